Context: an optimization exercise on an open-source flow, tuned for small area. The choices shown serve that exercise and are no tape-out recipe.
RTL that was checked went through simulation tests only; none was proved equivalent to the original.
Runs are listed by start time; runs that overlapped did not see each other's results, and the first one shown may already differ from the original design.
Some runs may be left out. An edit can pass the tests and still lose a function that they never use.
Function not checked in runs 2 to 7: the RTL went through the layout flow alone.
No activity file was given, so power comes from the tool's default toggle rates.

==> flow/design.v <==
module my_fifo #(
                   parameter DATA_W           = 128      ,         
                   parameter DEPTH            = 16     ,         
                   parameter UPP_TH           = 4      ,         
                   parameter LOW_TH           = 2                
                )
                (
                   input                   clk         ,         
                   input                   rstn        ,         
                   input                   i_wren      ,         
                   input  [DATA_W - 1 : 0] i_wrdata    ,         
                   output                  o_alm_full  ,         
                   output                  o_full      ,         
                   input                   i_rden      ,         
                   output [DATA_W - 1 : 0] o_rddata    ,         
                   output                  o_alm_empty ,         
                   output                  o_empty               
                );
logic [DATA_W - 1        : 0] data_rg [DEPTH] ;         
logic [$clog2(DEPTH) - 1 : 0] wrptr_rg        ;         
logic [$clog2(DEPTH) - 1 : 0] rdptr_rg        ;         
logic [$clog2(DEPTH)     : 0] dcount_rg       ;         
logic                         wren_s          ;         
logic                         rden_s          ;         
logic                         full_s          ;         
logic                         empty_s         ;         
always @ (posedge clk) begin
   if (!rstn) begin      
      for (int i = 0; i < DEPTH; i++) begin
         data_rg[i] <= '0 ;
      end
      wrptr_rg  <= 0              ;
      rdptr_rg  <= 0              ;      
      dcount_rg <= 0              ;
   end
   else begin   
      if (wren_s) begin                          
         data_rg [wrptr_rg] <= i_wrdata ;         
         if (wrptr_rg == DEPTH - 1) begin
            wrptr_rg <= 0               ;         
         end
         else begin
            wrptr_rg <= wrptr_rg + 1    ;         
         end
      end
      if (rden_s) begin         
         if (rdptr_rg == DEPTH - 1) begin
            rdptr_rg <= 0               ;         
         end
         else begin
            rdptr_rg <= rdptr_rg + 1    ;         
         end
      end
      if (wren_s && !rden_s) begin                
         dcount_rg <= dcount_rg + 1 ;
      end                    
      else if (!wren_s && rden_s) begin           
         dcount_rg <= dcount_rg - 1 ;         
      end
   end
end
assign full_s      = (dcount_rg == DEPTH) ? 1'b1 : 0                ; 
assign empty_s     = (dcount_rg == 0    ) ? 1'b1 : 0                ;
assign wren_s      = i_wren & !full_s                               ;  
assign rden_s      = i_rden & !empty_s                              ;
assign o_full      = full_s                          ;
assign o_empty     = empty_s                                        ;
assign o_alm_full  = ((dcount_rg > UPP_TH) ? 1'b1 : 0)              ;
assign o_alm_empty = (dcount_rg < LOW_TH) ? 1'b1 : 0                ;  
assign o_rddata    = data_rg [rdptr_rg]                             ;   
endmodule
==> flow/run.sh <==
#!/bin/bash
# synth_recipe.tcl (not shown) runs the flow's synth.tcl, then flattens the netlist and writes it again
# the make line also repeats each setting of config.mk as NAME=value (left out here)
make -C /OpenROAD-flow-scripts/flow DESIGN_CONFIG=/design/flow/config.mk WORK_HOME=/design/flow/orfs CLKGATE_MAP_FILE= SYNTH_SCRIPT=/design/flow/synth_recipe.tcl finish
==> flow/config.mk <==
export PLATFORM = sky130hd
export DESIGN_NAME = my_fifo
export DESIGN_NICKNAME = my_fifo
export VERILOG_FILES = /design/flow/design.v
export SDC_FILE = /design/flow/constraint.sdc
export NUM_CORES = 4
export LEC_CHECK = 0
export CAP_MARGIN = 20
export CORE_MARGIN = 2
export CORE_UTILIZATION = 45
export PLACE_DENSITY = 0.6
export SLEW_MARGIN = 20
==> flow/constraint.sdc <==
create_clock -name core_clock -period 4.5 [get_ports {clk}]
set_input_delay 0.9000 -clock core_clock [delete_from_list [all_inputs] [get_ports {clk}]]
set_output_delay 0.9000 -clock core_clock [all_outputs]
set_load 0.01 [all_outputs]
==> impl_metrics.ini, run 1 <==
[drt]
drt-pass1-iter-count = 6
met2WireLength_um = 133000
drt-total-wl_um = 266000
drtIter0Drc = 5955
drt-vias-per-instance = 5.84
vias = 50460
drc_errors = 0
top_layer = met5
routedWlPerCell_um = 30.8
met3_length_um = 20300
wl_met1_um = 106000
ant_nets = 0

[critical_path]
slowest_delay_ps = 690
cp-end-kind = primary output
critPathRequiredTime_ps = 3600
path_cells = buf_12 -> mux4_2 -> o22ai_1 -> nor2_1 -> clkdlybuf4s50_1
reg2reg_from = dcount_rg[0]
crit_slowest_cell = dfxtp_4
reg2regPathDepth = 9
start_kind = flip-flop
r2r_setup_slack_ps = 810
cp_max_fo = 43
arrival_ps = 3540
r2r_end = dcount_rg[4]
path_class = flip-flop to primary output

[clocking]
cts_root_buf = clkbuf_16
clk_latency_ps = 880
cts_buffer_depth = 3
hold_buffers = 0
clk_pin_slew_worst_paths_ps = 60
cts_tree = yes
cts_num_sinks = 2065
htreeDepth = 4
numCtsBuffers = 213

[logic_synthesis]
yosys_warnings = 1
yosysSeqAreaShare_pct = 67.2
synth_nets = 5819
ys_ff_latch = 2065
syn_area_mm2 = 0.0920
synth_cells = 5677
synth_area_per_cell_um2 = 16.2
synth.top_cell.area_share_pct = 66.9
async_flop_share_pct = 0
synthFlopType = edfxtp_1
synth.distinct_cells = 40
yosysMostFrequentCell = and2_1
synth_common_cells = and2_1 (2051), edfxtp_1 (2048), mux4_2 (512), clkbuf_1 (323), a22oi_1 (216)
synth.largest_area_cell = edfxtp_1
synth.top_cells.by_area = edfxtp_1 (67%), and2_1 (14%), mux4_2 (13%)
synth-edff-count = 2048

[die]
boundaryPins = 264
initial_core_util_pct = 45.4
rows = 165
dieWidth_um = 456
die_y_um = 456
core-area_mm2 = 0.203
dieArea_mm2 = 0.208

[timing]
setup_viol_count_final = 0
fmax_mhz = 225
timing.clock.skew_ps = 48.0
drv_slew = 0
timing.hold.ws_ps = 488
rsz0062_at_grt = no
period_needed_ps = 4440
worst_pin_slew_ps = 1060
fin_setup_tns_ps = 0
fin_crit_sh_pct = 98.7
maxSlewHeadroom_pct = 29.4
hold_viol = 0

[layout]
drive_gt1_share_pct = 16.7
fin_nets = 5925
final_cells = 8647
fillers = 16352
area_growth_pct = 14.0
final_area_mm2 = 0.105

[power]
max-vdd-ir-drop_v = 0.000365
p_leak_nw = 37.2
power.total_mw = 47.9
power_density_mw_per_mm2 = 457

[hold_path]
holdPathEnd = wrptr_rg[3]
hp-class = input port to flip-flop
hold_path_depth = 3
hold_path_startpoint = rstn

[placement]
gp_congestion = 0.742
place_area_mm2 = 0.0980
dp.cells = 8232
io_buffers = 263
place_hpwl_um = 129000

[run]
cap_violations = 0

[global_routing]
overflow = 0
grt_pass1_vias = 52400
grt_use_total_pct = 25.7
grt_max_degree = 129
antenna_found_initial = 38
grt_pass1_wl_um = 385000

[run_status]
status = timing/DRC/antenna clean
-- cells by family (layout without fill, tap and decap cells) --
kind of cell / after synthesis / count (layout) / synth area share [%]
AO/OA/AOI/OAI: 278 / 278 / 2.18
XOR/XNOR: 4 / 4 / 0.0381
adder cells (fa/ha/maj): 10 / 10 / 0.144
buffers and inverters: 541 / 828 / 2.80
flip-flops: 2065 / 2065 / 67.2
multiplexers: 515 / 515 / 12.6
other: 0 / 10 / 0
AND/OR/NAND/NOR: 2264 / 2265 / 15.0
-- worst max-delay path by stage --
stage            startpoint  cells after the start            end  slack [ps]
2_1_floorplan          rstn                      5  data_rg[5][0]        -910
3_3_place_gp   dcount_rg[0]                      9   dcount_rg[4]         740
3_5_place_dp      flip-flop                      4   o_rddata[96]         770
4_1_cts           flip-flop                      5   o_rddata[25]         0.1
5_1_grt           flip-flop                      6   o_rddata[13]           3
6_report          flip-flop                      5   o_rddata[69]          60
-- what timing repair did --
action	in CTS	in global routing
endpoints found under the hold margin	0	0
pin swaps	1	0
buffers inserted	5	2
setup endpoints to repair	47	4
gates cloned	1	0
resized for setup	3	3
-- where the power goes --
group | switching [mW] | internal [mW]
Clock | 7.64 | 9.48
Sequential | 0.293 | 22.1
Combinational | 4.44 | 3.99
Total | 12.4 | 35.5
-- per-stage QoR --
stage / util (%) / worst slack (ps)
after floorplan: - / -906
after global placement: 48.3 / 738
after detailed placement: 48.3 / 773
after CTS: 51.7 / 0.101
after global routing: 51.7 / 3.03
final: 51.7 / 59.4
-- sequential cells by signal (all words and copies together), names as in the netlist, named ones only --
signal     cells
wrptr_rg       4
dcount_rg      5
rdptr_rg       4
data_rg     2048
-- cell usage in the layout, fill, tap and decap left out, types with 3 or more instances in the layout --
master           netlist  final
clkbuf_16              0    214
nor2b_4                0      4
o21ai_0                4      4
a21oi_1                8      8
o22ai_1               40     40
dfxtp_1               17     13
nand2_1              125    125
mux4_2               512    512
inv_16                 0      3
diode_2                0     10
nand2b_4               0     16
mux2i_1                3      3
buf_4                100     60
nor3_4                 0      8
a22oi_1              216    216
clkdlybuf4s50_1        0    262
clkinv_1               0     60
nor4_4                 0      4
nand2b_1              22      6
nor3_2                 8      4
inv_1                  9      9
ha_1                   9      9
xor2_1                 3      3
buf_12                 0     96
edfxtp_1            2048   2048
nor2_1                37     34
dfxtp_4                0      3
and2_1              2051   2049
clkinv_16              0      7
clkbuf_1             323     64
o211ai_1               3      3
bufinv_16              0     12
clkinv_2               0     29
-- final cells by class --
cell class              count  area (um^2)  share of cell area (%)
repair buffers            422         5050                    4.82
diodes                     10         25.0                  0.0239
flip-flops and latches   2065        61900                    59.0
multi-input cells        3072        27800                    26.6
well taps                2672         3340                    3.19
clock inverters           119         1080                    1.03
clock buffers             278         5600                    5.34
inverters                   9         33.8                  0.0322
-- per-layer routing --
metal  GRT usage (%)  vias to the layer above
met5               0                        -
met4            6.84                       20
met3            3.59                      380
met2            43.2                     2172
met1            35.1                    26638
li1                -                    21250
-- worst max-delay path, delay by kind of cell (launching register included) --
kind	cells	cell delay, ps
buffers and inverters	2	1040
flip-flops	1	690
AND/OR/NAND/NOR	1	500
multiplexers	1	260
AO/OA/AOI/OAI	1	80
==> run 2, diff against run 1 <==
==> flow/design.v (replaced) <==
module my_fifo #(
                   parameter DATA_W           = 128      ,
                   parameter DEPTH            = 16     ,
                   parameter UPP_TH           = 4      ,
                   parameter LOW_TH           = 2
                )
                (
                   input                   clk         ,
                   input                   rstn        ,
                   input                   i_wren      ,
                   input  [DATA_W - 1 : 0] i_wrdata    ,
                   output                  o_alm_full  ,
                   output                  o_full      ,
                   input                   i_rden      ,
                   output [DATA_W - 1 : 0] o_rddata    ,
                   output                  o_alm_empty ,
                   output                  o_empty
                );
logic [DATA_W - 1        : 0] data_rg [DEPTH] ;
logic [DEPTH - 1         : 0] wrsel_rg        ;         
logic [DEPTH - 1         : 0] wrseln_rg       ;         
logic [DEPTH - 1         : 0] rdsel_rg        ;         
logic [$clog2(DEPTH)     : 0] dcount_rg       ;
logic [DATA_W - 1        : 0] rd_s            ;
logic [DEPTH - 1         : 0] we_s, hold_s    ;
logic wren_s, rden_s, full_s, empty_s;
assign we_s   = wrsel_rg & {DEPTH{wren_s}};
assign hold_s = wrseln_rg | {DEPTH{!wren_s}};
always @ (posedge clk) begin
   for (int i = 0; i < DEPTH; i++)
      data_rg[i] <= ({DATA_W{we_s[i]}} & i_wrdata) | ({DATA_W{hold_s[i]}} & data_rg[i]);
end
always @ (posedge clk) begin
   if (!rstn) begin
      wrsel_rg  <= 1;
      wrseln_rg <= ~1;
      rdsel_rg  <= 1;
      dcount_rg <= 0;
   end
   else begin
      if (wren_s) begin
         wrsel_rg  <= {wrsel_rg[DEPTH-2:0], wrsel_rg[DEPTH-1]};
         wrseln_rg <= {wrseln_rg[DEPTH-2:0], wrseln_rg[DEPTH-1]};
      end
      if (rden_s) rdsel_rg <= {rdsel_rg[DEPTH-2:0], rdsel_rg[DEPTH-1]};
      if (wren_s && !rden_s)      dcount_rg <= dcount_rg + 1'b1;
      else if (!wren_s && rden_s) dcount_rg <= dcount_rg - 1'b1;
   end
end
assign full_s      = (dcount_rg == DEPTH);
assign empty_s     = (dcount_rg == 0);
assign wren_s      = i_wren & !full_s & rstn;
assign rden_s      = i_rden & !empty_s;
assign o_full      = full_s;
assign o_empty     = empty_s;
assign o_alm_full  = (dcount_rg > UPP_TH);
assign o_alm_empty = (dcount_rg < LOW_TH);
always_comb begin
   rd_s = '0;
   for (int i = 0; i < DEPTH; i++) rd_s = rd_s | ({DATA_W{rdsel_rg[i]}} & data_rg[i]);
end
assign o_rddata    = rd_s;
endmodule
--- a/flow/config.mk
+++ b/flow/config.mk
@@ -7,6 +7,6 @@
 export LEC_CHECK = 0
 export CAP_MARGIN = 20
 export CORE_MARGIN = 2
-export CORE_UTILIZATION = 45
-export PLACE_DENSITY = 0.6
+export CORE_UTILIZATION = 65
+export PLACE_DENSITY = 0.75
 export SLEW_MARGIN = 20
==> run 2 against run 1 <==
Effect of this change: fmax is 0.39% higher; die area is 43% lower; power is 1.8% lower; clock skew is 25 ps lower; worst hold slack worse by 38 ps; sequential power hardly changed; largest cell class unchanged.
==> impl_metrics.ini, run 2 <==
[critical_path]
reg2regPathDepth = 6
cp_max_fo = 46
arrival_ps = 3520
r2r_setup_slack_ps = 1360
r2r_end = data_rg[13][112]
reg2reg_from = dcount_rg[0]
path_class = flip-flop to primary output
start_kind = flip-flop
critPathRequiredTime_ps = 3600
cp-end-kind = primary output

[layout]
fillers = 7955
largest_reg_flops = 2048
fin_nets = 6218
largest_register = data_rg
final_cells = 7771
final_cell_mix = a22o_1 (2560), dfxtp_1 (2085), a221oi_1 (512)
drive_gt1_share_pct = 8.64
area_growth_pct = 12.3
final_util_pct = 73.2
layout_commonest_cell = a22o_1

[clocking]
ctsResizeCount = 0
clk_latency_ps = 830
htreeDepth = 4
cts_buffer_depth = 3
cts_root_buf = clkbuf_16
cts_num_sinks = 2101
clk_pin_slew_worst_paths_ps = 60
post-cts-setup-buffers = 0
numCtsBuffers = 199
hold_buffers = 0
cts_tree = yes

[hold_path]
holdPathEnd = wrsel_rg[2]
hp-class = flip-flop to flip-flop
hold_path_depth = 1
hold_path_startpoint = wrsel_rg[2]

[placement]
post-place-ws_ps = 893
io_buffers = 263
gp_congestion = 0.831
dp.cells = 7404
place_hpwl_um = 134000

[logic_synthesis]
synth_nets = 6522
yosys_warnings = 2
syn_area_mm2 = 0.0755
async_flop_share_pct = 0
synth_common_cells = a22o_1 (2560), dfxtp_1 (2101), a221oi_1 (512), clkbuf_1 (348), buf_2 (250)
yosysSeqAreaShare_pct = 55.7
synth.distinct_cells = 32
ys_ff_latch = 2101
synth.largest_area_cell = dfxtp_1
synth_cells = 6385
synth.top_cell.area_share_pct = 55.7
synthFlopType = dfxtp_1
synth-edff-count = 0
synth.top_cells.by_area = dfxtp_1 (56%), a22o_1 (30%), a221oi_1 (5.9%)
yosysMostFrequentCell = a22o_1
synth_area_per_cell_um2 = 11.8

[timing]
drv_slew = 0
period_needed_ps = 4420
hold_viol = 0
worst_pin_slew_ps = 1240
setup_viol_count_final = 0
finalWorstSetupSlack_ps = 76.7
fin_setup_tns_ps = 0
fmax_mhz = 226
timing.clock.skew_ps = 23.1
rsz0062_at_grt = no
maxSlewHeadroom_pct = 17.1
fin_crit_sh_pct = 98.3

[drt]
drtIter0Drc = 8908
vias = 62047
ant_nets = 0
drt-pass1-iter-count = 8
drt-total-wl_um = 275000
drt-vias-per-instance = 7.98
drc_errors = 0
routedWlPerCell_um = 35.3

[die]
core-area_mm2 = 0.116
dieArea_mm2 = 0.119
initial_core_util_pct = 65.2
rows = 125
dieWidth_um = 345
die_y_um = 345
boundaryPins = 264

[global_routing]
antenna_found_initial = 26
grt_pass1_wl_um = 399000
overflow = 0
grt_pass1_vias = 59921
grt_use_total_pct = 44.5
grt_max_degree = 98

[power]
p_leak_nw = 32.7
power_density_mw_per_mm2 = 555
max-vdd-ir-drop_v = 0.000445

[run_status]
status = timing/DRC/antenna clean

[run]
cap_violations = 0
==> run 2: cell count changes in the layout (fill, tap and decap cells not counted), moves of 512 or more <==
cell      change
a221oi_1    +512
and2_1     -2045
mux4_2      -512
a22o_1     +2560
dfxtp_1    +2072
edfxtp_1   -2048
==> run 2: critical path, stage by stage, from the launching register on <==
cell and delay, ps:
dfxtp_4 1080, buf_4 430, a221oi_1 170, nand4_1 360, clkdlybuf4s50_1 620
==> run 2: area by class of cell <==
| type | instances | area (um^2) | area share, % |
|---|---|---|---|
| clock buffer | 291 | 5970 | 7.05 |
| multi-input combinational | 3340 | 28900 | 34.1 |
| sequential | 2101 | 42100 | 49.7 |
| inverter | 4 | 15.0 | 0.0177 |
| timing repair buffer | 435 | 4960 | 5.86 |
| clock inverter | 58 | 811 | 0.957 |
| tap | 1524 | 1910 | 2.25 |
| antenna | 18 | 45.0 | 0.0532 |
==> run 2: logic make-up (layout without fill, tap and decap cells) <==
| family | after synthesis | count (layout) | synth area share (%) |
|---|---|---|---|
| flip-flops | 2101 | 2101 | 55.7 |
| AND/OR/NAND/NOR | 202 | 202 | 1.69 |
| XOR/XNOR | 2 | 2 | 0.0232 |
| AO/OA/AOI/OAI | 3111 | 3111 | 36.0 |
| multiplexers | 20 | 20 | 0.265 |
| buffers and inverters | 944 | 788 | 6.16 |
| adder cells (fa/ha/maj) | 5 | 5 | 0.0929 |
| other | 0 | 18 | 0 |
==> run 2: worst max-delay path by stage <==
stage	start	to	slack, ps	cells after the start
after detailed placement	rstn	dcount_rg[3]	890	9
final	rdsel_rg[6]	o_rddata[1]	80	4
after global routing	rdsel_rg[6]	o_rddata[125]	110	5
after floorplan	dcount_rg[0]	dcount_rg[3]	1570	11
after global placement	rstn	dcount_rg[3]	880	9
after CTS	rdsel_rg[2]	o_rddata[98]	220	5
==> run 2: metrics by stage <==
stage          power [mW]  hold slack, ps  cell area, um^2
2_1_floorplan        26.5             427            75500
3_3_place_gp         29.4             433            77900
3_5_place_dp         29.6             439            77900
4_1_cts              46.8             453            84700
5_1_grt              48.3             471            84700
6_report             47.0             450            84700
==> run 2: per-layer routing <==
metal	vias up	GRT usage, %	routed length (um)
met5	-	0	133
met4	22	22.3	14800
met3	1160	11.5	39200
met2	5099	66.4	118000
met1	30833	60.1	103000
li1	24933	-	-
==> run 2: where the power goes <==
group	leakage (nW)	internal, mW	switching [mW]
Sequential	17.1	20.8	1.40
Combinational	12.3	3.98	3.34
Clock	3.36	10.3	7.22
==> run 3, diff against run 2 <==
--- a/flow/config.mk
+++ b/flow/config.mk
@@ -8,5 +8,7 @@
 export CAP_MARGIN = 20
 export CORE_MARGIN = 2
 export CORE_UTILIZATION = 65
+export CTS_BUF_LIST = sky130_fd_sc_hd__clkbuf_2 sky130_fd_sc_hd__clkbuf_4
+export CTS_CLUSTER_SIZE = 20
 export PLACE_DENSITY = 0.75
 export SLEW_MARGIN = 20
==> run 3 against run 2 <==
Effect of this change: via count increased by 3.8%; cell count rose by 7.2%; utilization decreased by 0.066 points; power is 3.7% lower; fmax down 1.1%; cell area is essentially flat; synthesized cell count unchanged; sequential power barely moved; setup slack lost 49 ps; non-clock buffer count up 15; critical path type unchanged.
==> impl_metrics.ini, run 3 <==
[hold_path]
hp-class = input port to flip-flop

[power]
p_leak_nw = 33.3
power_density_mw_per_mm2 = 535
power.total_mw = 45.3
max-vdd-ir-drop_v = 0.000494

[clocking]
clk_pin_slew_worst_paths_ps = 70
cts_buffer_depth = 4
cts_tree = yes
clk_latency_ps = 1300
numCtsBuffers = 543
hold_buffers = 0
cts_root_buf = clkbuf_4
cts_num_sinks = 2101
htreeDepth = 6

[timing]
maxSlewHeadroom_pct = 16.7
period_needed_ps = 4470
drv_slew = 0
worst_pin_slew_ps = 1250
fin_crit_sh_pct = 99.4
fmax_mhz = 224
timing.clock.skew_ps = 86.0
setup_viol_count_final = 0
finalWorstSetupSlack_ps = 27.5
hold_viol = 0

[placement]
post-place-ws_ps = 893
place_area_mm2 = 0.0779
dp.cells = 7404
gp_congestion = 0.831
io_buffers = 263
place_hpwl_um = 134000

[layout]
largest_register = data_rg
area_growth_pct = 12.2
fillers = 8225
final_cells = 8327
fin_nets = 6577
drive_gt1_share_pct = 15.2
final_area_mm2 = 0.0846
largest_reg_flops = 2048
final_cell_mix = a22o_1 (2560), dfxtp_1 (2085), clkbuf_4 (754)
layout_commonest_cell = a22o_1

[logic_synthesis]
synth_common_cells = a22o_1 (2560), dfxtp_1 (2101), a221oi_1 (512), clkbuf_1 (348), buf_2 (250)
synth_nets = 6522
async_flop_share_pct = 0
synth.top_cells.by_area = dfxtp_1 (56%), a22o_1 (30%), a221oi_1 (5.9%)
synth.distinct_cells = 32
synth_cells = 6385
synthFlopType = dfxtp_1
yosysSeqAreaShare_pct = 55.7
yosys_warnings = 2
syn_area_mm2 = 0.0755
ys_ff_latch = 2101
synth.top_cell.area_share_pct = 55.7
synth-edff-count = 0
yosysMostFrequentCell = a22o_1
synth.largest_area_cell = dfxtp_1
synth_area_per_cell_um2 = 11.8

[critical_path]
cp_max_fo = 25
path_class = flip-flop to primary output
critPathRequiredTime_ps = 3600
slowest_delay_ps = 800
cp-end-kind = primary output
start_kind = flip-flop
path_cells = buf_6 -> a22o_1 -> a221oi_1 -> nand4_1 -> clkdlybuf4s50_1
crit_slowest_cell = dfxtp_4
arrival_ps = 3570

[die]
rows = 125
initial_core_util_pct = 65.2
dieWidth_um = 345
die_y_um = 345
boundaryPins = 264
dieArea_mm2 = 0.119
core-area_mm2 = 0.116

[drt]
ant_nets = 0
routedWlPerCell_um = 33.7
drt-total-wl_um = 281000
vias = 64412
drt-pass1-iter-count = 6
drc_errors = 0
drt-vias-per-instance = 7.74
drtIter0Drc = 9296

[global_routing]
grt_pass1_vias = 62937
grt_max_degree = 98
overflow = 0
antenna_found_initial = 30
grt_pass1_wl_um = 408000
grt_use_total_pct = 45.5

[run_status]
status = timing/DRC/antenna clean

[run]
cap_violations = 0
## run 3: cell types whose count changed in the layout (fill, tap and decap cells not counted), moves of 13 or more
cell       change
clkbuf_16    -206
inv_2         +15
clkinv_1      +90
clkinv_2      -18
clkbuf_4     +754
clkbuf_8      -50
bufinv_16     -13
clkbuf_1      -35
## run 3: cell type report
type | instances | area, um^2 | area share (%)
Antenna cell | 28 | 70.1 | 0.0828
Clock buffer | 754 | 5660 | 6.69
Clock inverter | 126 | 674 | 0.797
Inverter | 4 | 15.0 | 0.0177
Multi-Input combinational cell | 3340 | 28900 | 34.1
Sequential cell | 2101 | 42100 | 49.8
Tap cell | 1524 | 1910 | 2.25
Timing Repair Buffer | 450 | 5310 | 6.28
## run 3: cells by family after synthesis
logic type | share of synthesized area (%)
buffers and inverters | 6.16
AOI/OAI and AO/OA | 36.0
DFF | 55.7
adders and majority gates | 0.0929
and+or+nand+nor | 1.69
muxes | 0.265
xor gates and xnor gates | 0.0232
## run 3: report_power, final
group	total, mW	switching [mW]	internal (mW)
combinational	7.42	3.41	4.01
sequential	22.1	1.33	20.8
clock	15.7	7.65	8.09
## run 3: layer usage
layer / up-vias / track usage (%) / wire length, um
met4: 16 / 23.8 / 15100
met2: 5646 / 67.5 / 120000
li1: 25974 / - / -
met5: - / 0 / 106
met1: 31577 / 60.3 / 103000
met3: 1199 / 13.4 / 43200
## run 3: critical path: cells and delay by family (launching register included)
kind            cells  cell delay [ps]
compound gates      2              250
simple gates        1              260
buf+inv             2             1000
flops               1              800
## run 3: stage by stage
step                util, %  setup TNS [ps]  hold WS (ps)
floorplan                 -               0           427
global placement       67.3               0           433
detailed placement     67.3               0           439
CTS                    73.0               0           354
global route           73.1           -10.8           410
finish                 73.1               0           449
## run 3: final timing paths
kind,slack [ps],to,from,depth (start not counted)
max,30,o_rddata[14],rdsel_rg[15],5
min,450,rdsel_rg[0],rstn,3
max reg2reg,1330,data_rg[13][110],dcount_rg[0],6
min reg2reg,450,wrsel_rg[9],wrsel_rg[9],1
## run 3: timing repair
item,in CTS,in global routing
endpoints found under the setup margin,121,10
buffers inserted,12,2
gates cloned,0,0
resized for setup,4,7
pin swaps,3,6
==> run 4, diff against run 3 <==
==> flow/design.v (replaced) <==
module my_fifo #(
                   parameter DATA_W           = 128      ,         
                   parameter DEPTH            = 16     ,         
                   parameter UPP_TH           = 4      ,         
                   parameter LOW_TH           = 2                
                )
                (
                   input                   clk         ,
                   input                   rstn        ,
                   input                   i_wren      ,
                   input  [DATA_W - 1 : 0] i_wrdata    ,
                   output                  o_alm_full  ,
                   output                  o_full      ,
                   input                   i_rden      ,
                   output [DATA_W - 1 : 0] o_rddata    ,
                   output                  o_alm_empty ,
                   output                  o_empty
                );
localparam NS = DEPTH - 1;
logic [DATA_W - 1        : 0] head_rg         ;         
logic [DATA_W - 1        : 0] mem_rg [NS]     ;         
logic [NS - 1            : 0] wrsel_rg        ;         
logic [NS - 1            : 0] wrseln_rg       ;         
logic [NS - 1            : 0] rdsel_rg        ;         
logic [$clog2(DEPTH)     : 0] dcount_rg       ;         
logic wren_s, rden_s, full_s, empty_s, one_s;
logic ld_wr_s, ld_mem_s, hold_head_s, wr_mem_s;
logic [NS - 1 : 0] we_s, hold_s, rs_s;
logic [DATA_W - 1 : 0] head_nx_s;
assign full_s   = (dcount_rg == DEPTH);
assign empty_s  = (dcount_rg == 0);
assign one_s    = (dcount_rg == 1);
assign wren_s   = i_wren & !full_s & rstn;
assign rden_s   = i_rden & !empty_s;
assign ld_wr_s     = wren_s & (empty_s | (one_s & i_rden));
assign ld_mem_s    = rden_s & !one_s;
assign hold_head_s = !(ld_wr_s | ld_mem_s);
assign wr_mem_s    = wren_s & !ld_wr_s;
assign we_s   = wrsel_rg & {NS{wr_mem_s}};
assign hold_s = wrseln_rg | {NS{!wr_mem_s}};
assign rs_s   = rdsel_rg & {NS{ld_mem_s}};
always @ (posedge clk) begin
   for (int i = 0; i < NS; i++)
      mem_rg[i] <= ({DATA_W{we_s[i]}} & i_wrdata) | ({DATA_W{hold_s[i]}} & mem_rg[i]);
end
always_comb begin
   head_nx_s = ({DATA_W{ld_wr_s}} & i_wrdata) | ({DATA_W{hold_head_s}} & head_rg);
   for (int i = 0; i < NS; i++) head_nx_s = head_nx_s | ({DATA_W{rs_s[i]}} & mem_rg[i]);
end
always @ (posedge clk) head_rg <= head_nx_s;
always @ (posedge clk) begin
   if (!rstn) begin
      wrsel_rg  <= 1;
      wrseln_rg <= ~1;
      rdsel_rg  <= 1;
      dcount_rg <= 0;
   end
   else begin
      if (wr_mem_s) begin
         wrsel_rg  <= {wrsel_rg[NS-2:0], wrsel_rg[NS-1]};
         wrseln_rg <= {wrseln_rg[NS-2:0], wrseln_rg[NS-1]};
      end
      if (ld_mem_s) rdsel_rg <= {rdsel_rg[NS-2:0], rdsel_rg[NS-1]};
      if (wren_s && !rden_s)      dcount_rg <= dcount_rg + 1'b1;
      else if (!wren_s && rden_s) dcount_rg <= dcount_rg - 1'b1;
   end
end
assign o_full      = full_s;
assign o_empty     = empty_s;
assign o_alm_full  = (dcount_rg > UPP_TH);
assign o_alm_empty = (dcount_rg < LOW_TH);
assign o_rddata    = head_rg;
endmodule
==> flow/flow/run.sh (new file) <==
#!/bin/bash
# Standard ORFS layout, with smaller port buffers and a clock tree without dummy loads.
set -euo pipefail
cat >> config.mk <<'EOF'
export BUFFER_PORTS_ARGS = -buffer_cell sky130_fd_sc_hd__buf_1
export CTS_ARGS = -sink_clustering_enable -repair_clock_nets -dont_use_dummy_load -buf_list {sky130_fd_sc_hd__clkbuf_2 sky130_fd_sc_hd__clkbuf_4 sky130_fd_sc_hd__clkbuf_8} -root_buf sky130_fd_sc_hd__clkbuf_8
EOF
bash standard.sh > standard.log 2>&1
==> flow/standard.sh (new file) <==
#!/bin/bash
# synth_recipe.tcl (not shown) runs the flow's synth.tcl, then flattens the netlist and writes it again
# the make line also repeats each setting of config.mk as NAME=value (left out here)
make -C /OpenROAD-flow-scripts/flow DESIGN_CONFIG=/design/flow/config.mk WORK_HOME=/design/flow/orfs CLKGATE_MAP_FILE= SYNTH_SCRIPT=/design/flow/synth_recipe.tcl "${@:-finish}"
--- a/flow/config.mk
+++ b/flow/config.mk
@@ -8,7 +8,7 @@
 export CAP_MARGIN = 20
 export CORE_MARGIN = 2
 export CORE_UTILIZATION = 65
-export CTS_BUF_LIST = sky130_fd_sc_hd__clkbuf_2 sky130_fd_sc_hd__clkbuf_4
-export CTS_CLUSTER_SIZE = 20
 export PLACE_DENSITY = 0.75
 export SLEW_MARGIN = 20
+export BUFFER_PORTS_ARGS = -buffer_cell sky130_fd_sc_hd__buf_1
+export CTS_ARGS = -sink_clustering_enable -repair_clock_nets -dont_use_dummy_load -buf_list {sky130_fd_sc_hd__clkbuf_2 sky130_fd_sc_hd__clkbuf_4 sky130_fd_sc_hd__clkbuf_8} -root_buf sky130_fd_sc_hd__clkbuf_8
removed: flow/run.sh
==> run 4 against run 3 <==
Effect of this change: still clean on timing, DRC and antenna; clock skew down 10 ps; first-iteration DRC count fell by 1.4%; die area is 1.1% lower; synthesized cell count increased by 0.83%; highest routed layer unchanged.
==> impl_metrics.ini, run 4 <==
[drt]
top_layer = met5
vias = 61792
ant_nets = 0
drc_errors = 0
wl_met1_um = 97800
drt-vias-per-instance = 7.96
met3_length_um = 35200
drt-pass1-iter-count = 8
drtIter0Drc = 9166
met2WireLength_um = 115000
routedWlPerCell_um = 33.8
drt-total-wl_um = 263000

[critical_path]
cp-startpoint = dcount_rg[2]
reg2regPathDepth = 9
reg2reg_from = dcount_rg[0]
cp_max_fo = 20
path_class = flip-flop to primary output
critPathRequiredTime_ps = 3600
arrival_ps = 2630
start_kind = flip-flop
cp-end-kind = primary output

[die]
dieArea_mm2 = 0.118
rows = 124
initial_core_util_pct = 65.4
boundaryPins = 264
core-area_mm2 = 0.114
die_y_um = 343
dieWidth_um = 343

[placement]
io_buffers = 263
post-place-ws_ps = 1060
gp_congestion = 0.800
place_area_mm2 = 0.0759
place_hpwl_um = 128000

[layout]
final_cell_mix = a22o_1 (2136), dfxtp_1 (2083), a22oi_1 (336)
reg_top3 = mem_rg: 1920 flops, head_rg: 128 flops
area_growth_pct = 7.89
fin_nets = 6380
largest_reg_flops = 1920
largest_register = mem_rg
final_util_pct = 70.6
drive_gt1_share_pct = 8.78
final_area_mm2 = 0.0805
layout_commonest_cell = a22o_1

[logic_synthesis]
synth_common_cells = a22o_1 (2136), dfxtp_1 (2098), clkbuf_1 (512), a22oi_1 (336), buf_2 (270)
syn_area_mm2 = 0.0746
synth.largest_area_cell = dfxtp_1
synth_cells = 6438
ys_ff_latch = 2098
synth_nets = 6575
synthFlopType = dfxtp_1
async_flop_share_pct = 0
synth.top_cell.area_share_pct = 56.3
synth.top_cells.by_area = dfxtp_1 (56%), a22o_1 (25%), a22oi_1 (3.4%)
yosysSeqAreaShare_pct = 56.3
synth-edff-count = 0
synth_area_per_cell_um2 = 11.6
synth.distinct_cells = 45
yosysMostFrequentCell = a22o_1
yosys_warnings = 2

[clocking]
clk_latency_ps = 1000
cts_num_sinks = 2098
htreeDepth = 5
ctsResizeCount = 0
numCtsBuffers = 333
cts_tree = yes
post-cts-setup-buffers = 0
cts_root_buf = clkbuf_8
clk_pin_slew_worst_paths_ps = 60
hold_buffers = 0
cts_buffer_depth = 4

[global_routing]
grt_pass1_wl_um = 388000
grt_max_degree = 130
overflow = 0
grt_pass1_vias = 59979
antenna_found_initial = 27
grt_use_total_pct = 43.2

[timing]
worst_pin_slew_ps = 1230
setup_viol_count_final = 0
maxSlewHeadroom_pct = 17.7
drv_slew = 0
fin_setup_tns_ps = 0
finalWorstSetupSlack_ps = 971
fmax_mhz = 283
period_needed_ps = 3530
timing.clock.skew_ps = 75.5
fin_crit_sh_pct = 78.4
rsz0062_at_grt = no
hold_viol = 0

[power]
power_density_mw_per_mm2 = 534
p_leak_nw = 29.8
max-vdd-ir-drop_v = 0.000673
p_sw_share_pct = 29.1
p_comb_share_pct = 18.1
internal_power_mw = 30.5
clkPwrFrac_pct = 30.7
p_switching_mw = 12.5
sequentialPowerShare_pct = 51.2

[run]
cap_violations = 0

[hold_path]
hold_path_depth = 2
hp-class = input port to flip-flop
hold_path_startpoint = rstn

[run_status]
status = timing/DRC/antenna clean
## run 4: cell count changes after synthesis, moves of 19 or more
cell      previous run  this run
nand2_1              8        49
a22oi_1              0       336
a222oi_1             0       128
and3_1               0        88
a221o_1              0       128
clkbuf_1           348       512
mux2i_1             20         1
a221oi_1           512       216
nand4_1            128         2
a22o_1            2560      2136
a31oi_1              0       128
buf_2              250       270
and4_1               0        40
buf_4              161         2
## run 4: cell families (layout without fill, tap and decap cells)
logic type / Yosys count / count (layout) / share of synthesized area [%]
buffers and inverters: 957 / 760 / 5.38
AO/OA/AOI/OAI: 3157 / 3157 / 36.4
other: 0 / 10 / 0
AND/OR/NAND/NOR: 216 / 216 / 1.79
adder cells (fa/ha/maj): 5 / 5 / 0.0838
XOR/XNOR: 4 / 4 / 0.0470
flip-flops: 2098 / 2098 / 56.3
multiplexers: 1 / 1 / 0.0134
## run 4: final timing paths
check | endpoint | slack [ps]
max | o_alm_empty | 970
min reg2reg | mem_rg[13][123] | 480
max reg2reg | mem_rg[14][96] | 1070
min | dcount_rg[2] | 270
## run 4: power by group through the flow
| stage | Sequential (mW) | Clock [mW] | Combinational, mW |
|---|---|---|---|
| 2_1_floorplan | 22.0 | 0 | 5.03 |
| 3_3_place_gp | 22.2 | 0 | 7.42 |
| 3_5_place_dp | 22.3 | 0 | 7.58 |
| 4_1_cts | 22.0 | 13.2 | 7.61 |
| 5_1_grt | 22.2 | 13.9 | 8.19 |
| 6_report | 22.0 | 13.2 | 7.77 |
## run 4: stage by stage
step / std cells / power (mW) / hold WS (ps)
6_report: 7763 / 43.0 / 273
5_1_grt: 7761 / 44.3 / 264
4_1_cts: 7752 / 42.8 / 200
3_5_place_dp: 7419 / 29.9 / 463
3_3_place_gp: 7419 / 29.7 / 460
2_1_floorplan: 6438 / 27.0 / 438
## run 4: per-layer routing
layer	GRT usage (%)	up-vias
met3	10.9	1067
met1	56.6	30600
met2	65.6	4879
met4	23.1	36
met5	0	-
li1	-	25210
## run 4: critical path, cell delays in order (launching register included)
cell and delay [ps]:
dfxtp_1 490, or3_1 880, nor2_1 120, buf_1 170
## run 4: layout make-up
cell class                      count  area (um^2)
Timing Repair Buffer              423         3150
Sequential cell                  2098        42100
Inverter                            4         15.0
Antenna cell                       10         25.0
Tap cell                         1512         1890
Clock buffer                      333         4580
Fill cell                        8255        33500
Multi-Input combinational cell   3383        28800
==> run 5, diff against run 4 <==
==> flow/design.v (replaced) <==
module fifo_ao22 (input a1, input a2, input b1, input b2, output x);
   assign x = (a1 & a2) | (b1 & b2);
endmodule
module fifo_aoi222 (input a1, input a2, input b1, input b2, input c1, input c2, output y);
   assign y = ~((a1 & a2) | (b1 & b2) | (c1 & c2));
endmodule
module fifo_nand2 (input a, input b, output y);
   assign y = ~(a & b);
endmodule
module my_fifo #(
                   parameter DATA_W           = 128      ,         
                   parameter DEPTH            = 16     ,         
                   parameter UPP_TH           = 4      ,         
                   parameter LOW_TH           = 2                
                )
                (
                   input                   clk         ,
                   input                   rstn        ,
                   input                   i_wren      ,
                   input  [DATA_W - 1 : 0] i_wrdata    ,
                   output                  o_alm_full  ,
                   output                  o_full      ,
                   input                   i_rden      ,
                   output [DATA_W - 1 : 0] o_rddata    ,
                   output                  o_alm_empty ,
                   output                  o_empty
                );
localparam NS = DEPTH - 1;           
localparam NP = NS + 2;              
localparam NG = (NP + 2) / 3;        
logic [DATA_W - 1        : 0] head_rg         ;         
logic [DATA_W - 1        : 0] mem_rg [NS]     ;         
logic [NS - 1            : 0] wrsel_rg        ;         
logic [NS - 1            : 0] rdsel_rg        ;         
logic [$clog2(DEPTH)     : 0] dcount_rg       ;         
logic wren_s, rden_s, full_s, empty_s, one_s;
logic ld_wr_s, ld_mem_s, hold_head_s, wr_mem_s;
logic [NS - 1 : 0] we_s, hold_s;
logic [NP - 1 : 0] hsel_s;                               
assign full_s   = (dcount_rg == DEPTH);
assign empty_s  = (dcount_rg == 0);
assign one_s    = (dcount_rg == 1);
assign wren_s   = i_wren & !full_s & rstn;
assign rden_s   = i_rden & !empty_s;
assign ld_wr_s     = wren_s & (empty_s | (one_s & i_rden));
assign ld_mem_s    = rden_s & !one_s;
assign hold_head_s = !(ld_wr_s | ld_mem_s);
assign wr_mem_s    = wren_s & !ld_wr_s;
assign we_s   = wrsel_rg & {NS{wr_mem_s}};
assign hold_s = ~we_s;
assign hsel_s = {hold_head_s, ld_wr_s, rdsel_rg & {NS{ld_mem_s}}};
genvar i, b, g;
generate
   for (i = 0; i < NS; i++) begin : g_ent
      logic [DATA_W - 1 : 0] nx;
      for (b = 0; b < DATA_W; b++) begin : g_bit
         fifo_ao22 u_mx (.a1(i_wrdata[b]), .a2(we_s[i]), .b1(mem_rg[i][b]), .b2(hold_s[i]), .x(nx[b]));
      end
      always @ (posedge clk) mem_rg[i] <= nx;
   end
   for (b = 0; b < DATA_W; b++) begin : g_rd
      logic [NP - 1 : 0]     src;
      logic [3 * NG - 1 : 0] sel_p, src_p;
      logic [NG - 1 : 0]     z;
      logic                  z2;
      for (i = 0; i < NS; i++) begin : g_src
         assign src[i] = mem_rg[i][b];
      end
      assign src[NS]     = i_wrdata[b];
      assign src[NS + 1] = head_rg[b];
      assign sel_p = {{(3 * NG - NP){1'b0}}, hsel_s};
      assign src_p = {{(3 * NG - NP){1'b0}}, src};
      for (g = 0; g < NG; g++) begin : g_grp
         if (3 * g + 2 < NP) begin : g3
            fifo_aoi222 u_ao (.a1(sel_p[3*g]), .a2(src_p[3*g]), .b1(sel_p[3*g+1]), .b2(src_p[3*g+1]),
                              .c1(sel_p[3*g+2]), .c2(src_p[3*g+2]), .y(z[g]));
         end else begin : g2
            fifo_nand2 u_n0 (.a(sel_p[3*g]), .b(src_p[3*g]), .y(z[g]));
            fifo_nand2 u_n1 (.a(sel_p[3*g+1]), .b(src_p[3*g+1]), .y(z2));
         end
      end
      always @ (posedge clk) head_rg[b] <= ~(&z & z2);
   end
endgenerate
always @ (posedge clk) begin
   if (!rstn) begin
      wrsel_rg  <= 1;
      rdsel_rg  <= 1;
      dcount_rg <= 0;
   end
   else begin
      if (wr_mem_s) wrsel_rg <= {wrsel_rg[NS-2:0], wrsel_rg[NS-1]};
      if (ld_mem_s) rdsel_rg <= {rdsel_rg[NS-2:0], rdsel_rg[NS-1]};
      if (wren_s && !rden_s)      dcount_rg <= dcount_rg + 1'b1;
      else if (!wren_s && rden_s) dcount_rg <= dcount_rg - 1'b1;
   end
end
assign o_full      = full_s;
assign o_empty     = empty_s;
assign o_alm_full  = (dcount_rg > UPP_TH);
assign o_alm_empty = (dcount_rg < LOW_TH);
assign o_rddata    = head_rg;
endmodule
==> flow/flow/run.sh (replaced) <==
#!/bin/bash
# Standard ORFS layout, with small port buffers, a clock tree of small buffers without
# dummy loads, and power recovery (downsizing) after global routing.
set -euo pipefail
cat >> config.mk <<'EOF'
export BUFFER_PORTS_ARGS = -buffer_cell sky130_fd_sc_hd__buf_1
export CTS_ARGS = -sink_clustering_enable -repair_clock_nets -dont_use_dummy_load -buf_list {sky130_fd_sc_hd__clkbuf_4 sky130_fd_sc_hd__clkbuf_8} -root_buf sky130_fd_sc_hd__clkbuf_8 -sink_clustering_buffer sky130_fd_sc_hd__clkbuf_4 -sink_clustering_size 10 -sink_clustering_max_diameter 35
export RECOVER_POWER = 100
EOF
bash standard.sh > standard.log 2>&1
==> flow/config.mk (replaced) <==
export PLATFORM = sky130hd
export DESIGN_NAME = my_fifo
export DESIGN_NICKNAME = my_fifo
export VERILOG_FILES = /design/flow/design.v
export SDC_FILE = /design/flow/constraint.sdc
export NUM_CORES = 4
export LEC_CHECK = 0
export CAP_MARGIN = 0
export CORE_MARGIN = 2
export CORE_UTILIZATION = 65
export PLACE_DENSITY = 0.8
export SLEW_MARGIN = 0
export SYNTH_HIERARCHICAL = 1
export SYNTH_MINIMUM_KEEP_SIZE = 0
export BUFFER_PORTS_ARGS = -buffer_cell sky130_fd_sc_hd__buf_1
export CTS_ARGS = -sink_clustering_enable -repair_clock_nets -dont_use_dummy_load -buf_list {sky130_fd_sc_hd__clkbuf_4 sky130_fd_sc_hd__clkbuf_8} -root_buf sky130_fd_sc_hd__clkbuf_8 -sink_clustering_buffer sky130_fd_sc_hd__clkbuf_4 -sink_clustering_size 10 -sink_clustering_max_diameter 35
export RECOVER_POWER = 100
==> run 5 against run 4 <==
Effect of this change: non-clock buffer count up 6; cell count down 4.0%; now fails the layout checks on max-capacitance violations, max-slew violations; cell area down 5.5%; clock power down 28%; highest routed layer unchanged; synthesized cell count down 15%.
==> impl_metrics.ini, run 5 <==
[run_status]
status = complete, but fails checks
violatedChecks = max-capacitance violations, max-slew violations

[clocking]
htreeDepth = 5
post-cts-setup-buffers = 0
cts_root_buf = clkbuf_8
clk_pin_slew_worst_paths_ps = 110
cts_buffer_depth = 4
cts_num_sinks = 2083
ctsResizeCount = 0
clk_latency_ps = 990
cts_tree = yes
numCtsBuffers = 293
hold_buffers = 0

[drt]
drc_errors = 0
drt-total-wl_um = 251000
drt-vias-per-instance = 8.14
routedWlPerCell_um = 33.7
drt-pass1-iter-count = 10
vias = 60678
ant_nets = 0
drtIter0Drc = 11768

[power]
max-vdd-ir-drop_v = 0.000524
power_density_mw_per_mm2 = 528
p_leak_nw = 28.3

[timing]
setup_viol_count_final = 0
timing.hold.ws_ps = 446
period_needed_ps = 4080
fin_crit_sh_pct = 90.8
timing.clock.skew_ps = 85.6
rsz0062_at_grt = no
drv_slew = 1316
hold_viol = 0
maxSlewHeadroom_pct = -67.5
fmax_mhz = 245
worst_pin_slew_ps = 2510

[placement]
place_area_mm2 = 0.0740
gp_congestion = 0.816
io_buffers = 263
dp.cells = 7141
place_hpwl_um = 129000

[layout]
reg_top3 = mem_rg: 1920 flops, head_rg: 128 flops
final_cells = 7452
regArea_mm2 = 0.0417
largest_reg_flops = 1920
final_cell_mix = dfxtp_1 (2083), a22o_1 (1920), a222oi_1 (640)
final_area_mm2 = 0.0761
drive_gt1_share_pct = 8.01
fillers = 7565
largest_register = mem_rg
multiInputGateArea_mm2 = 0.0271
area_growth_pct = 9.01
fin_nets = 6170
layout_commonest_cell = dfxtp_1

[logic_synthesis]
synth-edff-count = 0
synth_area_per_cell_um2 = 12.8
synth.top_cell.area_share_pct = 59.7
synth_nets = 5590
syn_area_mm2 = 0.0698
ys_ff_latch = 2083
synth.top_cells.by_area = dfxtp_1 (60%), a22o_1 (24%), a222oi_1 (9.2%)
synth.largest_area_cell = dfxtp_1
yosys_warnings = 9
yosysSeqAreaShare_pct = 59.7
synth_common_cells = dfxtp_1 (2083), a22o_1 (1920), a222oi_1 (640), nand2_1 (288), nand4_1 (130)
async_flop_share_pct = 0
yosysMostFrequentCell = dfxtp_1
synthFlopType = dfxtp_1
synth_cells = 5453
synth.distinct_cells = 31

[global_routing]
grt_pass1_vias = 58823
grt_max_degree = 129
grt_use_total_pct = 43.6
overflow = 0
antenna_found_initial = 29
grt_pass1_wl_um = 373000

[hold_path]
hp-class = flip-flop to flip-flop

[critical_path]
crit_slowest_cell = clkbuf_2
arrival_ps = 4950
cp_max_fo = 36
path_class = flip-flop to flip-flop
cp-end-kind = flip-flop
path_cells = inv_1 -> ha_1 -> or4bb_1 -> buf_4 -> o2111ai_1 -> clkbuf_2 -> clkbuf_2 -> a22o_1
critPathRequiredTime_ps = 5360
start_kind = flip-flop
slowest_delay_ps = 1090
critical_path.most_common_cell = clkbuf_2

[run]
cap_violations = 19

[die]
dieArea_mm2 = 0.110
rows = 120
core-area_mm2 = 0.107
initial_core_util_pct = 65.4
die_y_um = 332
dieWidth_um = 332
boundaryPins = 264
[run 5: cell types whose count changed in the layout (fill, tap and decap cells not counted), moves of 216 or more]
cell      delta
clkbuf_4   +253
a221oi_1   -216
nand2_1    +238
a222oi_1   +512
a22o_1     -216
a22oi_1    -336
clkbuf_8   -284
[run 5: area by class of cell]
| cell class | instances | area share, % |
|---|---|---|
| flip-flops and latches | 2083 | 54.8 |
| diodes | 18 | 0.0592 |
| well taps | 1403 | 2.31 |
| inverters | 23 | 0.252 |
| multi-input cells | 3203 | 35.6 |
| clock buffers | 293 | 3.29 |
| repair buffers | 429 | 3.66 |
[run 5: where the power goes]
part	internal (mW)	switching [mW]	leakage, nW
sequential	21.2	1.87	16.9
clock	3.50	5.97	1.48
combinational	3.38	4.28	9.92
[run 5: path summary, 6_finish.rpt]
kind / from / end / slack (ps) / cells past startpoint
worst max register to register: dcount_rg[1] / mem_rg[6][89] / 420 / 8
worst min register to register: mem_rg[1][80] / head_rg[80] / 450 / 2
worst max-delay path: dcount_rg[1] / mem_rg[6][89] / 420 / 8
worst min-delay path: mem_rg[1][80] / head_rg[80] / 450 / 2
[run 5: kinds of logic after synthesis]
family	share of synthesized area, %
AND/OR/NAND/NOR	4.59
adder cells (fa/ha/maj)	0.0896
multiplexers	0.258
buffers and inverters	1.63
AO/OA/AOI/OAI	33.7
XOR/XNOR	0.0251
flip-flops	59.7
[run 5: per-stage QoR]
| stage | utilization (%) | setup slack, ps | setup TNS, ps | total power [mW] |
|---|---|---|---|---|
| floorplan | - | -4270 | -5539710 | 28.3 |
| global placement | 69.3 | 920 | 0 | 30.6 |
| detailed placement | 69.3 | 871 | 0 | 30.9 |
| CTS | 71.7 | 822 | 0 | 40.0 |
| global route | 71.3 | 375 | 0 | 41.5 |
| finish | 71.3 | 415 | 0 | 40.2 |
[run 5: per-layer routing]
layer / global-route usage, % / wire (um) / vias to the layer above
li1: - / - / 24648
met1: 58.0 / 90700 / 29271
met2: 64.2 / 106000 / 5612
met3: 12.6 / 39900 / 1117
met4: 23.4 / 14200 / 30
met5: 0 / 180 / -
[run 5: critical path, delay by kind of cell (launching register included)]
kind                       cells  cell delay (ps)
and+or+nand+nor                1              490
AOI/OAI and AO/OA              2              580
DFF                            1              360
adders and majority gates      1              260
buffers and inverters          4             2280
[run 5: per-module statistics from Yosys, one instance, submodules excluded]
| module | flops+latches | times used | cells inside |
|---|---|---|---|
| fifo_aoi222 | 0 | 640 | 1 |
| fifo_ao22 | 0 | 1920 | 1 |
| my_fifo | 2083 | 1 | 2637 |
| fifo_nand2 | 0 | 256 | 1 |
==> run 6, diff against run 5 <==
==> flow/flow/run.sh (replaced) <==
#!/bin/bash
# Standard ORFS layout, with small port buffers, a clock tree of small buffers without
# dummy loads, and power recovery (downsizing) after global routing.
set -euo pipefail
cat >> config.mk <<'EOF'
export BUFFER_PORTS_ARGS = -buffer_cell sky130_fd_sc_hd__buf_1
export CTS_ARGS = -sink_clustering_enable -repair_clock_nets -dont_use_dummy_load -buf_list {sky130_fd_sc_hd__clkbuf_4 sky130_fd_sc_hd__clkbuf_8} -root_buf sky130_fd_sc_hd__clkbuf_8 -sink_clustering_buffer sky130_fd_sc_hd__clkbuf_8 -sink_clustering_size 16 -sink_clustering_max_diameter 40
export RECOVER_POWER = 100
EOF
bash standard.sh > standard.log 2>&1
==> flow/config.mk (replaced) <==
export PLATFORM = sky130hd
export DESIGN_NAME = my_fifo
export DESIGN_NICKNAME = my_fifo
export VERILOG_FILES = /design/flow/design.v
export SDC_FILE = /design/flow/constraint.sdc
export NUM_CORES = 4
export LEC_CHECK = 0
export CAP_MARGIN = 0
export CORE_MARGIN = 2
export CORE_UTILIZATION = 65
export PLACE_DENSITY = 0.8
export SLEW_MARGIN = 0
export SYNTH_HIERARCHICAL = 1
export SYNTH_MINIMUM_KEEP_SIZE = 0
export BUFFER_PORTS_ARGS = -buffer_cell sky130_fd_sc_hd__buf_1
export CTS_ARGS = -sink_clustering_enable -repair_clock_nets -dont_use_dummy_load -buf_list {sky130_fd_sc_hd__clkbuf_4 sky130_fd_sc_hd__clkbuf_8} -root_buf sky130_fd_sc_hd__clkbuf_8 -sink_clustering_buffer sky130_fd_sc_hd__clkbuf_8 -sink_clustering_size 16 -sink_clustering_max_diameter 40
export RECOVER_POWER = 100
==> run 6 against run 5 <==
Effect of this change: the layout still fails its checks (max-capacitance violations, max-slew violations); count of clock-buffer cells in the layout fell by 107; cell count down 1.4%; cell area about the same; combinational power barely moved; register-to-register slack better by 20 ps; sequential cell count did not move; synthesized area unchanged; first-iteration DRC count fell by 0.12%; power increased by 0.13%; fmax grew 0.38%; critical path depth unchanged; wire length fell by 0.16%; critical path type unchanged; highest routed layer unchanged.
==> impl_metrics.ini, run 6 <==
[timing]
period_needed_ps = 4070
hold_viol = 0
fmax_mhz = 246
setup_viol_count_final = 0
fin_crit_sh_pct = 90.4
fin_setup_tns_ps = 0
maxSlewHeadroom_pct = -69.1
rsz0062_at_grt = no
worst_pin_slew_ps = 2540
finalWorstSetupSlack_ps = 431
drv_slew = 1288
timing.clock.skew_ps = 93.6

[die]
dieWidth_um = 332
core-area_mm2 = 0.107
initial_core_util_pct = 65.4
boundaryPins = 264
rows = 120
die_y_um = 332
dieArea_mm2 = 0.110

[global_routing]
grt_max_degree = 129
grt_pass1_vias = 58103
overflow = 0
grt_pass1_wl_um = 372000
grt_use_total_pct = 43.5
antenna_found_initial = 32

[clocking]
htreeDepth = 4
cts_tree = yes
post-cts-setup-buffers = 0
hold_buffers = 0
cts_root_buf = clkbuf_8
clk_pin_slew_worst_paths_ps = 80
ctsResizeCount = 0
clk_latency_ps = 940
cts_num_sinks = 2083
cts_buffer_depth = 3
numCtsBuffers = 186

[critical_path]
critical_path.most_common_cell = clkbuf_2
cp-end-kind = flip-flop
critPathRequiredTime_ps = 5320
path_cells = inv_1 -> ha_1 -> or4bb_1 -> buf_4 -> o2111ai_1 -> clkbuf_2 -> clkbuf_2 -> a22o_1
crit_slowest_cell = clkbuf_2
cp_max_fo = 36
r2r_setup_slack_ps = 430
start_kind = flip-flop
r2r_end = mem_rg[6][97]
critical_path_buf_inv_count = 4
path_class = flip-flop to flip-flop
crit_family = buffers and inverters
slowest_delay_ps = 1130
arrival_ps = 4890
reg2regPathDepth = 8
reg2reg_from = dcount_rg[1]

[logic_synthesis]
synth.distinct_cells = 31
yosys_warnings = 9
ys_ff_latch = 2083
async_flop_share_pct = 0
synth_common_cells = dfxtp_1 (2083), a22o_1 (1920), a222oi_1 (640), nand2_1 (288), nand4_1 (130)
synth.top_cells.by_area = dfxtp_1 (60%), a22o_1 (24%), a222oi_1 (9.2%)
synth.largest_area_cell = dfxtp_1
synth_nets = 5590
syn_area_mm2 = 0.0698
synth_cells = 5453
synth-edff-count = 0
yosysMostFrequentCell = dfxtp_1
yosysSeqAreaShare_pct = 59.7
synthFlopType = dfxtp_1
synth.top_cell.area_share_pct = 59.7
synth_area_per_cell_um2 = 12.8

[drt]
drt-pass1-iter-count = 10
drtIter0Drc = 11754
ant_nets = 0
routedWlPerCell_um = 34.1
vias = 59856
drt-total-wl_um = 251000
drc_errors = 0
drt-vias-per-instance = 8.15

[hold_path]
holdPathEnd = head_rg[91]
hold_path_depth = 2
hp-class = flip-flop to flip-flop
hold_path_startpoint = mem_rg[4][91]

[power]
power_density_mw_per_mm2 = 529
p_leak_nw = 28.2
max-vdd-ir-drop_v = 0.000525
power.total_mw = 40.3

[layout]
area_growth_pct = 9.06
reg_top3 = mem_rg: 1920 flops, head_rg: 128 flops
final_cell_mix = dfxtp_1 (2083), a22o_1 (1920), a222oi_1 (640)
layout_commonest_cell = dfxtp_1
largest_reg_flops = 1920
fin_nets = 6063
drive_gt1_share_pct = 6.36
largest_register = mem_rg

[placement]
gp_congestion = 0.816
post-place-ws_ps = 871
place_hpwl_um = 129000
io_buffers = 263

[run_status]
status = complete, but fails checks
violatedChecks = max-capacitance violations, max-slew violations

[run]
cap_violations = 18
run 6: worst max path at each step:
stage | start | to | depth (start not counted) | slack (ps)
4_1_cts | dcount_rg[1] | o_full | 6 | 880
6_report | dcount_rg[1] | mem_rg[6][97] | 8 | 430
2_1_floorplan | i_rden | head_rg[100] | 7 | -4270
3_5_place_dp | i_rden | head_rg[87] | 7 | 870
5_1_grt | dcount_rg[1] | mem_rg[11][23] | 8 | 410
3_3_place_gp | i_rden | head_rg[87] | 7 | 920
run 6: report_power, final:
group | total, mW | internal, mW | switching [mW]
sequential | 23.1 | 21.2 | 1.87
clock | 9.54 | 3.67 | 5.87
combinational | 7.65 | 3.39 | 4.26
run 6: layer usage:
layer,wire length [um],track usage (%)
met1,91100,58.3
met2,106000,64.3
met3,39200,12.4
met4,13600,22.3
met5,206,0
run 6: modules after synthesis, one instance, submodules excluded:
module	cells	times used	area, um^2
fifo_nand2	1	256	3.75
my_fifo	2637	1	45600
fifo_aoi222	1	640	10.0
fifo_ao22	1	1920	8.76
run 6: worst reg2reg max path, stage by stage, from the launching register on:
cell and delay [ps]:
dfxtp_1 350, inv_1 110, ha_1 260, or4bb_1 490, buf_4 230, o2111ai_1 340, clkbuf_2 1130, clkbuf_2 880
a22o_1 250
run 6: final cells by class:
| cell class | count | area [um^2] |
|---|---|---|
| multi-input combinational | 3203 | 27100 |
| sequential | 2083 | 41700 |
| fill | 7542 | 30600 |
| tap | 1403 | 1760 |
| timing repair buffer | 429 | 2800 |
| clock buffer | 186 | 2560 |
| antenna | 20 | 50.0 |
| inverter | 23 | 191 |
run 6: kinds of logic after synthesis:
| group | share of synthesized area (%) |
|---|---|
| adders and majority gates | 0.0896 |
| AOI/OAI and AO/OA | 33.7 |
| and+or+nand+nor | 4.59 |
| DFF | 59.7 |
| buffers and inverters | 1.63 |
| xor gates and xnor gates | 0.0251 |
| muxes | 0.258 |
run 6: through the flow:
| step | util, % | hold WS [ps] | area, um^2 | instances |
|---|---|---|---|---|
| after floorplan | - | 438 | 69900 | 5453 |
| after global placement | 69.3 | 451 | 74000 | 7141 |
| after detailed placement | 69.3 | 453 | 74000 | 7141 |
| after CTS | 71.7 | 455 | 76600 | 7327 |
| after global routing | 71.3 | 481 | 76100 | 7344 |
| final | 71.3 | 448 | 76100 | 7347 |
==> run 7, diff against run 6 <==
--- a/flow/design.v
+++ b/flow/design.v
@@ -6,6 +6,9 @@
 endmodule
 module fifo_nand2 (input a, input b, output y);
    assign y = ~(a & b);
+endmodule
+module fifo_nor2 (input a, input b, output y);
+   assign y = ~(a | b);
 endmodule
 module my_fifo #(
                    parameter DATA_W           = 128      ,         
@@ -26,17 +29,21 @@
                    output                  o_empty
                 );
 localparam NS = DEPTH - 1;           
+localparam NC = 4;                   
+localparam NB = DATA_W / NC;         
 localparam NP = NS + 2;              
 localparam NG = (NP + 2) / 3;        
 logic [DATA_W - 1        : 0] head_rg         ;         
 logic [DATA_W - 1        : 0] mem_rg [NS]     ;         
-logic [NS - 1            : 0] wrsel_rg        ;         
-logic [NS - 1            : 0] rdsel_rg        ;         
+logic [3                 : 0] wrptr_rg        ;         
+logic [3                 : 0] rdptr_rg        ;         
+logic [NS - 1            : 0] wrsel_s         ;         
+logic [NS - 1            : 0] rdsel_s         ;         
 logic [$clog2(DEPTH)     : 0] dcount_rg       ;         
 logic wren_s, rden_s, full_s, empty_s, one_s;
 logic ld_wr_s, ld_mem_s, hold_head_s, wr_mem_s;
-logic [NS - 1 : 0] we_s, hold_s;
-logic [NP - 1 : 0] hsel_s;                               
+logic [NC * NS - 1 : 0] we_c, hold_c;                    
+logic [NC * NP - 1 : 0] hsel_c;                          
 assign full_s   = (dcount_rg == DEPTH);
 assign empty_s  = (dcount_rg == 0);
 assign one_s    = (dcount_rg == 1);
@@ -46,15 +53,39 @@
 assign ld_mem_s    = rden_s & !one_s;
 assign hold_head_s = !(ld_wr_s | ld_mem_s);
 assign wr_mem_s    = wren_s & !ld_wr_s;
-assign we_s   = wrsel_rg & {NS{wr_mem_s}};
-assign hold_s = ~we_s;
-assign hsel_s = {hold_head_s, ld_wr_s, rdsel_rg & {NS{ld_mem_s}}};
-genvar i, b, g;
+function automatic [3:0] lfsr_nx(input [3:0] p);
+   lfsr_nx = {p[2:0], p[3] ^ p[2]};
+endfunction
+function automatic [3:0] lfsr_st(input integer k);    
+   integer j;
+   lfsr_st = 4'b0001;
+   for (j = 0; j < k; j = j + 1) lfsr_st = lfsr_nx(lfsr_st);
+endfunction
+genvar k;
+generate
+   for (k = 0; k < NS; k++) begin : g_dec
+      assign wrsel_s[k] = (wrptr_rg == lfsr_st(k));
+      assign rdsel_s[k] = (rdptr_rg == lfsr_st(k));
+   end
+endgenerate
+genvar c, i, b, g;
+generate
+   for (c = 0; c < NC; c++) begin : g_cp
+      for (i = 0; i < NS; i++) begin : g_ent
+         fifo_nor2  u_we (.a(~wrsel_s[i]), .b(full_s),    .y(we_c[c * NS + i]));
+         fifo_nand2 u_ho (.a(wrsel_s[i]),  .b(!full_s),   .y(hold_c[c * NS + i]));
+         fifo_nor2  u_rs (.a(~rdsel_s[i]), .b(!ld_mem_s), .y(hsel_c[c * NP + i]));
+      end
+      fifo_nor2 u_lw (.a(!wren_s), .b(!(empty_s | (one_s & i_rden))), .y(hsel_c[c * NP + NS]));
+      fifo_nor2 u_hh (.a(ld_wr_s), .b(ld_mem_s), .y(hsel_c[c * NP + NS + 1]));
+   end
+endgenerate
 generate
    for (i = 0; i < NS; i++) begin : g_ent
       logic [DATA_W - 1 : 0] nx;
       for (b = 0; b < DATA_W; b++) begin : g_bit
-         fifo_ao22 u_mx (.a1(i_wrdata[b]), .a2(we_s[i]), .b1(mem_rg[i][b]), .b2(hold_s[i]), .x(nx[b]));
+         fifo_ao22 u_mx (.a1(i_wrdata[b]), .a2(we_c[(b / NB) * NS + i]), .b1(mem_rg[i][b]),
+                         .b2(hold_c[(b / NB) * NS + i]), .x(nx[b]));
       end
       always @ (posedge clk) mem_rg[i] <= nx;
    end
@@ -68,7 +99,7 @@
       end
       assign src[NS]     = i_wrdata[b];
       assign src[NS + 1] = head_rg[b];
-      assign sel_p = {{(3 * NG - NP){1'b0}}, hsel_s};
+      assign sel_p = {{(3 * NG - NP){1'b0}}, hsel_c[(b / NB) * NP +: NP]};
       assign src_p = {{(3 * NG - NP){1'b0}}, src};
       for (g = 0; g < NG; g++) begin : g_grp
          if (3 * g + 2 < NP) begin : g3
@@ -84,13 +115,13 @@
 endgenerate
 always @ (posedge clk) begin
    if (!rstn) begin
-      wrsel_rg  <= 1;
-      rdsel_rg  <= 1;
+      wrptr_rg  <= 4'b0001;
+      rdptr_rg  <= 4'b0001;
       dcount_rg <= 0;
    end
    else begin
-      if (wr_mem_s) wrsel_rg <= {wrsel_rg[NS-2:0], wrsel_rg[NS-1]};
-      if (ld_mem_s) rdsel_rg <= {rdsel_rg[NS-2:0], rdsel_rg[NS-1]};
+      if (wr_mem_s) wrptr_rg <= lfsr_nx(wrptr_rg);
+      if (ld_mem_s) rdptr_rg <= lfsr_nx(rdptr_rg);
       if (wren_s && !rden_s)      dcount_rg <= dcount_rg + 1'b1;
       else if (!wren_s && rden_s) dcount_rg <= dcount_rg - 1'b1;
    end
==> flow/flow/run.sh (replaced) <==
#!/bin/bash
# Standard ORFS layout, with small port buffers and a clock tree of small buffers without
# dummy loads.
set -euo pipefail
cat >> config.mk <<'EOF'
export BUFFER_PORTS_ARGS = -buffer_cell sky130_fd_sc_hd__buf_1
export CTS_ARGS = -sink_clustering_enable -repair_clock_nets -dont_use_dummy_load -buf_list {sky130_fd_sc_hd__clkbuf_4 sky130_fd_sc_hd__clkbuf_8} -root_buf sky130_fd_sc_hd__clkbuf_8 -sink_clustering_buffer sky130_fd_sc_hd__clkbuf_8 -sink_clustering_size 18 -sink_clustering_max_diameter 40
EOF
bash standard.sh > standard.log 2>&1
==> flow/config.mk (replaced) <==
export PLATFORM = sky130hd
export DESIGN_NAME = my_fifo
export DESIGN_NICKNAME = my_fifo
export VERILOG_FILES = /design/flow/design.v
export SDC_FILE = /design/flow/constraint.sdc
export NUM_CORES = 4
export LEC_CHECK = 0
export CAP_MARGIN = 20
export CORE_MARGIN = 2
export CORE_UTILIZATION = 60
export PLACE_DENSITY = 0.75
export SLEW_MARGIN = 20
export SYNTH_HIERARCHICAL = 1
export SYNTH_MINIMUM_KEEP_SIZE = 0
export BUFFER_PORTS_ARGS = -buffer_cell sky130_fd_sc_hd__buf_1
export CTS_ARGS = -sink_clustering_enable -repair_clock_nets -dont_use_dummy_load -buf_list {sky130_fd_sc_hd__clkbuf_4 sky130_fd_sc_hd__clkbuf_8} -root_buf sky130_fd_sc_hd__clkbuf_8 -sink_clustering_buffer sky130_fd_sc_hd__clkbuf_8 -sink_clustering_size 18 -sink_clustering_max_diameter 40
==> run 7 against run 6 <==
Effect of this change: the run now finishes clean; sequential power rose by 13%; die area grew 8.3%; count of clock-buffer cells in the layout up 13; synthesized cell count up 2.4%; first-iteration DRC count fell by 4.4%; fmax rose by 10%; clock skew is 1.1 ps higher; combinational power grew 62%; cell count is 3.5% higher; critical path type is now flip-flop to primary output; largest cell class unchanged.
==> impl_metrics.ini, run 7 <==
[power]
p_switching_mw = 15.7
internal_power_mw = 32.7
sequentialPowerShare_pct = 54.1
power_density_mw_per_mm2 = 630
max-vdd-ir-drop_v = 0.000466
p_sw_share_pct = 32.5
p_leak_nw = 28.9
p_comb_share_pct = 25.7
clkPwrFrac_pct = 20.2

[timing]
maxSlewHeadroom_pct = 16.8
fmax_mhz = 271
rsz0062_at_grt = no
hold_viol = 0
setup_viol_count_final = 0
timing.clock.skew_ps = 94.7
fin_crit_sh_pct = 82.0
worst_pin_slew_ps = 1250
period_needed_ps = 3690
fin_setup_tns_ps = 0
finalWorstSetupSlack_ps = 809
drv_slew = 0

[clocking]
numCtsBuffers = 199
cts_root_buf = clkbuf_8
cts_num_sinks = 2061
clk_pin_slew_worst_paths_ps = 100
cts_buffer_depth = 3
ctsResizeCount = 0
cts_tree = yes
clk_latency_ps = 970
hold_buffers = 0
htreeDepth = 4
post-cts-setup-buffers = 0

[drt]
drt-vias-per-instance = 7.79
vias = 59276
drt-pass1-iter-count = 8
routedWlPerCell_um = 32.5
ant_nets = 0
drc_errors = 0
drt-total-wl_um = 247000
drtIter0Drc = 11240

[die]
dieArea_mm2 = 0.119
core-area_mm2 = 0.116
dieWidth_um = 345
boundaryPins = 264
die_y_um = 345
initial_core_util_pct = 60.3
rows = 125

[logic_synthesis]
synth_common_cells = dfxtp_1 (2061), a22o_1 (1920), a222oi_1 (640), nand2_1 (349), nor2_1 (138)
yosys_warnings = 9
yosysMostFrequentCell = dfxtp_1
synth.top_cell.area_share_pct = 59.1
ys_ff_latch = 2061
synth_cells = 5585
yosysSeqAreaShare_pct = 59.1
synth.largest_area_cell = dfxtp_1
synthFlopType = dfxtp_1
async_flop_share_pct = 0
syn_area_mm2 = 0.0699
synth.top_cells.by_area = dfxtp_1 (59%), a22o_1 (24%), a222oi_1 (9.2%)
synth-edff-count = 0
synth_nets = 5730
synth.distinct_cells = 35
synth_area_per_cell_um2 = 12.5

[layout]
multiInputGateArea_mm2 = 0.0286
final_cell_mix = dfxtp_1 (2061), a22o_1 (1920), a222oi_1 (640)
drive_gt1_share_pct = 8.59
fillers = 8701
largest_reg_flops = 1920
reg_top3 = mem_rg: 1920 flops, head_rg: 128 flops, dcount_rg: 5 flops
largest_register = mem_rg
layout_commonest_cell = dfxtp_1
area_growth_pct = 10.0
regArea_mm2 = 0.0413
final_util_pct = 66.3
fin_nets = 6212

[critical_path]
path_class = flip-flop to primary output
cp_max_fo = 6
arrival_ps = 2790
critPathRequiredTime_ps = 3600
start_kind = flip-flop
cp-end-kind = primary output
r2r_setup_slack_ps = 950

[global_routing]
grt_max_degree = 61
overflow = 0
grt_pass1_wl_um = 364000
antenna_found_initial = 33
grt_pass1_vias = 57375
grt_use_total_pct = 39.4

[run]
cap_violations = 0

[placement]
gp_congestion = 0.911
io_buffers = 263
place_hpwl_um = 127000
post-place-ws_ps = 863

[run_status]
status = timing/DRC/antenna clean

[hold_path]
hp-class = input port to flip-flop
[run 7: layout make-up]
class	count	area share, %
Inverter	24	0.124
Sequential cell	2061	53.7
Antenna cell	18	0.0586
Clock buffer	199	3.56
Tap cell	1524	2.48
Multi-Input combinational cell	3367	37.2
Timing Repair Buffer	414	2.90
[run 7: final timing paths]
check,cells past startpoint,from,endpoint
worst max register to register,11,dcount_rg[1],head_rg[89]
worst min register to register,2,mem_rg[4][24],head_rg[24]
worst max-delay path,4,dcount_rg[0],o_alm_full
worst min-delay path,3,rstn,rdptr_rg[0]
[run 7: Yosys stat by module (local to each module, per instance)]
module | copies in the design | cell area (um^2)
my_fifo | 1 | 45000
fifo_aoi222 | 640 | 10.0
fifo_nand2 | 316 | 3.75
fifo_nor2 | 128 | 3.75
fifo_ao22 | 1920 | 8.76
[run 7: metrics by stage]
step	hold WS [ps]	total power, mW	instances	instance area (um^2)
2_1_floorplan	441	33.9	5585	69900
3_3_place_gp	454	37.9	7386	74000
3_5_place_dp	453	38.3	7386	74000
4_1_cts	329	47.9	7585	76700
5_1_grt	388	50.3	7605	76800
6_report	383	48.4	7607	76900
[run 7: critical path: stages, from the launching register on]
cell and delay, ps:
dfxtp_1 450, inv_1 100, ha_1 290, o21ai_0 760, buf_1 220
[run 7: cells by family (layout without fill, tap and decap cells)]
group                    Yosys count  count (layout)  share of synthesized area, %
AO/OA/AOI/OAI                   2572            2572                          33.4
XOR/XNOR                           2               2                        0.0251
adder cells (fa/ha/maj)           13              13                         0.233
buffers and inverters            157             637                          1.54
flip-flops                      2061            2061                          59.1
multiplexers                      10              10                         0.143
other                              0              18                             0
AND/OR/NAND/NOR                  770             770                          5.62
[run 7: power groups by stage]
stage | Combinational, mW | Clock (mW) | Sequential (mW)
2_1_floorplan | 8.54 | 0 | 25.4
5_1_grt | 13.2 | 10.5 | 26.6
3_3_place_gp | 11.6 | 0 | 26.3
6_report | 12.4 | 9.80 | 26.2
3_5_place_dp | 12.0 | 0 | 26.3
4_1_cts | 12.1 | 9.83 | 26.0
[run 7: metal layers]
| metal | wire length [um] | track usage, % | part of all wire, % |
|---|---|---|---|
| met5 | 237 | 0.360 | 0.096 |
| met4 | 11600 | 18.9 | 4.7 |
| met3 | 34700 | 12.3 | 14 |
| met2 | 106000 | 58.0 | 43 |
| met1 | 94900 | 52.7 | 38 |
==> run 8, diff against run 7 <==
--- a/flow/design.v
+++ b/flow/design.v
@@ -6,9 +6,6 @@
 endmodule
 module fifo_nand2 (input a, input b, output y);
    assign y = ~(a & b);
-endmodule
-module fifo_nor2 (input a, input b, output y);
-   assign y = ~(a | b);
 endmodule
 module my_fifo #(
                    parameter DATA_W           = 128      ,         
@@ -29,8 +26,6 @@
                    output                  o_empty
                 );
 localparam NS = DEPTH - 1;           
-localparam NC = 4;                   
-localparam NB = DATA_W / NC;         
 localparam NP = NS + 2;              
 localparam NG = (NP + 2) / 3;        
 logic [DATA_W - 1        : 0] head_rg         ;         
@@ -42,8 +37,8 @@
 logic [$clog2(DEPTH)     : 0] dcount_rg       ;         
 logic wren_s, rden_s, full_s, empty_s, one_s;
 logic ld_wr_s, ld_mem_s, hold_head_s, wr_mem_s;
-logic [NC * NS - 1 : 0] we_c, hold_c;                    
-logic [NC * NP - 1 : 0] hsel_c;                          
+logic [NS - 1 : 0] we_s, hold_s;
+logic [NP - 1 : 0] hsel_s;                               
 assign full_s   = (dcount_rg == DEPTH);
 assign empty_s  = (dcount_rg == 0);
 assign one_s    = (dcount_rg == 1);
@@ -68,24 +63,15 @@
       assign rdsel_s[k] = (rdptr_rg == lfsr_st(k));
    end
 endgenerate
-genvar c, i, b, g;
-generate
-   for (c = 0; c < NC; c++) begin : g_cp
-      for (i = 0; i < NS; i++) begin : g_ent
-         fifo_nor2  u_we (.a(~wrsel_s[i]), .b(full_s),    .y(we_c[c * NS + i]));
-         fifo_nand2 u_ho (.a(wrsel_s[i]),  .b(!full_s),   .y(hold_c[c * NS + i]));
-         fifo_nor2  u_rs (.a(~rdsel_s[i]), .b(!ld_mem_s), .y(hsel_c[c * NP + i]));
-      end
-      fifo_nor2 u_lw (.a(!wren_s), .b(!(empty_s | (one_s & i_rden))), .y(hsel_c[c * NP + NS]));
-      fifo_nor2 u_hh (.a(ld_wr_s), .b(ld_mem_s), .y(hsel_c[c * NP + NS + 1]));
-   end
-endgenerate
+assign we_s   = wrsel_s & {NS{!full_s}};
+assign hold_s = ~we_s;
+assign hsel_s = {hold_head_s, ld_wr_s, rdsel_s & {NS{ld_mem_s}}};
+genvar i, b, g;
 generate
    for (i = 0; i < NS; i++) begin : g_ent
       logic [DATA_W - 1 : 0] nx;
       for (b = 0; b < DATA_W; b++) begin : g_bit
-         fifo_ao22 u_mx (.a1(i_wrdata[b]), .a2(we_c[(b / NB) * NS + i]), .b1(mem_rg[i][b]),
-                         .b2(hold_c[(b / NB) * NS + i]), .x(nx[b]));
+         fifo_ao22 u_mx (.a1(i_wrdata[b]), .a2(we_s[i]), .b1(mem_rg[i][b]), .b2(hold_s[i]), .x(nx[b]));
       end
       always @ (posedge clk) mem_rg[i] <= nx;
    end
@@ -99,7 +85,7 @@
       end
       assign src[NS]     = i_wrdata[b];
       assign src[NS + 1] = head_rg[b];
-      assign sel_p = {{(3 * NG - NP){1'b0}}, hsel_c[(b / NB) * NP +: NP]};
+      assign sel_p = {{(3 * NG - NP){1'b0}}, hsel_s};
       assign src_p = {{(3 * NG - NP){1'b0}}, src};
       for (g = 0; g < NG; g++) begin : g_grp
          if (3 * g + 2 < NP) begin : g3
==> run 8 against run 7 <==
Effect of this change: critical endpoint is now mem_rg[4][122]; clock skew is 1.9 ps higher; largest power group unchanged; wire length rose by 0.83%; still clean on timing, DRC and antenna; die area shrank 0.87%; synthesized area shrank 0.88%; global-route usage increased by 1.0 points; cell area fell by 0.97%; utilization grew 0.24 points; non-clock buffer count shrank 14.
==> impl_metrics.ini, run 8 <==
[hold_path]
hold_path_depth = 3
hold_path_startpoint = rstn
hp-class = input port to flip-flop
holdPathEnd = rdptr_rg[0]

[die]
dieArea_mm2 = 0.118
core-area_mm2 = 0.114
die_y_um = 344
initial_core_util_pct = 60.6
boundaryPins = 264
rows = 124
dieWidth_um = 344

[clocking]
hold_buffers = 0
clk_latency_ps = 990
cts_buffer_depth = 3
htreeDepth = 4
post-cts-setup-buffers = 0
numCtsBuffers = 192
cts_root_buf = clkbuf_8
clk_pin_slew_worst_paths_ps = 100
cts_tree = yes
cts_num_sinks = 2061
ctsResizeCount = 0

[critical_path]
start_kind = flip-flop
reg2reg_from = dcount_rg[1]
r2r_setup_slack_ps = 850
critPathRequiredTime_ps = 5370
cp_max_fo = 53
reg2regPathDepth = 7
path_class = flip-flop to flip-flop
cp-end-kind = flip-flop
arrival_ps = 4510
r2r_end = mem_rg[4][122]

[logic_synthesis]
async_flop_share_pct = 0
ys_ff_latch = 2061
synth.top_cells.by_area = dfxtp_1 (60%), a22o_1 (24%), a222oi_1 (9.3%)
synth_nets = 5555
yosys_warnings = 9
synth_cells = 5410
synth_common_cells = dfxtp_1 (2061), a22o_1 (1920), a222oi_1 (640), nand2_1 (286)
synthFlopType = dfxtp_1
yosysSeqAreaShare_pct = 59.6
synth_area_per_cell_um2 = 12.8
yosysMostFrequentCell = dfxtp_1
synth-edff-count = 0
synth.top_cell.area_share_pct = 59.6
syn_area_mm2 = 0.0692
synth.largest_area_cell = dfxtp_1
synth.distinct_cells = 36

[power]
power.total_mw = 46.8
p_leak_nw = 28.5
power_density_mw_per_mm2 = 616
max-vdd-ir-drop_v = 0.000983

[layout]
drive_gt1_share_pct = 6.60
final_area_mm2 = 0.0761
final_cells = 7398
final_cell_mix = dfxtp_1 (2059), a22o_1 (1920), a222oi_1 (640)
layout_commonest_cell = dfxtp_1
largest_reg_flops = 1920
reg_top3 = mem_rg: 1920 flops, head_rg: 128 flops, dcount_rg: 5 flops
fillers = 8544
fin_nets = 6013
area_growth_pct = 9.92
largest_register = mem_rg

[drt]
drc_errors = 0
drtIter0Drc = 11625
routedWlPerCell_um = 33.7
vias = 58746
ant_nets = 0
met3_length_um = 37400
drt-vias-per-instance = 7.94
top_layer = met5
drt-total-wl_um = 249000
wl_met1_um = 95600
met2WireLength_um = 105000
drt-pass1-iter-count = 10

[placement]
dp.cells = 7185
place_area_mm2 = 0.0734
io_buffers = 263
place_hpwl_um = 124000
gp_congestion = 0.803

[timing]
setup_viol_count_final = 0
hold_viol = 0
worst_pin_slew_ps = 1230
period_needed_ps = 3650
maxSlewHeadroom_pct = 17.8
rsz0062_at_grt = no
fin_crit_sh_pct = 81.0
timing.clock.skew_ps = 96.6
drv_slew = 0
fmax_mhz = 274

[run]
cap_violations = 0

[run_status]
status = timing/DRC/antenna clean

[global_routing]
grt_max_degree = 129
grt_pass1_vias = 56631
grt_pass1_wl_um = 365000
grt_use_total_pct = 40.4
antenna_found_initial = 33
overflow = 0
==> run 8: changes by cell type after synthesis, sizes merged, moves of 3 or more <==
cell and delta:
nand3 -5, nor3 +5, o211ai +3, inv -13, nand2 -63, nor2 -108
==> run 8: modules after synthesis (local to each module, per instance) <==
module	flops+latches	cells inside	cell area [um^2]
fifo_aoi222	0	1	10.0
fifo_nand2	0	1	3.75
my_fifo	2061	2594	45100
fifo_ao22	0	1	8.76
==> run 8: cell type report <==
class | instances | area [um^2] | share of cell area [%]
Sequential cell | 2061 | 41300 | 54.2
Tap cell | 1512 | 1890 | 2.49
Inverter | 11 | 43.8 | 0.0575
Multi-Input combinational cell | 3202 | 27300 | 35.9
Antenna cell | 20 | 50.0 | 0.0658
Clock buffer | 192 | 2640 | 3.47
Timing Repair Buffer | 400 | 2890 | 3.80
==> run 8: worst max-delay path by stage <==
| stage | end | slack [ps] | cells past startpoint | from |
|---|---|---|---|---|
| finish | mem_rg[4][122] | 850 | 7 | dcount_rg[1] |
| global route | mem_rg[4][122] | 810 | 7 | dcount_rg[0] |
| global placement | head_rg[52] | 960 | 6 | i_rden |
| detailed placement | mem_rg[4][86] | 980 | 7 | dcount_rg[1] |
| CTS | o_full | 920 | 5 | dcount_rg[1] |
| floorplan | head_rg[100] | -4090 | 6 | i_rden |
==> run 8: metrics by stage <==
stage	util, %	setup slack, ps	setup TNS (ps)	hold WS [ps]
3_3_place_gp	64.2	960	0	454
5_1_grt	66.5	807	0	410
4_1_cts	66.5	924	0	357
3_5_place_dp	64.2	985	0	453
2_1_floorplan	-	-4090	-523580	441
6_report	66.6	854	0	414
==> run 8: cells by family (layout without fill, tap and decap cells) <==
kind of cell / Yosys count / count (layout) / synth area share (%)
compound gates: 2574 / 2574 / 33.7
xor+xnor: 2 / 2 / 0.0253
fa+ha+maj: 13 / 13 / 0.235
buf+inv: 147 / 603 / 1.51
flops: 2061 / 2061 / 59.6
mux: 11 / 11 / 0.166
other cells: 0 / 20 / 0
simple gates: 602 / 602 / 4.77
==> run 8: where the power goes <==
part,internal [mW],switching [mW],total [mW]
Sequential,22.8,2.81,25.7
Combinational,5.18,6.38,11.6
Clock,3.78,5.86,9.64
Total,31.8,15.0,46.8
==> run 8: worst max-delay path, cell delays in order, from the launching register on <==
cell,delay [ps]
dfxtp_2,370
inv_1,100
ha_2,200
or4bb_1,430
nand2_1,280
nor2_4,960
buf_4,890
a22o_1,290
==> run 8: layer usage <==
| layer | global-route usage, % | vias up |
|---|---|---|
| li1 | - | 24125 |
| met1 | 56.6 | 28814 |
| met2 | 58.0 | 4901 |
| met3 | 11.0 | 874 |
| met4 | 18.9 | 32 |
| met5 | 0 | - |
==> run 9, diff against run 8 <==
==> flow/flow/run.sh (replaced) <==
#!/bin/bash
# Standard ORFS layout, with small port buffers and a clock tree of small buffers without
# dummy loads.
set -euo pipefail
cat >> config.mk <<'EOF'
export BUFFER_PORTS_ARGS = -buffer_cell sky130_fd_sc_hd__buf_1
export CTS_ARGS = -sink_clustering_enable -repair_clock_nets -dont_use_dummy_load -buf_list {sky130_fd_sc_hd__clkbuf_4 sky130_fd_sc_hd__clkbuf_8} -root_buf sky130_fd_sc_hd__clkbuf_8 -sink_clustering_buffer sky130_fd_sc_hd__clkbuf_8 -sink_clustering_size 18 -sink_clustering_max_diameter 50
EOF
bash standard.sh > standard.log 2>&1
==> flow/config.mk (replaced) <==
export PLATFORM = sky130hd
export DESIGN_NAME = my_fifo
export DESIGN_NICKNAME = my_fifo
export VERILOG_FILES = /design/flow/design.v
export SDC_FILE = /design/flow/constraint.sdc
export NUM_CORES = 4
export LEC_CHECK = 0
export CAP_MARGIN = 20
export CORE_MARGIN = 2
export CORE_UTILIZATION = 60
export PLACE_DENSITY = 0.75
export SLEW_MARGIN = 20
export SYNTH_HIERARCHICAL = 1
export SYNTH_MINIMUM_KEEP_SIZE = 0
export BUFFER_PORTS_ARGS = -buffer_cell sky130_fd_sc_hd__buf_1
export CTS_ARGS = -sink_clustering_enable -repair_clock_nets -dont_use_dummy_load -buf_list {sky130_fd_sc_hd__clkbuf_4 sky130_fd_sc_hd__clkbuf_8} -root_buf sky130_fd_sc_hd__clkbuf_8 -sink_clustering_buffer sky130_fd_sc_hd__clkbuf_8 -sink_clustering_size 18 -sink_clustering_max_diameter 50
==> run 9 against run 8 <==
Effect of this change: first-iteration DRC count shrank 0.39%; via count shrank 0.28%; die area is the same; largest cell class unchanged; power shrank 2.0%; combinational power is essentially flat; non-clock buffer count is the same; worst hold slack gained 31 ps; critical endpoint is now mem_rg[4][120]; count of clock-buffer cells in the layout shrank 40; synthesized area is the same; critical path depth shrank 3; largest power group unchanged; cell count shrank 0.55%; clock skew shrank 28 ps.
==> impl_metrics.ini, run 9 <==
[critical_path]
r2r_setup_slack_ps = 840
cp.depth = 4
reg2reg_from = wrptr_rg[1]
cp-end-kind = flip-flop
path_cells = nand2_1 -> nor2_4 -> buf_4 -> a22o_1
critical_path_buf_inv_count = 1
start_kind = flip-flop
critPathRequiredTime_ps = 5310
cp-startpoint = wrptr_rg[1]
reg2regPathDepth = 4
r2r_end = mem_rg[4][120]
slowest_delay_ps = 1030
cp_max_fo = 53
crit_family = simple AND/OR/NAND/NOR gates
path_class = flip-flop to flip-flop
crit_slowest_cell = nor2_4
arrival_ps = 4470
endpoint = mem_rg[4][120]

[clocking]
htreeDepth = 4
numCtsBuffers = 152
cts_tree = yes
cts_num_sinks = 2061
ctsResizeCount = 0
clk_pin_slew_worst_paths_ps = 100
post-cts-setup-buffers = 0
cts_root_buf = clkbuf_8
clk_latency_ps = 920
cts_buffer_depth = 3
hold_buffers = 0

[logic_synthesis]
synth_top_family_by_area = compound AO/OA/AOI/OAI gates
yosys.area_share.simple_pct = 4.77
synth_xor_area_share_pct = 0.0253
synthMuxAreaShare_pct = 0.166
async_flop_share_pct = 0
synth-compound-area-share_pct = 33.7
yosys.area_share.adder_pct = 0.235
yosysMostFrequentCell = dfxtp_1
yosysSeqAreaShare_pct = 59.6
synth.top_cells.by_area = dfxtp_1 (60%), a22o_1 (24%), a222oi_1 (9.3%)
synth.distinct_cells = 36
ys_ff_latch = 2061
synth_nets = 5555
synth_cells = 5410
synth_area_per_cell_um2 = 12.8
synth.largest_area_cell = dfxtp_1
yosys_warnings = 9
synthFlopType = dfxtp_1
synth.top_cell.area_share_pct = 59.6
synth_common_cells = dfxtp_1 (2061), a22o_1 (1920), a222oi_1 (640), nand2_1 (286)
synth-edff-count = 0
syn_area_mm2 = 0.0692

[timing]
hold_viol = 0
fmax_mhz = 273
period_needed_ps = 3660
setup_viol_count_final = 0
drv_slew = 0
timing.hold.ws_ps = 445
maxSlewHeadroom_pct = 18.7
rsz0062_at_grt = no
worst_pin_slew_ps = 1220
fin_crit_sh_pct = 81.3
timing.clock.skew_ps = 68.2

[die]
boundaryPins = 264
dieWidth_um = 344
rows = 124
die_y_um = 344
dieArea_mm2 = 0.118
initial_core_util_pct = 60.6
core-area_mm2 = 0.114

[layout]
final_cell_mix = dfxtp_1 (2059), a22o_1 (1920), a222oi_1 (640)
fin_nets = 5973
drive_gt1_share_pct = 5.96
final_cells = 7357
reg_top3 = mem_rg: 1920 flops, head_rg: 128 flops, dcount_rg: 5 flops
fillers = 8604
largest_register = mem_rg
largest_reg_flops = 1920
area_growth_pct = 9.12
layout_commonest_cell = dfxtp_1

[drt]
routedWlPerCell_um = 33.8
drc_errors = 0
ant_nets = 0
drtIter0Drc = 11580
drt-pass1-iter-count = 10
vias = 58583
drt-total-wl_um = 249000
drt-vias-per-instance = 7.96

[power]
max-vdd-ir-drop_v = 0.000988
power_density_mw_per_mm2 = 607
power.total_mw = 45.9
p_leak_nw = 28.2

[global_routing]
grt_use_total_pct = 40.3
grt_max_degree = 129
grt_pass1_vias = 56027
overflow = 0
grt_pass1_wl_um = 364000
antenna_found_initial = 30

[run_status]
status = timing/DRC/antenna clean

[placement]
gp_congestion = 0.803
dp.cells = 7185
io_buffers = 263
place_hpwl_um = 124000

[run]
cap_violations = 0

[hold_path]
hp-class = flip-flop to flip-flop
## run 9: worst min path at each step
stage | start | to | cells past startpoint
after floorplan | mem_rg[0][0] | mem_rg[0][0] | 1
final | mem_rg[4][13] | head_rg[13] | 2
after CTS | rstn | rdptr_rg[0] | 3
after global routing | rstn | rdptr_rg[0] | 3
after global placement | mem_rg[0][39] | mem_rg[0][39] | 1
after detailed placement | mem_rg[0][104] | mem_rg[0][104] | 1
## run 9: per-layer routing
layer | wire length (um) | track usage, % | up-vias
li1 | - | - | 24041
met1 | 95700 | 57.2 | 28762
met2 | 105000 | 58.2 | 4959
met3 | 37200 | 9.60 | 795
met4 | 10600 | 17.9 | 26
met5 | 174 | 0 | -
## run 9: per-stage QoR
step	TNS [ps]	util (%)	area (um^2)	worst slack (ps)
4_1_cts	0	66.0	75500	998
3_5_place_dp	0	64.2	73400	985
5_1_grt	0	66.1	75500	811
3_3_place_gp	0	64.2	73400	960
6_report	0	66.1	75600	841
2_1_floorplan	-523580	-	69400	-4090
## run 9: layout make-up
class / count / area [um^2] / share of cell area, %
Sequential cell: 2061 / 41300 / 54.6
Multi-Input combinational cell: 3202 / 27300 / 36.2
Timing Repair Buffer: 400 / 2890 / 3.83
Clock buffer: 152 / 2090 / 2.77
Tap cell: 1512 / 1890 / 2.50
Antenna cell: 19 / 47.5 / 0.0629
Inverter: 11 / 43.8 / 0.0580
## run 9: logic make-up (layout without fill, tap and decap cells)
group / Yosys count / after routing
mux: 11 / 11
flops: 2061 / 2061
other cells: 0 / 19
simple gates: 602 / 602
xor+xnor: 2 / 2
compound gates: 2574 / 2574
buf+inv: 147 / 563
fa+ha+maj: 13 / 13
## run 9: where the power goes
| part | switching, mW | total (mW) | internal [mW] |
|---|---|---|---|
| sequential | 2.81 | 25.6 | 22.8 |
| clock | 5.65 | 8.69 | 3.03 |
| combinational | 6.39 | 11.6 | 5.18 |
## run 9: per-module statistics from Yosys, one instance, submodules excluded
module       cell area [um^2]  cells inside  times used  flops+latches
fifo_ao22                8.76             1        1920              0
fifo_aoi222              10.0             1         640              0
fifo_nand2               3.75             1         256              0
my_fifo                 45100          2594           1           2061
## run 9: worst register-to-register path: stages (launching register included)
cell	delay [ps]
dfxtp_1	860
nand2_1	420
nor2_4	1030
buf_4	890
a22o_1	400
==> run 10, diff against run 9 <==
--- a/flow/config.mk
+++ b/flow/config.mk
@@ -5,11 +5,11 @@
 export SDC_FILE = /design/flow/constraint.sdc
 export NUM_CORES = 4
 export LEC_CHECK = 0
-export CAP_MARGIN = 20
+export CAP_MARGIN = 0
 export CORE_MARGIN = 2
 export CORE_UTILIZATION = 60
 export PLACE_DENSITY = 0.75
-export SLEW_MARGIN = 20
+export SLEW_MARGIN = 0
 export SYNTH_HIERARCHICAL = 1
 export SYNTH_MINIMUM_KEEP_SIZE = 0
 export BUFFER_PORTS_ARGS = -buffer_cell sky130_fd_sc_hd__buf_1
==> run 10 against run 9 <==
Effect of this change: largest cell class unchanged; wire length down 0.18%; power about the same; worst hold slack better by 20 ps; setup slack better by 22 ps; die area unchanged; clock skew up 25 ps; clock power up 0.7%; first-iteration DRC count down 4.5%; cell area about the same; sequential cell count unchanged; synthesized cell count unchanged.
==> impl_metrics.ini, run 10 <==
[run_status]
status = timing/DRC/antenna clean

[clocking]
ctsResizeCount = 0
htreeDepth = 4
clk_pin_slew_worst_paths_ps = 110
numCtsBuffers = 155
cts_buffer_depth = 3
hold_buffers = 0
clk_latency_ps = 930
cts_root_buf = clkbuf_8
post-cts-setup-buffers = 0
cts_num_sinks = 2061
cts_tree = yes

[placement]
place_hpwl_um = 124000
dp.cells = 7184
place_area_mm2 = 0.0734
gp_congestion = 0.803
io_buffers = 263
post-place-ws_ps = 953

[global_routing]
grt_pass1_wl_um = 364000
grt_use_total_pct = 40.2
grt_max_degree = 129
antenna_found_initial = 29
grt_pass1_vias = 56062
overflow = 0

[layout]
final_area_mm2 = 0.0755
regArea_mm2 = 0.0413
largest_reg_flops = 1920
multiInputGateArea_mm2 = 0.0273
fin_nets = 5974
reg_top3 = mem_rg: 1920 flops, head_rg: 128 flops, dcount_rg: 5 flops
fillers = 8675
final_cells = 7348
final_util_pct = 66.0
largest_register = mem_rg
area_growth_pct = 9.06
layout_commonest_cell = dfxtp_1
final_cell_mix = dfxtp_1 (2059), a22o_1 (1920), a222oi_1 (640)
drive_gt1_share_pct = 5.97

[die]
core-area_mm2 = 0.114
initial_core_util_pct = 60.6
dieWidth_um = 344
die_y_um = 344
rows = 124
dieArea_mm2 = 0.118
boundaryPins = 264

[timing]
maxSlewHeadroom_pct = 12.0
worst_pin_slew_ps = 1320
rsz0062_at_grt = no
fin_crit_sh_pct = 80.8
period_needed_ps = 3640
drv_slew = 0
fin_setup_tns_ps = 0
timing.clock.skew_ps = 93.3
finalWorstSetupSlack_ps = 863
timing.hold.ws_ps = 465
setup_viol_count_final = 0
hold_viol = 0
fmax_mhz = 275

[critical_path]
arrival_ps = 4450
reg2reg_from = wrptr_rg[1]
r2r_end = mem_rg[4][69]
path_class = flip-flop to flip-flop
r2r_setup_slack_ps = 860
critPathRequiredTime_ps = 5310
path_cells = nand2_1 -> nor2_4 -> buf_4 -> a22o_1
crit_slowest_cell = nor2_4
reg2regPathDepth = 4
cp_max_fo = 53
slowest_delay_ps = 1040
start_kind = flip-flop
cp-end-kind = flip-flop

[drt]
drtIter0Drc = 11059
drc_errors = 0
vias = 58451
drt-total-wl_um = 248000
drt-vias-per-instance = 7.95
routedWlPerCell_um = 33.8
ant_nets = 0
drt-pass1-iter-count = 9

[logic_synthesis]
syn_area_mm2 = 0.0692
synth-edff-count = 0
async_flop_share_pct = 0
synth.top_cell.area_share_pct = 59.6
synth.distinct_cells = 36
yosysSeqAreaShare_pct = 59.6
yosysMostFrequentCell = dfxtp_1
synth.top_cells.by_area = dfxtp_1 (60%), a22o_1 (24%), a222oi_1 (9.3%)
yosys_warnings = 9
synth.largest_area_cell = dfxtp_1
synth_area_per_cell_um2 = 12.8
ys_ff_latch = 2061
synth_nets = 5555
synthFlopType = dfxtp_1
synth_cells = 5410
synth_common_cells = dfxtp_1 (2061), a22o_1 (1920), a222oi_1 (640), nand2_1 (286)

[hold_path]
hold_path_depth = 2
holdPathEnd = head_rg[104]
hp-class = flip-flop to flip-flop
hold_path_startpoint = mem_rg[1][104]

[power]
p_switching_mw = 14.8
power.total_mw = 45.9
p_comb_share_pct = 25.1
max-vdd-ir-drop_v = 0.000980
sequentialPowerShare_pct = 55.8
clkPwrFrac_pct = 19.0
internal_power_mw = 31.1
p_sw_share_pct = 32.3
power_density_mw_per_mm2 = 608
p_leak_nw = 28.2

[run]
cap_violations = 0
## run 10: cell types whose count changed in the layout (fill, tap and decap cells not counted)
| cell | previous run | this run |
|---|---|---|
| buf_16 | 2 | 0 |
| diode_2 | 19 | 9 |
| clkbuf_8 | 152 | 155 |
## run 10: worst max-delay path: cells and delay by family, from the launching register on
kind,cells,cell delay [ps]
simple gates,2,1470
buf+inv,1,930
flops,1,870
compound gates,1,270
## run 10: worst max path at each step
stage	start	endpoint	slack, ps	depth (start not counted)
2_1_floorplan	i_rden	head_rg[100]	-4090	6
3_3_place_gp	i_rden	head_rg[52]	960	6
3_5_place_dp	i_rden	head_rg[107]	950	6
4_1_cts	wrptr_rg[1]	mem_rg[4][69]	1030	4
5_1_grt	dcount_rg[0]	mem_rg[3][76]	840	7
6_report	wrptr_rg[1]	mem_rg[4][69]	860	4
## run 10: modules after synthesis, one instance, submodules excluded
module	cells	flops+latches
fifo_aoi222	1	0
my_fifo	2594	2061
fifo_ao22	1	0
fifo_nand2	1	0
## run 10: area by class of cell
type	count	area share [%]
sequential	2061	54.6
timing repair buffer	398	3.76
tap	1512	2.51
multi-input combinational	3202	36.2
inverter	11	0.0580
clock buffer	155	2.83
antenna	9	0.0298
## run 10: kinds of logic (layout without fill, tap and decap cells)
| group | Yosys count | in the layout | synth area share, % |
|---|---|---|---|
| mux | 11 | 11 | 0.166 |
| xor+xnor | 2 | 2 | 0.0253 |
| other cells | 0 | 9 | 0 |
| buf+inv | 147 | 564 | 1.51 |
| compound gates | 2574 | 2574 | 33.7 |
| simple gates | 602 | 602 | 4.77 |
| fa+ha+maj | 13 | 13 | 0.235 |
| flops | 2061 | 2061 | 59.6 |
## run 10: power groups by stage
stage	Combinational [mW]	Sequential (mW)	Clock, mW
after global routing	12.2	26.0	9.37
after CTS	11.2	25.5	8.78
after floorplan	8.34	24.8	0
final	11.5	25.7	8.75
after detailed placement	11.2	25.8	0
after global placement	10.8	25.8	0
## run 10: metal layers
layer	share of wire (%)	track usage, %	vias to the layer above
met3	15	9.94	781
met1	39	57.3	28777
li1	-	-	24017
met5	0.10	0	-
met4	3.9	16.8	36
met2	42	58.2	4840
==> run 11, diff against run 10 <==
--- a/flow/config.mk
+++ b/flow/config.mk
@@ -7,8 +7,8 @@
 export LEC_CHECK = 0
 export CAP_MARGIN = 0
 export CORE_MARGIN = 2
-export CORE_UTILIZATION = 60
-export PLACE_DENSITY = 0.75
+export CORE_UTILIZATION = 70
+export PLACE_DENSITY = 0.8
 export SLEW_MARGIN = 0
 export SYNTH_HIERARCHICAL = 1
 export SYNTH_MINIMUM_KEEP_SIZE = 0
==> run 11 against run 10 <==
Effect of this change: power shrank 0.36%; largest cell class unchanged; still clean on timing, DRC and antenna; register-to-register slack gained 90 ps; non-clock buffer count grew 28; cell count shrank 2.6%; clock power shrank 2.5%.
==> impl_metrics.ini, run 11 <==
[power]
p_sw_share_pct = 32.4
internal_power_mw = 30.9
p_comb_share_pct = 25.4
power_density_mw_per_mm2 = 609
p_leak_nw = 28.2
p_switching_mw = 14.8
max-vdd-ir-drop_v = 0.000714
clkPwrFrac_pct = 18.6
sequentialPowerShare_pct = 55.9

[placement]
gp_congestion = 0.833
dp.cells = 6987
post-place-ws_ps = 1020
io_buffers = 263
place_hpwl_um = 130000

[die]
core-area_mm2 = 0.0983
rows = 115
die_y_um = 319
dieWidth_um = 319
boundaryPins = 264
initial_core_util_pct = 70.5
dieArea_mm2 = 0.101

[drt]
ant_nets = 0
drt-total-wl_um = 251000
drt-pass1-iter-count = 10
routedWlPerCell_um = 35.0
drtIter0Drc = 12066
drc_errors = 0
drt-vias-per-instance = 8.39
vias = 60058

[logic_synthesis]
ys_ff_latch = 2061
synth-edff-count = 0
yosysSeqAreaShare_pct = 59.6
synth.distinct_cells = 36
async_flop_share_pct = 0
synth_cells = 5410
synth.top_cells.by_area = dfxtp_1 (60%), a22o_1 (24%), a222oi_1 (9.3%)
synth_common_cells = dfxtp_1 (2061), a22o_1 (1920), a222oi_1 (640), nand2_1 (286)
synth.top_cell.area_share_pct = 59.6
syn_area_mm2 = 0.0692
yosys_warnings = 9
synth.largest_area_cell = dfxtp_1
synth_area_per_cell_um2 = 12.8
synth_nets = 5555
yosysMostFrequentCell = dfxtp_1
synthFlopType = dfxtp_1

[timing]
period_needed_ps = 3550
fmax_mhz = 282
maxSlewHeadroom_pct = 18.7
hold_viol = 0
timing.hold.ws_ps = 429
fin_crit_sh_pct = 78.9
rsz0062_at_grt = no
timing.clock.skew_ps = 90.2
drv_slew = 0
setup_viol_count_final = 0
finalWorstSetupSlack_ps = 951
worst_pin_slew_ps = 1220

[layout]
final_util_pct = 76.5
largest_register = mem_rg
final_cells = 7156
drive_gt1_share_pct = 6.29
area_growth_pct = 8.52
fillers = 6509
fin_nets = 5994
reg_top3 = mem_rg: 1920 flops, head_rg: 128 flops, dcount_rg: 5 flops
largest_reg_flops = 1920
layout_commonest_cell = dfxtp_1
final_cell_mix = dfxtp_1 (2059), a22o_1 (1920), a222oi_1 (640)

[clocking]
clk_pin_slew_worst_paths_ps = 100
hold_buffers = 0
numCtsBuffers = 147
post-cts-setup-buffers = 0
cts_tree = yes
cts_root_buf = clkbuf_8
clk_latency_ps = 900
htreeDepth = 4
ctsResizeCount = 0
cts_num_sinks = 2061
cts_buffer_depth = 3

[run_status]
status = timing/DRC/antenna clean

[hold_path]
hp-class = input port to flip-flop

[critical_path]
reg2reg_from = dcount_rg[4]
r2r_end = head_rg[36]
r2r_setup_slack_ps = 950
critPathRequiredTime_ps = 5210
path_class = flip-flop to flip-flop
arrival_ps = 4260
cp_max_fo = 28
reg2regPathDepth = 7
endpoint = head_rg[36]
cp-startpoint = dcount_rg[4]
start_kind = flip-flop
cp-end-kind = flip-flop

[run]
cap_violations = 0

[global_routing]
overflow = 0
grt_max_degree = 129
grt_pass1_wl_um = 372000
grt_use_total_pct = 47.5
grt_pass1_vias = 58385
antenna_found_initial = 26
==> run 11: routing by layer <==
| metal | up-vias | global-route usage [%] | share of wire [%] |
|---|---|---|---|
| li1 | 24090 | - | - |
| met1 | 29058 | 62.2 | 35 |
| met2 | 5678 | 71.2 | 43 |
| met3 | 1214 | 12.8 | 16 |
| met4 | 18 | 27.4 | 6.3 |
| met5 | - | 0 | 0.050 |
==> run 11: modules after synthesis (local to each module, per instance) <==
module       times used  cells
fifo_ao22          1920      1
fifo_aoi222         640      1
fifo_nand2          256      1
my_fifo               1   2594
==> run 11: logic make-up (layout without fill, tap and decap cells) <==
logic type | count (synthesis) | count (layout) | synth area share (%)
xor+xnor | 2 | 2 | 0.0253
flops | 2061 | 2061 | 59.6
fa+ha+maj | 13 | 13 | 0.235
buf+inv | 147 | 584 | 1.51
mux | 11 | 11 | 0.166
other cells | 0 | 22 | 0
simple gates | 602 | 602 | 4.77
compound gates | 2574 | 2574 | 33.7
==> run 11: layout make-up <==
class | count | area [um^2] | share of cell area, %
repair buffers | 426 | 2820 | 3.76
diodes | 22 | 55.1 | 0.0733
multi-input cells | 3202 | 27300 | 36.4
well taps | 1287 | 1610 | 2.14
clock buffers | 147 | 2020 | 2.69
inverters | 11 | 43.8 | 0.0583
flip-flops and latches | 2061 | 41300 | 54.9
==> run 11: critical path: stages (launching register included) <==
cell	delay, ps
dfxtp_1	350
or3_1	580
o211ai_1	830
nor2_4	360
buf_4	390
a222oi_1	450
and4_1	250
nand4_1	120
==> run 11: power by group through the flow <==
stage	Combinational, mW	Clock, mW	Sequential, mW
after floorplan	8.34	0	24.8
after global placement	10.8	0	25.7
after detailed placement	11.2	0	25.7
after CTS	11.3	8.49	25.4
after global routing	12.2	9.13	26.0
final	11.6	8.53	25.6
==> run 11: worst min path at each step <==
stage / depth (start not counted) / endpoint / slack [ps] / start
2_1_floorplan: 1 / mem_rg[0][0] / 440 / mem_rg[0][0]
3_3_place_gp: 1 / mem_rg[3][19] / 450 / mem_rg[3][19]
3_5_place_dp: 1 / mem_rg[6][59] / 450 / mem_rg[6][59]
4_1_cts: 3 / rdptr_rg[0] / 350 / rstn
5_1_grt: 3 / rdptr_rg[0] / 410 / rstn
6_report: 3 / rdptr_rg[0] / 430 / rstn
==> run 11: metrics by stage <==
step	cell area, um^2	setup TNS [ps]	power, mW
2_1_floorplan	69400	-523580	33.2
3_3_place_gp	73100	0	36.5
3_5_place_dp	73100	0	37.0
4_1_cts	75100	0	45.2
5_1_grt	75100	0	47.3
6_report	75100	0	45.8
==> run 12, diff against run 11 <==
==> flow/flow/run.sh (replaced) <==
#!/bin/bash
# Standard ORFS layout, with small port buffers and a clock tree of small buffers without
# dummy loads.
set -euo pipefail
cat >> config.mk <<'EOF'
export BUFFER_PORTS_ARGS = -buffer_cell sky130_fd_sc_hd__buf_1
export CTS_ARGS = -sink_clustering_enable -repair_clock_nets -dont_use_dummy_load -buf_list {sky130_fd_sc_hd__clkbuf_4 sky130_fd_sc_hd__clkbuf_8} -root_buf sky130_fd_sc_hd__clkbuf_8 -sink_clustering_buffer sky130_fd_sc_hd__clkbuf_8 -sink_clustering_size 18 -sink_clustering_max_diameter 60
EOF
bash standard.sh > standard.log 2>&1
==> flow/config.mk (replaced) <==
export PLATFORM = sky130hd
export DESIGN_NAME = my_fifo
export DESIGN_NICKNAME = my_fifo
export VERILOG_FILES = /design/flow/design.v
export SDC_FILE = /design/flow/constraint.sdc
export NUM_CORES = 4
export LEC_CHECK = 0
export CAP_MARGIN = 0
export CORE_MARGIN = 2
export CORE_UTILIZATION = 70
export PLACE_DENSITY = 0.8
export SLEW_MARGIN = 0
export SYNTH_HIERARCHICAL = 1
export SYNTH_MINIMUM_KEEP_SIZE = 0
export BUFFER_PORTS_ARGS = -buffer_cell sky130_fd_sc_hd__buf_1
export CTS_ARGS = -sink_clustering_enable -repair_clock_nets -dont_use_dummy_load -buf_list {sky130_fd_sc_hd__clkbuf_4 sky130_fd_sc_hd__clkbuf_8} -root_buf sky130_fd_sc_hd__clkbuf_8 -sink_clustering_buffer sky130_fd_sc_hd__clkbuf_8 -sink_clustering_size 18 -sink_clustering_max_diameter 60
==> run 12 against run 11 <==
Effect of this change: sequential power hardly changed; utilization shrank 0.13 points; largest power group unchanged; register-to-register slack gained 20 ps; still clean.
==> impl_metrics.ini, run 12 <==
[run_status]
status = timing/DRC/antenna clean

[drt]
routedWlPerCell_um = 35.1
drc_errors = 0
drt-total-wl_um = 251000
drt-pass1-iter-count = 10
ant_nets = 0
drt-vias-per-instance = 8.34
drtIter0Drc = 11856
vias = 59632

[timing]
maxSlewHeadroom_pct = 21.4
period_needed_ps = 3530
finalWorstSetupSlack_ps = 967
worst_pin_slew_ps = 1180
fin_setup_tns_ps = 0
hold_viol = 0
setup_viol_count_final = 0
timing.clock.skew_ps = 70.5
fmax_mhz = 283
rsz0062_at_grt = no
drv_slew = 0
fin_crit_sh_pct = 78.5
timing.hold.ws_ps = 480

[hold_path]
hold_path_depth = 3
hp-class = input port to flip-flop
hold_path_startpoint = rstn

[clocking]
htreeDepth = 4
cts_tree = yes
ctsResizeCount = 0
cts_root_buf = clkbuf_8
cts_buffer_depth = 3
numCtsBuffers = 138
clk_latency_ps = 890
clk_pin_slew_worst_paths_ps = 100
hold_buffers = 0
post-cts-setup-buffers = 0
cts_num_sinks = 2061

[power]
p_sw_share_pct = 32.4
p_leak_nw = 28.1
power.total_mw = 45.5
clkPwrFrac_pct = 18.2
internal_power_mw = 30.8
p_switching_mw = 14.8
power_density_mw_per_mm2 = 607
p_comb_share_pct = 25.5
max-vdd-ir-drop_v = 0.000668
sequentialPowerShare_pct = 56.2

[layout]
multiInputGateArea_mm2 = 0.0273
area_growth_pct = 8.34
largest_register = mem_rg
regArea_mm2 = 0.0413
fillers = 6537
reg_top3 = mem_rg: 1920 flops, head_rg: 128 flops, dcount_rg: 5 flops
final_cells = 7146
final_cell_mix = dfxtp_1 (2059), a22o_1 (1920), a222oi_1 (640)
layout_commonest_cell = dfxtp_1
final_util_pct = 76.3
final_area_mm2 = 0.0750
largest_reg_flops = 1920
fin_nets = 5985
drive_gt1_share_pct = 6.15

[critical_path]
endpoint = head_rg[17]
crit_family = compound AO/OA/AOI/OAI gates
path_cells = or3_1 -> o211ai_1 -> nor2_4 -> buf_4 -> a222oi_1 -> and4_1 -> nand4_1
start_kind = flip-flop
cp-startpoint = dcount_rg[2]
reg2regPathDepth = 7
cp_max_fo = 25
reg2reg_from = dcount_rg[2]
cp-end-kind = flip-flop
critical_path_buf_inv_count = 1
cp.depth = 7
crit_slowest_cell = o211ai_1
critPathRequiredTime_ps = 5230
path_class = flip-flop to flip-flop
r2r_end = head_rg[17]
slowest_delay_ps = 850
arrival_ps = 4260
r2r_setup_slack_ps = 970

[logic_synthesis]
synth.distinct_cells = 36
synth-edff-count = 0
synth_area_per_cell_um2 = 12.8
synth_cells = 5410
ys_ff_latch = 2061
synth.top_cell.area_share_pct = 59.6
synthFlopType = dfxtp_1
synth_common_cells = dfxtp_1 (2061), a22o_1 (1920), a222oi_1 (640), nand2_1 (286)
synth.top_cells.by_area = dfxtp_1 (60%), a22o_1 (24%), a222oi_1 (9.3%)
synth.largest_area_cell = dfxtp_1
syn_area_mm2 = 0.0692
synth_nets = 5555
async_flop_share_pct = 0
yosys_warnings = 9
yosysSeqAreaShare_pct = 59.6
yosysMostFrequentCell = dfxtp_1

[die]
rows = 115
die_y_um = 319
core-area_mm2 = 0.0983
boundaryPins = 264
dieWidth_um = 319
dieArea_mm2 = 0.101
initial_core_util_pct = 70.5

[placement]
post-place-ws_ps = 1020
place_hpwl_um = 130000
dp.cells = 6987
place_area_mm2 = 0.0731
gp_congestion = 0.833
io_buffers = 263

[run]
cap_violations = 0

[global_routing]
overflow = 0
antenna_found_initial = 27
grt_pass1_wl_um = 371000
grt_pass1_vias = 58354
grt_use_total_pct = 47.5
grt_max_degree = 129
==> run 12: changes by cell type in the layout (fill, tap and decap cells not counted) <==
| cell | previous run | this run |
|---|---|---|
| diode_2 | 22 | 21 |
| clkbuf_8 | 147 | 138 |
==> run 12: how the worst min path moves through the flow <==
stage	to
floorplan	mem_rg[0][0]
global placement	mem_rg[3][19]
detailed placement	mem_rg[6][59]
CTS	rdptr_rg[0]
global route	rdptr_rg[0]
finish	rdptr_rg[0]
==> run 12: metal layers <==
| metal | vias to the layer above | track usage, % | share of wire, % |
|---|---|---|---|
| li1 | 24060 | - | - |
| met4 | 16 | 28.1 | 6.1 |
| met3 | 1126 | 12.1 | 16 |
| met1 | 28831 | 62.3 | 35 |
| met5 | - | 0 | 0.045 |
| met2 | 5599 | 71.0 | 43 |
==> run 12: Yosys stat by module, one instance, submodules excluded <==
module       flip-flops and latches  cell area (um^2)  cells inside
fifo_ao22                         0              8.76             1
fifo_aoi222                       0              10.0             1
fifo_nand2                        0              3.75             1
my_fifo                        2061             45100          2594
==> run 12: power groups by stage <==
stage	registers, mW	clock network (mW)	logic (mW)
2_1_floorplan	24.8	0	8.34
3_3_place_gp	25.7	0	10.8
3_5_place_dp	25.7	0	11.2
4_1_cts	25.4	8.26	11.3
5_1_grt	26.0	8.91	12.2
6_report	25.6	8.31	11.6
==> run 12: layout make-up <==
type / count / share of cell area (%)
antenna: 21 / 0.0701
clock buffer: 138 / 2.53
inverter: 11 / 0.0584
multi-input combinational: 3202 / 36.4
sequential: 2061 / 55.0
tap: 1287 / 2.15
timing repair buffer: 426 / 3.76
==> run 12: logic make-up (layout without fill, tap and decap cells) <==
logic type	after synthesis	in the layout	share of synthesized area (%)
fa+ha+maj	13	13	0.235
mux	11	11	0.166
xor+xnor	2	2	0.0253
compound gates	2574	2574	33.7
buf+inv	147	575	1.51
flops	2061	2061	59.6
simple gates	602	602	4.77
other cells	0	21	0
==> run 12: worst register-to-register path, stage by stage (launching register included) <==
cell and delay, ps:
dfxtp_1 380, or3_1 580, o211ai_1 850, nor2_4 360, buf_4 390, a222oi_1 510, and4_1 280, nand4_1 90
==> run 13, diff against run 12 <==
--- a/flow/config.mk
+++ b/flow/config.mk
@@ -7,8 +7,8 @@
 export LEC_CHECK = 0
 export CAP_MARGIN = 0
 export CORE_MARGIN = 2
-export CORE_UTILIZATION = 70
-export PLACE_DENSITY = 0.8
+export CORE_UTILIZATION = 75
+export PLACE_DENSITY = 0.85
 export SLEW_MARGIN = 0
 export SYNTH_HIERARCHICAL = 1
 export SYNTH_MINIMUM_KEEP_SIZE = 0
==> run 13 against run 12 <==
Effect of this change: still clean on timing, DRC and antenna; non-clock buffer count down 33; sequential power about the same; fmax up 2.3%; global-route usage up 1.7 points; clock power down 0.6%; synthesized cell count unchanged; first-iteration DRC count up 11%; cell count down 1.9%; die area down 6.6%; count of clock-buffer cells in the layout unchanged; wire length down 3.6%.
==> impl_metrics.ini, run 13 <==
[layout]
layout_commonest_cell = dfxtp_1
final_cells = 7013
final_cell_mix = dfxtp_1 (2059), a22o_1 (1920), a222oi_1 (640)
largest_reg_flops = 1920
largest_register = mem_rg
drive_gt1_share_pct = 5.62
reg_top3 = mem_rg: 1920 flops, head_rg: 128 flops, dcount_rg: 5 flops
area_growth_pct = 8.08
fin_nets = 5952
final_util_pct = 81.8

[logic_synthesis]
synth.largest_area_cell = dfxtp_1
yosys_warnings = 9
yosysSeqAreaShare_pct = 59.6
yosysMostFrequentCell = dfxtp_1
synth_common_cells = dfxtp_1 (2061), a22o_1 (1920), a222oi_1 (640), nand2_1 (286)
async_flop_share_pct = 0
synth.top_cells.by_area = dfxtp_1 (60%), a22o_1 (24%), a222oi_1 (9.3%)
synth-edff-count = 0
synth_cells = 5410
synth.distinct_cells = 36
ys_ff_latch = 2061
synthFlopType = dfxtp_1
synth.top_cell.area_share_pct = 59.6
synth_area_per_cell_um2 = 12.8
syn_area_mm2 = 0.0692
synth_nets = 5555

[global_routing]
grt_pass1_wl_um = 359000
grt_pass1_vias = 58297
antenna_found_initial = 31
grt_use_total_pct = 49.2
grt_max_degree = 129
overflow = 0

[clocking]
clk_latency_ps = 890
cts_buffer_depth = 3
cts_num_sinks = 2061
ctsResizeCount = 0
post-cts-setup-buffers = 0
cts_root_buf = clkbuf_8
hold_buffers = 0
htreeDepth = 4
clk_pin_slew_worst_paths_ps = 100
cts_tree = yes
numCtsBuffers = 138

[timing]
timing.clock.skew_ps = 85.2
setup_viol_count_final = 0
drv_slew = 0
maxSlewHeadroom_pct = 18.6
fin_crit_sh_pct = 76.8
rsz0062_at_grt = no
hold_viol = 0
worst_pin_slew_ps = 1220
fin_setup_tns_ps = 0
period_needed_ps = 3450
fmax_mhz = 289

[hold_path]
hold_path_depth = 3
hp-class = input port to flip-flop

[critical_path]
cp_max_fo = 103
reg2regPathDepth = 4
start_kind = flip-flop
critPathRequiredTime_ps = 5310
path_class = flip-flop to flip-flop
cp-end-kind = flip-flop
arrival_ps = 4270

[drt]
vias = 60018
drt-total-wl_um = 241000
drt-pass1-iter-count = 14
drt-vias-per-instance = 8.56
routedWlPerCell_um = 34.4
ant_nets = 0
drtIter0Drc = 13217
drc_errors = 0

[placement]
place_hpwl_um = 122000
io_buffers = 263
dp.cells = 6852
gp_congestion = 0.844

[die]
core-area_mm2 = 0.0915
rows = 111
dieWidth_um = 308
dieArea_mm2 = 0.0948
die_y_um = 308
initial_core_util_pct = 75.7
boundaryPins = 264

[power]
max-vdd-ir-drop_v = 0.00103
p_leak_nw = 28.0
power_density_mw_per_mm2 = 607

[run]
cap_violations = 0

[run_status]
status = timing/DRC/antenna clean
## run 13: cell types whose count changed in the layout (fill, tap and decap cells not counted)
cell,delta
clkbuf_16,+1
buf_4,-48
buf_12,+14
diode_2,+1
## run 13: stage by stage
stage	power, mW	worst slack [ps]	hold slack [ps]	area, um^2
after floorplan	33.2	-4090	441	69400
after global placement	36.3	941	454	72900
after detailed placement	36.9	798	453	72900
after CTS	44.8	849	403	74800
after global routing	46.9	942	434	74800
final	45.5	1050	442	74800
## run 13: worst paths after layout
kind / start / to / slack (ps)
worst min-delay path: rstn / rdptr_rg[0] / 440
worst max register to register: wrptr_rg[0] / mem_rg[4][63] / 1050
worst min register to register: mem_rg[4][48] / head_rg[48] / 480
worst max-delay path: wrptr_rg[0] / mem_rg[4][63] / 1050
## run 13: per-module statistics from Yosys (local to each module, per instance)
| module | flip-flops and latches | times used | cell area [um^2] | cells |
|---|---|---|---|---|
| fifo_nand2 | 0 | 256 | 3.75 | 1 |
| my_fifo | 2061 | 1 | 45100 | 2594 |
| fifo_ao22 | 0 | 1920 | 8.76 | 1 |
| fifo_aoi222 | 0 | 640 | 10.0 | 1 |
## run 13: per-layer routing
metal  vias to the layer above  GRT usage (%)  part of all wire (%)
met1                     28814           64.9                    35
met5                         -          0.258                 0.055
li1                      24013              -                     -
met2                      5966           70.6                    42
met3                      1203           16.7                    17
met4                        22           28.3                   6.1
## run 13: cells by family (layout without fill, tap and decap cells)
group | Yosys count | count (layout) | synth area share [%]
AOI/OAI and AO/OA | 2574 | 2574 | 33.7
DFF | 2061 | 2061 | 59.6
and+or+nand+nor | 602 | 602 | 4.77
buffers and inverters | 147 | 542 | 1.51
adders and majority gates | 13 | 13 | 0.235
muxes | 11 | 11 | 0.166
xor gates and xnor gates | 2 | 2 | 0.0253
other | 0 | 22 | 0
## run 13: area by class of cell
type	count	area, um^2
Tap cell	1186	1480
Multi-Input combinational cell	3202	27300
Antenna cell	22	55.1
Sequential cell	2061	41300
Timing Repair Buffer	393	2770
Clock buffer	138	1900
Fill cell	5399	16700
Inverter	11	43.8
## run 13: critical path: stages, from the launching register on
cell and delay (ps):
dfxtp_1 890, nand2_1 460, nor2_4 1030, buf_12 670, a22o_1 270
## run 13: report_power, final
part | total, mW | switching [mW] | leakage, nW | internal [mW]
clock | 8.26 | 5.49 | 0.992 | 2.77
sequential | 25.6 | 2.82 | 16.8 | 22.8
combinational | 11.6 | 6.37 | 10.2 | 5.18

## port drivers added, routing unchanged
How much do the figures lean on ideal ports? The routed layouts below were timed once more, with nothing changed but the port constraints.
Step 1: set_driving_cell puts a clkbuf_16 on clk and a buf_2 on each other input, an assumption about the parent block.
Step 2 adds t to the input delays and takes it off the output delays; t is the mean of the earliest and latest rising clock arrival at the registers after step 1. Input paths then give back, and output paths get back, about the clock's delay inside the block.
a / b / c = ideal / step 1 / step 2; a / b = the first two.
run	shift t [ns]	slack for setup (ns)	worst hold slack (ns)	clock arrival spread, ns	slew at the worst register clock pin (ns)
run 1	0.950	0.059 / -0.035 / 0.810	0.488 / 0.449 / 0.543	0.051 / 0.052	0.07 / 0.07
run 2	0.895	0.077 / 0.002 / 0.878	0.450 / 0.450 / 0.450	0.031 / 0.031	0.07 / 0.07
run 3	1.316	0.028 / -0.043 / 0.856	0.449 / 0.399 / 0.452	0.118 / 0.117	0.08 / 0.08
run 4	1.042	0.971 / 0.893 / 0.991	0.273 / 0.215 / 0.477	0.082 / 0.081	0.07 / 0.07
run 5	1.020	0.415 / 0.415 / 0.081	0.446 / 0.425 / 0.446	0.097 / 0.096	0.11 / 0.11
run 6	0.963	0.431 / 0.431 / 0.100	0.448 / 0.448 / 0.448	0.094 / 0.094	0.10 / 0.10
run 7	0.999	0.809 / 0.739 / 0.751	0.383 / 0.337 / 0.459	0.110 / 0.110	0.11 / 0.11
run 8	1.018	0.854 / 0.854 / 0.854	0.414 / 0.352 / 0.451	0.107 / 0.107	0.11 / 0.11
run 9	0.953	0.841 / 0.841 / 0.841	0.445 / 0.387 / 0.445	0.092 / 0.092	0.12 / 0.12
run 10	0.956	0.863 / 0.863 / 0.757	0.465 / 0.410 / 0.465	0.093 / 0.093	0.11 / 0.11
run 11	0.929	0.951 / 0.951 / 0.841	0.429 / 0.368 / 0.449	0.100 / 0.100	0.11 / 0.11
run 12	0.927	0.967 / 0.967 / 0.848	0.480 / 0.427 / 0.481	0.071 / 0.070	0.11 / 0.11
run 13	0.919	1.046 / 1.036 / 0.935	0.442 / 0.392 / 0.480	0.085 / 0.085	0.11 / 0.11
The setup slack of run 5, which loses most, moves by 0.000 ns with the drivers and by -0.334 ns with both steps.
